Context: an optimization exercise on an open-source flow, tuned for small area. The choices shown serve that exercise and are no tape-out recipe. Where RTL was checked, it was by simulation tests only, not by an equivalence proof against the original. The runs stand in the order in which they began. Some may have run side by side, so a run need not build on the results above it, and the first need not be the original design. Not every run is shown, and edits may drop behaviour that the tests do not exercise. For runs 5 to 9, only the layout was checked, not whether the RTL still works. No driver is modelled on the clock port, so clocking that relies on it looks cheaper here than on a real chip.

==> design/flow/run.sh <==
#!/bin/bash
# synth_recipe.tcl (not shown) runs the flow's synth.tcl, then flattens the netlist and writes it again
# the make line also repeats each setting of config.mk as NAME=value (left out here)
make -C /OpenROAD-flow-scripts/flow DESIGN_CONFIG=/design/flow/config.mk WORK_HOME=/design/flow/orfs CLKGATE_MAP_FILE= SYNTH_SCRIPT=/design/flow/synth_recipe.tcl finish
==> design/flow/constraint.sdc <==
create_clock -name core_clock -period 20.0 [get_ports {clk}]
set_input_delay 4.0000 -clock core_clock [delete_from_list [all_inputs] [get_ports {clk}]]
set_output_delay 4.0000 -clock core_clock [all_outputs]
set_load 0.01 [all_outputs]
==> design/flow/design.v <==
`timescale 1ns / 1ps
`default_nettype none
 `timescale 1ns / 1ps
`default_nettype none
 `timescale 1ns / 1ps
`default_nettype none
module xmodem(
    output wire xmodem_done,
    output wire xmodem_saw_valid_block,
    output wire xmodem_saw_invalid_block,
    output wire xmodem_receiving_repeat_block,
    output wire xmodem_saw_valid_msg_byte,
    output wire [7:0] xmodem_data_byte,
    output wire tx,
    input wire start,
    input wire rx_pin,
    input wire clk, rst
);
    reg rx_q1, rx_s, rx_d;
    always @(posedge clk, posedge rst)
        if (rst) begin
            rx_q1 <= 1'b1;
            rx_s  <= 1'b1;
        end else begin
            rx_q1 <= rx_pin;
            rx_s  <= rx_q1;
        end
    always @(posedge clk) rx_d <= rx_s;
    wire negedge_rx = ~rx_s & rx_d;
    reg [3:0] r;                             
    reg [8:0] rc;                            
    reg [8:0] data;
    wire r_idle = r[3] & r[1] & r[0];        
    wire r_b10  = r[3] & r[1] & ~r[0];       
    wire rc_max = (rc[7:0] == 8'b0111_1000);
    wire take_sample = ~r_idle & rc_max;
    always @(posedge clk, posedge rst)
        if (rst) r <= 4'd11;
        else if (r_idle) r <= negedge_rx ? 4'd0 : 4'd11;
        else if (rc_max | r_b10) r <= r + 4'd1;
    always @(posedge clk)
        if (r_idle) rc <= 9'b1_0110_0010;    
        else rc <= {rc[7:4], rc[3] ^ rc_max, rc[2:0], rc[8] ^ rc[3]};
    always @(posedge clk, posedge rst)
        if (rst) data <= 9'd0;
        else if (take_sample) data <= {rx_s, data[8:1]};
    wire [7:0] data_byte = data[7:0];
    wire svb = r_b10 & data[8];              
    reg       D;
    reg [6:0] n;
    reg [7:0] chk;
    reg [7:0] prev;
    reg       F1, F2;
    wire b_SA = ~D &  n[1] &  n[0];
    wire b_SB = ~D & ~n[1] & ~n[0];
    wire b_SC = ~D & ~n[1] &  n[0];
    wire b_SE = ~D &  n[1] & ~n[0];
    wire is_SOH = (data_byte == 8'h01);
    wire is_EOT = (data_byte == 8'h04);
    wire adv = svb & (~b_SA | is_SOH);
    always @(posedge clk, posedge rst)
        if (rst) begin
            D <= 1'b0;
            n <= 7'd3;
        end else if (adv) begin
            n[1:0] <= n[1:0] + 2'd1;
            n[6:2] <= n[6:2] + {4'd0, D & n[1] & n[0]};
            D <= D ^ (n == 7'd1);
        end
    always @(posedge clk)
        if (~D & ~n[1]) chk <= 8'd0;
        else if (svb) chk <= chk + data_byte;
    wire [7:0] t;                            
    assign t[0] = 1'b1;
    genvar gi;
    generate
        for (gi = 1; gi < 8; gi = gi + 1) begin : g_t
            assign t[gi] = t[gi-1] & prev[gi-1];
        end
    endgenerate
    wire [7:0] dd = data_byte ^ prev;
    wire [7:0] de = dd ^ t;
    always @(posedge clk)
        if (svb & b_SB) begin
            F1 <= ~|dd;
            F2 <= ~|de;
        end else if (svb & b_SC) begin
            F1 <= (F1 & (&dd)) | (F2 & (&de));
        end
    wire saw_block = svb & b_SE;
    wire valid_block = F1 & (chk == data_byte);
    wire saw_valid_block = saw_block & valid_block;
    wire saw_invalid_block = saw_block & ~valid_block;
    wire saw_EOT_block = svb & b_SA & is_EOT;
    always @(posedge clk, posedge rst)
        if (rst) prev <= 8'd0;
        else if (saw_valid_block & F2) prev <= prev ^ t;
    assign xmodem_data_byte = data_byte;
    assign xmodem_saw_valid_msg_byte = svb & D;
    assign xmodem_saw_valid_block = saw_valid_block;
    assign xmodem_saw_invalid_block = saw_invalid_block;
    assign xmodem_receiving_repeat_block = svb & b_SC & F1;
    assign xmodem_done = saw_EOT_block;
    reg        ps;
    reg [3:0]  tc, ic;
    reg [17:0] tmr;
    wire tfN = (tmr[16:0] == 17'b0_1101_1001_1110_1010);
    wire timeout = (tc == 4'd10) | (ic == 4'd10);
    always @(posedge clk, posedge rst)
        if (rst) ps <= 1'b0;
        else ps <= ps ? ~(timeout | saw_EOT_block) : start;
    always @(posedge clk, posedge rst)
        if (rst) tc <= 4'd0;
        else if (ps & saw_valid_block) tc <= 4'd0;
        else if (ps & tfN) tc <= tc + 4'd1;
    always @(posedge clk, posedge rst)
        if (rst) ic <= 4'd0;
        else if (ps & saw_valid_block) ic <= 4'd0;
        else if (ps & saw_invalid_block) ic <= ic + 4'd1;
    always @(posedge clk, posedge rst)
        if (rst) tmr <= 18'b01_1011_0011_1101_0101;    
        else if (ps & (tfN | ~saw_valid_block))
            tmr <= {tmr[16:0], tmr[17] ^ tmr[6] ^ tfN};
    wire send_ACK = ps ? saw_valid_block : saw_EOT_block;
    wire send_NAK = ps ? (tfN | saw_invalid_block) : start;
    reg [3:0] s;                             
    reg       ack;
    reg [8:0] tcy;                           
    wire s_idle = s[3] & s[1] & s[0];
    wire s_b10  = s[3] & s[1] & ~s[0];
    wire bit_sent = (tcy[7:0] == 8'b0111_1000);
    always @(posedge clk, posedge rst)
        if (rst) s <= 4'd11;
        else if (s_idle) s <= (send_ACK | send_NAK) ? 4'd0 : 4'd11;
        else if (bit_sent | s_b10) s <= s + 4'd1;
    always @(posedge clk)
        if (s_idle) ack <= send_ACK;
    always @(posedge clk)
        if (s_idle) tcy <= 9'b0_1110_0001;   
        else tcy <= {tcy[7:4], tcy[3] ^ bit_sent, tcy[2:0], tcy[8] ^ tcy[3]};
    reg txb;
    always @(*)
        case (s)
            4'd1:    txb = 1'b0;
            4'd2:    txb = ~ack;             
            4'd3:    txb = ack;
            4'd5:    txb = 1'b0;
            4'd6:    txb = ~ack;
            4'd7:    txb = 1'b0;
            4'd8:    txb = 1'b0;
            4'd9:    txb = 1'b0;
            default: txb = 1'b1;
        endcase
    assign tx = txb;
endmodule
==> design/flow/config.mk <==
export PLATFORM = sky130hd
export DESIGN_NAME = xmodem
export DESIGN_NICKNAME = xmodem
export VERILOG_FILES = /design/flow/design.v
export SDC_FILE = /design/flow/constraint.sdc
export NUM_CORES = 4
export LEC_CHECK = 0
export CAP_MARGIN = 20
export CORE_MARGIN = 2
export CORE_UTILIZATION = 40
export SLEW_MARGIN = 20
==> key figures, run 1 <==
Run status
  – Outcome: no timing/DRC/antenna violations

Timing
  – Pins Over Slew Limit: 0
  – Post-Route Setup TNS: 0 ns
  – Achievable Freq: 146 MHz
  – Final setup violating endpoints: 0
  – Final Hold Fails: 0
  – Final min period: 6.85 ns
  – Final worst-path cycle share: 34.2%
  – RSZ-0062 raised after global routing: no
  – Worst slew margin: 32.8%
  – Clk_skew: 0.00612 ns
  – Slew @ Worst Pin: 0.999 ns

Floorplan
  – Die width: 113 microns
  – Die area: 12,700 sq um
  – Core area: 11,500 sq um
  – Initial core utilization: 41.2%
  – I/O pins: 18
  – Site Rows: 39
  – Die height: 113 microns

Cells and area
  – Share of cells above drive strength 1: 17.4%
  – Nets: 480
  – Area Growth Syn to Fin: 10.6%
  – Diodes inserted: 0

Global routing
  – Global-route wire length before repair: 15.4 mm
  – Initial antenna violation count: 0
  – Vias in the first global route: 3,168
  – GR Overflow Total: 0
  – Largest net degree at the start of global routing: 63
  – Gr usage total: 15.1%

Logic synthesis
  – FFs w/ async S/R, synth: 67.4%
  – Synthesis-stage register bit count: 92
  – Synthesized netlist net count: 470
  – Syn Std Cell Area: 4720 sq um
  – Synth cell count leaders: dfrtp_1, nand2_1, dfxtp_1
  – Netlist cell types: 60
  – Synth area leader: dfrtp_1
  – Yosys warns: 1
  – Sequential-to-total area share from yosys stat: 46.8%
  – Area contributors post-synth: dfrtp_1, dfstp_2, dfxtp_1
  – Yosys top cell area share: 21.7%
  – Post-synth top flop: dfrtp_1
  – Gate Count Post-Synth: 440
  – Synthesized area per cell: 10.7 sq um
  – Number of enable flip-flop cells after synthesis: 3
  – Top-count cell post-synth: dfrtp_1

Clock tree
  – Post-CTS Setup Bufs: 0
  – Register clock-pin slew on the reported worst setup and hold paths: 0.06 ns
  – CTS tree: done
  – Clk root buf: clkbuf_16
  – Inserted Clock Buffers: 9
  – CTS H-tree lvls: 3
  – Clock tree buffer depth: 2
  – Post-CTS sizing: 0
  – Clock latency on the worst-skew pair: 0.34 ns
  – # clock sinks: 92
  – Cts hold-fix bufs: 0

Worst setup path
  – CP Cell Sequence: ha_1 > or4b_4 > or3_4 > nor2_1 > clkdlybuf4s50_1
  – R2R setup slack: 17.36 ns
  – Element type at the critical path end: primary output
  – Slowest stage delay, CP: 0.56 ns
  – Crit path arrival time: 2.85 ns
  – Critical path depth: 5
  – Setup CP Type: reg2out
  – CP max stage cell: clkdlybuf4s50_1
  – CP required: 16.00 ns
  – Crit-path max FO: 7
  – Worst reg2reg path endpoint: tmr[5]
  – Crit Reg-Reg Startpoint: data[2]
  – Worst reg-to-reg path cell count: 6
  – CP delay by family, top: simple AND/OR/NAND/NOR gates
  – Buffering stage count on the worst path with inverters included: 1
  – Startpoint types: flop

Drt
  – Vias per cell: 5.33
  – Routed WL: 8.79 mm
  – Drt drc: 0
  – 1st-pass router iterations: 4
  – Wirelength per Cell: 14.7 microns
  – Via count: 3,186
  – ANT nets after route: 0
  – DRT iter0 DRCs: 160

Run
  – Max-cap viol count: 0

Hold path
  – Hold path startpoint: rx_q1
  – Worst hold stages: 0
  – Hold WC Path Type: reg2reg
  – Hold Path End: rx_s

Placement
  – HPWL after DPL: 6.21 mm
  – IO Port Bufs: 17
  – GPL Wtd Cong: 0.798
stage by stage:
stage	area [sq um]	instances	hold slack, ns	utilization (%)	setup WS (ns)
after floorplan	4720	440	0.345	-	14.14
after global placement	4950	582	0.347	43.2	13.53
after detailed placement	4950	582	0.348	43.2	13.51
after CTS	5220	598	0.357	45.5	13.14
after global routing	5220	598	0.365	45.5	13.08
final	5220	598	0.356	45.5	13.15
worst max path at each step:
stage                 start                      to  slack [ns]
finish              data[2]  xmodem_saw_valid_block       13.15
CTS                 data[0]  xmodem_saw_valid_block       13.14
detailed placement  data[0]  xmodem_saw_valid_block       13.51
floorplan           data[2]  xmodem_saw_valid_block       14.14
global placement    data[0]  xmodem_saw_valid_block       13.53
global route        data[0]  xmodem_saw_valid_block       13.08
sequential cells by signal (all words and copies together), names as in the netlist, 7 cells and up:
signal  cells
tmr        18
prev        8
rc          9
chk         8
n           7
tcy         9
data        9
area by class of cell:
type                       count  area [sq um]
inverter                      20          75.1
tap                          143           179
timing repair buffer          18           178
clock inverter                 4          22.5
multi-input combinational    309          2310
clock buffer                  12           246
fill                        1083          6250
sequential                    92          2210
per-layer routing:
layer	track usage [%]	vias up	routed length, microns
met5	0	-	0
met4	4.63	0	105
met3	5.29	9	394
met2	23.1	45	3980
met1	20.2	1555	4310
li1	-	1577	-
cells by family after synthesis:
| logic type | count (synthesis) | synth area share, % |
|---|---|---|
| muxes | 35 | 9.12 |
| xor gates and xnor gates | 30 | 5.57 |
| AOI/OAI and AO/OA | 63 | 8.62 |
| DFF | 92 | 46.8 |
| and+or+nand+nor | 155 | 18.6 |
| adders and majority gates | 26 | 7.05 |
| buffers and inverters | 39 | 4.24 |
placed cells by master (no fill, tap or decap), types with 17 or more instances in the layout:
cell type        count
dfrtp_1             41
nand2_1             30
dfxtp_1             27
ha_1                25
mux2_2              24
nor2_1              23
dfstp_2             21
inv_1               19
o21ai_0             18
nand3_1             17
clkdlybuf4s50_1     17
Power of run 1 is not shown: the default activity estimate is doubtful for this run.
==> inputs of run 2 (changes only) <==
--- a/design/flow/config.mk
+++ b/design/flow/config.mk
@@ -10,2 +10,4 @@
 export CORE_UTILIZATION = 40
+export CTS_BUF_LIST = sky130_fd_sc_hd__clkbuf_8
+export CTS_CLUSTER_SIZE = 24
 export SLEW_MARGIN = 20
==> key figures, run 2 <==
Worst setup path
  – Element type at the critical path end: primary output
  – Crit-path max FO: 7
  – Setup CP Type: reg2out
  – Critical path launch point: data[2]
  – Crit path arrival time: 2.88 ns
  – CP required: 16.00 ns
  – CP Cell Sequence: ha_1 > or4b_4 > or3_4 > nor2_1 > clkdlybuf4s50_1
  – Crit path to: xmodem_saw_valid_block
  – Startpoint types: flop
  – R2R setup slack: 17.35 ns
  – Worst reg-to-reg path cell count: 6
  – Worst reg2reg path endpoint: tmr[5]
  – Slowest stage delay, CP: 0.56 ns
  – Crit Reg-Reg Startpoint: data[2]
  – CP max stage cell: clkdlybuf4s50_1

Logic synthesis
  – Netlist cell types: 60
  – FFs w/ async S/R, synth: 67.4%
  – Synthesis-stage register bit count: 92
  – Syn Std Cell Area: 4720 sq um
  – Synthesized netlist net count: 470
  – Synth area leader: dfrtp_1
  – Synthesized area per cell: 10.7 sq um
  – Yosys top cell area share: 21.7%
  – Post-synth top flop: dfrtp_1
  – Yosys warns: 1
  – Sequential-to-total area share from yosys stat: 46.8%
  – Number of enable flip-flop cells after synthesis: 3
  – Synth cell count leaders: dfrtp_1, nand2_1, dfxtp_1
  – Area contributors post-synth: dfrtp_1, dfstp_2, dfxtp_1
  – Gate Count Post-Synth: 440
  – Top-count cell post-synth: dfrtp_1

Floorplan
  – Die height: 113 microns
  – Initial core utilization: 41.2%
  – Core area: 11,500 sq um
  – Die width: 113 microns
  – I/O pins: 18
  – Die area: 12,700 sq um
  – Site Rows: 39

Placement
  – IO Port Bufs: 17
  – HPWL after DPL: 6.21 mm
  – GPL Wtd Cong: 0.798
  – Pre-CTS WS: 13.51 ns

Timing
  – Worst slew margin: 34.6%
  – Post-Route Setup TNS: 0 ns
  – Final setup violating endpoints: 0
  – Final min period: 6.88 ns
  – Worst Hold Margin: 0.359 ns
  – Final worst slack: 13.12 ns
  – Slew @ Worst Pin: 0.972 ns
  – Pins Over Slew Limit: 0
  – Final worst-path cycle share: 34.4%
  – RSZ-0062 raised after global routing: no
  – Clk_skew: 0.00754 ns
  – Achievable Freq: 145 MHz
  – Final Hold Fails: 0

Clock tree
  – Clk root buf: clkbuf_8
  – Cts hold-fix bufs: 0
  – # clock sinks: 92
  – Register clock-pin slew on the reported worst setup and hold paths: 0.08 ns
  – CTS tree: done
  – Post-CTS Setup Bufs: 0
  – Clock latency on the worst-skew pair: 0.37 ns
  – Inserted Clock Buffers: 9
  – CTS H-tree lvls: 3
  – Clock tree buffer depth: 2
  – Post-CTS sizing: 0

Cells and area
  – Nets: 480
  – Max reg flops: 18
  – Diodes inserted: 0
  – Share of cells above drive strength 1: 17.4%
  – Most frequent cells in the layout: dfrtp_1, nand2_1, dfxtp_1, ha_1, mux2_2
  – Top reg by flops: tmr
  – Commonest non-fill, non-tap cell in the layout: dfrtp_1
  – Area Growth Syn to Fin: 8.46%

Run
  – Max-cap viol count: 0

Drt
  – Drt drc: 0
  – Wirelength per Cell: 14.6 microns
  – Routed WL: 8.73 mm
  – ANT nets after route: 0
  – DRT iter0 DRCs: 168
  – 1st-pass router iterations: 5
  – Via count: 3,176
  – Vias per cell: 5.31

Global routing
  – Global-route wire length before repair: 15.3 mm
  – Vias in the first global route: 3,155
  – Largest net degree at the start of global routing: 63
  – Initial antenna violation count: 0
  – Gr usage total: 15.0%
  – GR Overflow Total: 0

Run status
  – Outcome: no timing/DRC/antenna violations

Hold path
  – Hold WC Path Type: reg2reg
run 2: logic make-up after synthesis:
kind of cell	after synthesis	share of synthesized area, %
and+or+nand+nor	155	18.6
DFF	92	46.8
AOI/OAI and AO/OA	63	8.62
buffers and inverters	39	4.24
muxes	35	9.12
xor gates and xnor gates	30	5.57
adders and majority gates	26	7.05
run 2: metal layers:
layer	vias to the layer above	track usage [%]	share of wire [%]	routed length, microns
met4	0	4.63	1.4	123
met2	43	23.1	45	3910
met1	1551	20.1	49	4310
met3	10	4.81	4.4	385
met5	-	0	0	0
li1	1572	-	-	-
run 2: final cells by class:
| class | count | area, sq um |
|---|---|---|
| fill | 1094 | 6350 |
| multi-input combinational | 309 | 2310 |
| sequential | 92 | 2210 |
| tap | 143 | 179 |
| timing repair buffer | 18 | 178 |
| clock buffer | 10 | 138 |
| inverter | 20 | 75.1 |
| clock inverter | 6 | 30.0 |
run 2: worst min-delay path by stage:
stage	from	to	slack, ns	cells past startpoint
after global routing	rx_q1	rx_s	0.37	0
after detailed placement	rx_q1	rx_s	0.35	0
after global placement	rx_q1	rx_s	0.35	0
after floorplan	rx_q1	rx_s	0.35	0
final	rx_q1	rx_s	0.36	0
after CTS	rx_q1	rx_s	0.36	0
run 2: worst max-delay path, delay by kind of cell, from the launching register on:
family | cells | cell delay (ns)
adders and majority gates | 1 | 0.38
and+or+nand+nor | 3 | 1.11
buffers and inverters | 1 | 0.56
DFF | 1 | 0.47
run 2: per-stage QoR:
step | area, sq um | util, % | cells
final | 5120 | 44.6 | 598
after global routing | 5120 | 44.6 | 598
after CTS | 5120 | 44.6 | 598
after detailed placement | 4950 | 43.2 | 582
after global placement | 4950 | 43.2 | 582
after floorplan | 4720 | - | 440
Power of run 2 is not shown: the default activity estimate is doubtful for this run.
==> inputs of run 3 (changes only) <==
--- a/design/flow/config.mk
+++ b/design/flow/config.mk
@@ -10,4 +10,3 @@
 export CORE_UTILIZATION = 40
-export CTS_BUF_LIST = sky130_fd_sc_hd__clkbuf_8
-export CTS_CLUSTER_SIZE = 24
+export CTS_BUF_LIST = sky130_fd_sc_hd__clkbuf_4 sky130_fd_sc_hd__clkbuf_8
 export SLEW_MARGIN = 20
==> key figures, run 3 <==
Logic synthesis
  – Syn Std Cell Area: 4720 sq um
  – Combinational family with the most area after synthesis: simple AND/OR/NAND/NOR gates
  – Post-synthesis xor/xnor area fraction: 5.57%
  – Post-synthesis simple-gate area fraction: 18.6%
  – Yosys warns: 1
  – Area contributors post-synth: dfrtp_1, dfstp_2, dfxtp_1
  – Synth area leader: dfrtp_1
  – Sequential-to-total area share from yosys stat: 46.8%
  – Mux share of post-synthesis cell area: 9.12%
  – Gate Count Post-Synth: 440
  – Post-synthesis compound-gate area fraction: 8.62%
  – Number of enable flip-flop cells after synthesis: 3
  – Synth cell count leaders: dfrtp_1, nand2_1, dfxtp_1
  – Synthesized netlist net count: 470
  – Yosys top cell area share: 21.7%
  – Netlist cell types: 60
  – Post-synth top flop: dfrtp_1
  – Synthesized area per cell: 10.7 sq um
  – Adder-cell area share of the yosys netlist: 7.05%
  – Top-count cell post-synth: dfrtp_1
  – FFs w/ async S/R, synth: 67.4%
  – Synthesis-stage register bit count: 92

Cells and area
  – Nets: 480
  – Utilization after layout: 44.7%
  – Area Growth Syn to Fin: 8.62%
  – Top reg by flops: tmr
  – Max reg flops: 18
  – Cell Count, Final, Fillers Out: 598
  – Most frequent cells in the layout: dfrtp_1, nand2_1, dfxtp_1, ha_1, mux2_2
  – Share of cells above drive strength 1: 17.8%
  – Diodes inserted: 0
  – Filler Cell Count: 1,091
  – Commonest non-fill, non-tap cell in the layout: dfrtp_1

Timing
  – Final worst-path cycle share: 34.3%
  – Final worst slack: 13.13 ns
  – Worst slew margin: 34.5%
  – Final setup violating endpoints: 0
  – Final Hold Fails: 0
  – Clk_skew: 0.00530 ns
  – Slew @ Worst Pin: 0.973 ns
  – Post-Route Setup TNS: 0 ns
  – Pins Over Slew Limit: 0
  – Final min period: 6.87 ns
  – Achievable Freq: 146 MHz
  – RSZ-0062 raised after global routing: no

Drt
  – Drt drc: 0
  – Routed WL: 8.72 mm
  – 1st-pass router iterations: 4
  – Via count: 3,197
  – Vias per cell: 5.35
  – ANT nets after route: 0
  – Wirelength per Cell: 14.6 microns
  – DRT iter0 DRCs: 162

Floorplan
  – Die width: 113 microns
  – Core area: 11,500 sq um
  – Die area: 12,700 sq um
  – Site Rows: 39
  – I/O pins: 18
  – Die height: 113 microns
  – Initial core utilization: 41.2%

Worst setup path
  – Crit path arrival time: 2.87 ns
  – CP required: 16.00 ns
  – Worst reg-to-reg path cell count: 6
  – Startpoint types: flop
  – Critical path launch point: data[0]
  – Crit-path max FO: 10
  – Element type at the critical path end: primary output
  – Setup CP Type: reg2out
  – Worst reg2reg path endpoint: tmr[5]
  – R2R setup slack: 17.37 ns
  – Crit Reg-Reg Startpoint: data[0]

Clock tree
  – Post-CTS sizing: 0
  – CTS tree: done
  – Clock latency on the worst-skew pair: 0.37 ns
  – Clock tree buffer depth: 2
  – Inserted Clock Buffers: 9
  – Register clock-pin slew on the reported worst setup and hold paths: 0.08 ns
  – Clk root buf: clkbuf_8
  – CTS H-tree lvls: 3
  – # clock sinks: 92
  – Cts hold-fix bufs: 0
  – Post-CTS Setup Bufs: 0

Global routing
  – Gr usage total: 15.0%
  – Global-route wire length before repair: 15.3 mm
  – Largest net degree at the start of global routing: 63
  – Vias in the first global route: 3,159
  – GR Overflow Total: 0
  – Initial antenna violation count: 0

Placement
  – DP Cell Count: 582
  – HPWL after DPL: 6.21 mm
  – GPL Wtd Cong: 0.798
  – IO Port Bufs: 17
  – Pre-CTS WS: 13.51 ns

Hold path
  – Worst hold stages: 0
  – Hold Path End: rx_s
  – Hold path startpoint: rx_q1
  – Hold WC Path Type: reg2reg

Run
  – Max-cap viol count: 0

Run status
  – Outcome: no timing/DRC/antenna violations
[run 3: cell count changes in the layout (fill, tap and decap cells not counted)]
cell      previous run  this run
inv_1               21        19
clkbuf_4             0         2
[run 3: area by class of cell]
| class | instances | area, sq um | share of cell area (%) |
|---|---|---|---|
| flip-flops and latches | 92 | 2210 | 43.1 |
| clock inverters | 4 | 22.5 | 0.439 |
| inverters | 20 | 75.1 | 1.46 |
| repair buffers | 18 | 178 | 3.47 |
| well taps | 143 | 179 | 3.49 |
| clock buffers | 12 | 153 | 2.98 |
| multi-input cells | 309 | 2310 | 45.1 |
[run 3: routing by layer]
layer | GRT usage [%] | part of all wire [%] | up-vias
met5 | 0 | 0 | -
li1 | - | - | 1575
met3 | 4.81 | 5.4 | 12
met1 | 20.1 | 48 | 1562
met4 | 4.63 | 1.5 | 0
met2 | 23.1 | 45 | 48
[run 3: logic make-up after synthesis]
logic type,Yosys count
compound gates,63
xor+xnor,30
flops,92
fa+ha+maj,26
mux,35
simple gates,155
buf+inv,39
[run 3: worst max-delay path by stage]
stage                             endpoint  slack [ns]  depth (start not counted)
finish              xmodem_saw_valid_block       13.13                          5
global route        xmodem_saw_valid_block       13.04                          5
CTS                 xmodem_saw_valid_block       13.10                          5
detailed placement  xmodem_saw_valid_block       13.51                          5
global placement    xmodem_saw_valid_block       13.53                          5
floorplan           xmodem_saw_valid_block       14.14                          4
[run 3: worst max-delay path, cell delays in order (launching register included)]
cell and delay (ns):
dfrtp_1 0.49, ha_1 0.35, or4b_4 0.56, or3_4 0.42, nor2_1 0.12, clkdlybuf4s50_1 0.56
[run 3: through the flow]
stage / instance area, sq um / hold slack [ns]
after floorplan: 4720 / 0.345
after detailed placement: 4950 / 0.348
final: 5130 / 0.360
after global routing: 5130 / 0.369
after global placement: 4950 / 0.347
after CTS: 5130 / 0.360
Power of run 3 is not shown: the default activity estimate is doubtful for this run.
==> inputs of run 4 (changes only) <==
==> design/flow/flow/run.sh (new file) <==
#!/bin/bash
# Own layout flow: the standard synthesis, then an area-oriented re-mapping
# of its combinational logic (registers, their names and cell types kept),
# then the standard layout steps with 1-drive port buffers.
set -euo pipefail
W=$PWD
R=$W/orfs/results/$FLOW_PLATFORM/xmodem/base
LIB=$FLOW_HOME/platforms/$FLOW_PLATFORM/lib/sky130_fd_sc_hd__tt_025C_1v80.lib
YOSYS=${YOSYS_EXE:-$FLOW_HOME/../tools/install/yosys/bin/yosys}

bash standard.sh synth > $W/std_synth.log 2>&1
cp $R/1_2_yosys.v $W/std_1_2_yosys.v

RS_LIB=$LIB RS_IN=$W/std_1_2_yosys.v RS_OUT=$W/resynth.v RS_TOP=$FLOW_TOP \
  RS_ABC=$W/flow/area.abc $YOSYS -c $W/flow/resynth.tcl > $W/resynth.log 2>&1

# replace the synthesized netlist and rebuild 1_synth.odb from it
cp $W/resynth.v $R/1_2_yosys.v
rm -f $R/1_synth.odb $R/1_synth.sdc
bash standard.sh synth > $W/std_synth_odb.log 2>&1

bash standard.sh "BUFFER_PORTS_ARGS=-buffer_cell sky130_fd_sc_hd__buf_1" finish > $W/std_finish.log 2>&1
==> design/flow/flow/area.abc (new file) <==
strash; balance -l; resub -K 6 -l; rewrite -l; resub -K 6 -N 2 -l; refactor -l; resub -K 8 -l; balance -l; resub -K 8 -N 2 -l; rewrite -l; resub -K 10 -l; rewrite -z -l; resub -K 10 -N 2 -l; balance -l; resub -K 12 -l; refactor -z -l; resub -K 12 -N 2 -l; rewrite -z -l; balance -l; balance -l; resub -K 6 -l; rewrite -l; resub -K 6 -N 2 -l; refactor -l; resub -K 8 -l; balance -l; resub -K 8 -N 2 -l; rewrite -l; resub -K 10 -l; rewrite -z -l; resub -K 10 -N 2 -l; balance -l; resub -K 12 -l; refactor -z -l; resub -K 12 -N 2 -l; rewrite -z -l; balance -l; dch -f; amap; strash; balance -l; resub -K 6 -l; rewrite -l; resub -K 6 -N 2 -l; refactor -l; resub -K 8 -l; balance -l; resub -K 8 -N 2 -l; rewrite -l; resub -K 10 -l; rewrite -z -l; resub -K 10 -N 2 -l; balance -l; resub -K 12 -l; refactor -z -l; resub -K 12 -N 2 -l; rewrite -z -l; balance -l; dch -f; amap; topo; dnsize
==> design/flow/flow/resynth.tcl (new file) <==
# Area re-mapping of the standard synthesis's combinational logic.
# The registers (and their names and cell types) are kept as blackbox
# instances; every other cell is read as its liberty function, flattened
# and mapped again by ABC with an area-oriented script.
yosys -import
set LIB $::env(RS_LIB)
set dont_use {}
set fh [open $LIB r]
while {[gets $fh line] >= 0} {
  if {[regexp {^\s*cell\s*\(\s*"?(sky130_fd_sc_hd__\w+)"?\s*\)} $line -> c]} {
    if {[string match *lpflow* $c] || [string match *probe* $c]} { lappend dont_use -dont_use $c }
  }
}
close $fh
read_liberty -ignore_miss_func $LIB
blackbox sky130_fd_sc_hd__df* sky130_fd_sc_hd__edf* sky130_fd_sc_hd__sdf* sky130_fd_sc_hd__sedf* sky130_fd_sc_hd__dl* sky130_fd_sc_hd__conb_1
read_verilog $::env(RS_IN)
hierarchy -top $::env(RS_TOP)
flatten
yosys rename -hide w:*.*
opt -purge
abc -liberty $LIB {*}$dont_use -script $::env(RS_ABC)
setundef -zero
splitnets
opt_clean -purge
hilomap -singleton -hicell sky130_fd_sc_hd__conb_1 HI -locell sky130_fd_sc_hd__conb_1 LO
insbuf -buf sky130_fd_sc_hd__buf_4 A X
opt_clean -purge
yosys rename -hide w:*.*
opt_clean -purge
tee -o $::env(RS_OUT).stat stat -liberty $LIB
write_verilog -noattr -nohex -nodec $::env(RS_OUT)
==> design/flow/standard.sh (new file) <==
#!/bin/bash
# synth_recipe.tcl (not shown) runs the flow's synth.tcl, then flattens the netlist and writes it again
# the make line also repeats each setting of config.mk as NAME=value (left out here)
make -C /OpenROAD-flow-scripts/flow DESIGN_CONFIG=/design/flow/config.mk WORK_HOME=/design/flow/orfs CLKGATE_MAP_FILE= SYNTH_SCRIPT=/design/flow/synth_recipe.tcl "${@:-finish}"
--- a/design/flow/config.mk
+++ b/design/flow/config.mk
@@ -10,3 +10,4 @@
 export CORE_UTILIZATION = 40
-export CTS_BUF_LIST = sky130_fd_sc_hd__clkbuf_4 sky130_fd_sc_hd__clkbuf_8
+export CTS_BUF_LIST = sky130_fd_sc_hd__clkbuf_8
+export CTS_CLUSTER_SIZE = 24
 export SLEW_MARGIN = 20
removed: design/flow/run.sh
==> key figures, run 4 <==
Worst setup path
  – Crit path arrival time: 2.75 ns
  – R2R setup slack: 16.35 ns
  – Setup CP Type: reg2out
  – Worst reg2reg path endpoint: prev[7]
  – Crit Reg-Reg Startpoint: r[1]
  – Worst reg-to-reg path cell count: 14
  – Element type at the critical path end: primary output
  – CP required: 16.00 ns
  – Startpoint types: flop
  – Crit-path max FO: 8

Floorplan
  – Site Rows: 36
  – Die area: 10,900 sq um
  – Initial core utilization: 41.1%
  – Die width: 104 microns
  – Die height: 104 microns
  – Core area: 9770 sq um
  – I/O pins: 18

Timing
  – RSZ-0062 raised after global routing: no
  – Clk_skew: 0.00873 ns
  – Worst slew margin: 37.8%
  – Final Hold Fails: 0
  – Pins Over Slew Limit: 0
  – Achievable Freq: 148 MHz
  – Final worst-path cycle share: 33.7%
  – Post-Route Setup TNS: 0 ns
  – Final setup violating endpoints: 0
  – Slew @ Worst Pin: 0.924 ns
  – Final min period: 6.75 ns
  – Final worst slack: 13.25 ns

Placement
  – GPL Wtd Cong: 0.854
  – Pre-CTS WS: 13.66 ns
  – HPWL after DPL: 5.62 mm
  – Placed standard-cell area: 4200 sq um
  – IO Port Bufs: 17

Clock tree
  – CTS tree: done
  – Inserted Clock Buffers: 9
  – Clk root buf: clkbuf_8
  – Post-CTS sizing: 0
  – Clock tree buffer depth: 2
  – # clock sinks: 92
  – Clock latency on the worst-skew pair: 0.36 ns
  – Post-CTS Setup Bufs: 0
  – CTS H-tree lvls: 3
  – Register clock-pin slew on the reported worst setup and hold paths: 0.09 ns
  – Cts hold-fix bufs: 0

Cells and area
  – Diodes inserted: 0
  – Share of cells above drive strength 1: 7.96%
  – Max reg flops: 18
  – Area Growth Syn to Fin: 9.81%
  – Commonest non-fill, non-tap cell in the layout: nor2_1
  – Utilization after layout: 45.1%
  – Most frequent cells in the layout: nor2_1, clkinv_1, dfrtp_1, o22ai_1, dfxtp_1
  – Finished Cell Area: 4410 sq um
  – Top reg by flops: tmr
  – Nets: 464

Global routing
  – Global-route wire length before repair: 13.5 mm
  – Gr usage total: 15.5%
  – Initial antenna violation count: 0
  – Largest net degree at the start of global routing: 63
  – Vias in the first global route: 2,888
  – GR Overflow Total: 0

Hold path
  – Worst hold stages: 0
  – Hold WC Path Type: reg2reg
  – Hold Path End: rx_s
  – Hold path startpoint: rx_q1

Drt
  – Routed WL: 7.83 mm
  – Via count: 3,097
  – Wirelength per Cell: 13.1 microns
  – Vias per cell: 5.18
  – ANT nets after route: 0
  – Drt drc: 0
  – 1st-pass router iterations: 4
  – DRT iter0 DRCs: 142

Run
  – Max-cap viol count: 0

Logic synthesis
  – Synthesized netlist net count: 442
  – Syn Std Cell Area: 4020 sq um
  – Synthesized area per cell: 9.17 sq um
  – Yosys warns: 1
  – Gate Count Post-Synth: 438

Run status
  – Outcome: no timing/DRC/antenna violations
## run 4: final cells by class
type	count	area, sq um
Fill cell	986	5360
Sequential cell	92	2210
Multi-Input combinational cell	275	1510
Inverter	63	236
Tap cell	133	166
Clock buffer	9	124
Clock inverter	7	85.1
Timing Repair Buffer	19	78.8
## run 4: per-layer routing
metal / part of all wire (%) / routed length [microns] / track usage [%] / vias to the layer above
met3: 1.9 / 152 / 2.94 / 11
li1: - / - / - / 1601
met2: 45 / 3530 / 24.2 / 26
met1: 51 / 3970 / 20.6 / 1459
met5: 0 / 0 / 0 / -
met4: 2.3 / 183 / 8.11 / 0
## run 4: critical path, cell delays in order, from the launching register on
cell and delay (ns):
dfstp_2 0.55, and2_0 0.21, nand3_1 0.24, nor2_1 0.20, nand3_1 0.22, nor4b_1 0.73, buf_1 0.23
## run 4: metrics by stage
step           std cells  hold WS (ns)
2_1_floorplan        438         0.345
5_1_grt              598         0.369
4_1_cts              598         0.361
3_5_place_dp         582         0.348
6_report             598         0.360
3_3_place_gp         582         0.347
## run 4: worst max-delay path by stage
stage / from / end / slack (ns)
detailed placement: r[1] / xmodem_saw_valid_block / 13.66
finish: r[1] / xmodem_saw_valid_block / 13.25
global placement: r[1] / xmodem_saw_valid_block / 13.84
CTS: r[1] / xmodem_saw_valid_block / 13.26
global route: r[1] / xmodem_saw_valid_block / 13.06
floorplan: r[1] / xmodem_saw_valid_block / 14.06
Power of run 4 is not shown: the default activity estimate is doubtful for this run.
==> inputs of run 5 (changes only) <==
--- a/design/flow/design.v
+++ b/design/flow/design.v
@@ -18,2 +18,25 @@
 );
+    wire [7:0] data_byte;
+    wire svb;
+    wire saw_block, valid_block, saw_EOT_block;
+    wire send_ACK, send_NAK;
+    xm_rx u_rx(.clk(clk), .rst(rst), .rx_pin(rx_pin), .data_byte(data_byte), .svb(svb));
+    xm_blk u_blk(.clk(clk), .rst(rst), .data_byte(data_byte), .svb(svb),
+        .saw_block(saw_block), .valid_block(valid_block), .saw_EOT_block(saw_EOT_block),
+        .msg_byte(xmodem_saw_valid_msg_byte), .repeat_block(xmodem_receiving_repeat_block));
+    xm_proto u_proto(.clk(clk), .rst(rst), .start(start), .saw_block(saw_block),
+        .valid_block(valid_block), .saw_EOT_block(saw_EOT_block),
+        .send_ACK(send_ACK), .send_NAK(send_NAK));
+    xm_tx u_tx(.clk(clk), .rst(rst), .send_ACK(send_ACK), .send_NAK(send_NAK), .tx(tx));
+    assign xmodem_data_byte = data_byte;
+    assign xmodem_saw_valid_block = saw_block & valid_block;
+    assign xmodem_saw_invalid_block = saw_block & ~valid_block;
+    assign xmodem_done = saw_EOT_block;
+endmodule
+module xm_rx(
+    input wire clk, rst,
+    input wire rx_pin,
+    output wire [7:0] data_byte,
+    output wire svb                          
+);
     reg rx_q1, rx_s, rx_d;
@@ -32,4 +55,4 @@
     reg [8:0] data;
-    wire r_idle = r[3] & r[1] & r[0];        
-    wire r_b10  = r[3] & r[1] & ~r[0];       
+    wire r_idle = ~r[3] & ~r[2];             
+    wire r_b10  = &r;                        
     wire rc_max = (rc[7:0] == 8'b0111_1000);
@@ -37,4 +60,4 @@
     always @(posedge clk, posedge rst)
-        if (rst) r <= 4'd11;
-        else if (r_idle) r <= negedge_rx ? 4'd0 : 4'd11;
+        if (rst) r <= 4'd0;
+        else if (r_idle) r <= negedge_rx ? 4'd5 : 4'd0;
         else if (rc_max | r_b10) r <= r + 4'd1;
@@ -46,4 +69,12 @@
         else if (take_sample) data <= {rx_s, data[8:1]};
-    wire [7:0] data_byte = data[7:0];
-    wire svb = r_b10 & data[8];              
+    assign data_byte = data[7:0];
+    assign svb = r_b10 & data[8];
+endmodule
+module xm_blk(
+    input wire clk, rst,
+    input wire [7:0] data_byte,
+    input wire svb,
+    output wire saw_block, valid_block, saw_EOT_block,
+    output wire msg_byte, repeat_block
+);
     reg       D;
@@ -53,6 +84,6 @@
     reg       F1, F2;
-    wire b_SA = ~D &  n[1] &  n[0];
-    wire b_SB = ~D & ~n[1] & ~n[0];
-    wire b_SC = ~D & ~n[1] &  n[0];
-    wire b_SE = ~D &  n[1] & ~n[0];
+    wire b_SA = ~D & ~n[1] & ~n[0];
+    wire b_SB = ~D & ~n[1] &  n[0];
+    wire b_SC = ~D &  n[1] & ~n[0];
+    wire b_SE = ~D &  n[1] &  n[0];
     wire is_SOH = (data_byte == 8'h01);
@@ -63,3 +94,3 @@
             D <= 1'b0;
-            n <= 7'd3;
+            n <= 7'd0;
         end else if (adv) begin
@@ -67,7 +98,8 @@
             n[6:2] <= n[6:2] + {4'd0, D & n[1] & n[0]};
-            D <= D ^ (n == 7'd1);
+            D <= D ^ (n == 7'd2);
         end
+    wire [7:0] sum = chk + data_byte;
     always @(posedge clk)
-        if (~D & ~n[1]) chk <= 8'd0;
-        else if (svb) chk <= chk + data_byte;
+        if (b_SA | (b_SC & svb)) chk <= 8'd0;
+        else if (svb) chk <= sum;
     wire [7:0] t;                            
@@ -80,25 +112,26 @@
     endgenerate
-    wire [7:0] dd = data_byte ^ prev;
-    wire [7:0] de = dd ^ t;
+    wire [7:0] dd = chk ^ prev;
+    wire num_eq = ~|dd;                      
+    wire num_p1 = ~|(dd ^ t);                
+    wire cpl_ok = &sum;                      
     always @(posedge clk)
-        if (svb & b_SB) begin
-            F1 <= ~|dd;
-            F2 <= ~|de;
-        end else if (svb & b_SC) begin
-            F1 <= (F1 & (&dd)) | (F2 & (&de));
+        if (svb & b_SC) begin
+            F1 <= cpl_ok & (num_eq | num_p1);
+            F2 <= num_p1;
         end
-    wire saw_block = svb & b_SE;
-    wire valid_block = F1 & (chk == data_byte);
-    wire saw_valid_block = saw_block & valid_block;
-    wire saw_invalid_block = saw_block & ~valid_block;
-    wire saw_EOT_block = svb & b_SA & is_EOT;
+    assign saw_block = svb & b_SE;
+    assign valid_block = F1 & (chk == data_byte);
+    assign saw_EOT_block = svb & b_SA & is_EOT;
+    assign msg_byte = svb & D;
+    assign repeat_block = svb & b_SC & num_eq;
     always @(posedge clk, posedge rst)
         if (rst) prev <= 8'd0;
-        else if (saw_valid_block & F2) prev <= prev ^ t;
-    assign xmodem_data_byte = data_byte;
-    assign xmodem_saw_valid_msg_byte = svb & D;
-    assign xmodem_saw_valid_block = saw_valid_block;
-    assign xmodem_saw_invalid_block = saw_invalid_block;
-    assign xmodem_receiving_repeat_block = svb & b_SC & F1;
-    assign xmodem_done = saw_EOT_block;
+        else if (saw_block & valid_block & F2) prev <= prev ^ t;
+endmodule
+module xm_proto(
+    input wire clk, rst,
+    input wire start,
+    input wire saw_block, valid_block, saw_EOT_block,
+    output wire send_ACK, send_NAK
+);
     reg        ps;
@@ -106,2 +139,4 @@
     reg [17:0] tmr;
+    wire saw_valid_block = saw_block & valid_block;
+    wire saw_invalid_block = saw_block & ~valid_block;
     wire tfN = (tmr[16:0] == 17'b0_1101_1001_1110_1010);
@@ -123,4 +158,10 @@
             tmr <= {tmr[16:0], tmr[17] ^ tmr[6] ^ tfN};
-    wire send_ACK = ps ? saw_valid_block : saw_EOT_block;
-    wire send_NAK = ps ? (tfN | saw_invalid_block) : start;
+    assign send_ACK = ps ? saw_valid_block : saw_EOT_block;
+    assign send_NAK = ps ? (tfN | saw_invalid_block) : start;
+endmodule
+module xm_tx(
+    input wire clk, rst,
+    input wire send_ACK, send_NAK,
+    output wire tx
+);
     reg [3:0] s;                             
--- a/design/flow/config.mk
+++ b/design/flow/config.mk
@@ -7,3 +7,3 @@
 export LEC_CHECK = 0
-export CAP_MARGIN = 20
+export CAP_MARGIN = 0
 export CORE_MARGIN = 2
@@ -12,2 +12,2 @@
 export CTS_CLUSTER_SIZE = 24
-export SLEW_MARGIN = 20
+export SLEW_MARGIN = 0
==> key figures, run 5 <==
Drt
  – DRT iter0 DRCs: 169
  – Via count: 3,131
  – Routed WL: 7.97 mm
  – ANT nets after route: 0
  – 1st-pass router iterations: 4
  – Drt drc: 0
  – Wirelength per Cell: 13.3 microns
  – Vias per cell: 5.24

Worst setup path
  – Startpoint types: flop
  – Crit-path max FO: 12
  – Crit path arrival time: 2.56 ns
  – Crit Reg-Reg Startpoint: u_rx.r[0]
  – Crit path top cell by count: clkinv_1
  – Worst reg-to-reg path cell count: 22
  – Element type at the critical path end: primary output
  – Setup CP Type: reg2out
  – Buffering stage count on the worst path with inverters included: 3
  – CP delay by family, top: simple AND/OR/NAND/NOR gates
  – Worst reg2reg path endpoint: u_blk.prev[7]
  – CP Cell Sequence: clkinv_1 > nor3_1 > nand3_1 > clkinv_1 > nand4_1 > nor2b_1 > buf_1
  – R2R setup slack: 16.10 ns
  – CP required: 16.00 ns
  – CP max stage cell: nand3_1
  – Slowest stage delay, CP: 0.40 ns

Logic synthesis
  – Gate Count Post-Synth: 430
  – Synthesized netlist net count: 434
  – Syn Std Cell Area: 3960 sq um
  – Synthesized area per cell: 9.21 sq um
  – Yosys warns: 4

Floorplan
  – Core area: 9680 sq um
  – Die area: 10,700 sq um
  – Initial core utilization: 40.9%
  – Site Rows: 36
  – Die width: 103 microns
  – Die height: 103 microns
  – I/O pins: 18

Clock tree
  – Clock tree buffer depth: 2
  – Clk root buf: clkbuf_8
  – CTS tree: done
  – Register clock-pin slew on the reported worst setup and hold paths: 0.09 ns
  – Inserted Clock Buffers: 9
  – Cts hold-fix bufs: 0
  – Post-CTS sizing: 0
  – Clock latency on the worst-skew pair: 0.37 ns
  – CTS H-tree lvls: 3
  – # clock sinks: 92
  – Post-CTS Setup Bufs: 0

Cells and area
  – Most frequent cells in the layout: nor2_1, clkinv_1, dfrtp_1, a21oi_1, dfxtp_1
  – Max reg flops: 18
  – Diodes inserted: 0
  – Share of cells above drive strength 1: 7.31%
  – Commonest non-fill, non-tap cell in the layout: nor2_1
  – Cell Count, Final, Fillers Out: 598
  – Nets: 464
  – Area Growth Syn to Fin: 11.9%
  – Top reg by flops: u_proto.tmr

Global routing
  – Initial antenna violation count: 0
  – Global-route wire length before repair: 13.8 mm
  – Vias in the first global route: 3,001
  – Largest net degree at the start of global routing: 63
  – Gr usage total: 16.6%
  – GR Overflow Total: 0

Timing
  – Final worst-path cycle share: 32.8%
  – Clk_skew: 0.0116 ns
  – Final Hold Fails: 0
  – RSZ-0062 raised after global routing: no
  – Slew @ Worst Pin: 0.787 ns
  – Worst slew margin: 47.5%
  – Final setup violating endpoints: 0
  – Post-Route Setup TNS: 0 ns
  – Final min period: 6.56 ns
  – Achievable Freq: 153 MHz
  – Pins Over Slew Limit: 0

Placement
  – IO Port Bufs: 17
  – GPL Wtd Cong: 0.830
  – DP Cell Count: 582
  – HPWL after DPL: 5.63 mm

Run status
  – Outcome: no timing/DRC/antenna violations

Run
  – Max-cap viol count: 0

Hold path
  – Hold Path End: u_rx.rx_s
  – Hold path startpoint: u_rx.rx_q1
  – Hold WC Path Type: reg2reg
  – Worst hold stages: 0
[run 5: worst register-to-register path, cell delays in order (launching register included)]
cell      delay [ns]
dfrtp_1         0.39
clkinv_1        0.11
nor3_1          0.31
nand3_1         0.40
clkinv_1        0.28
nand4_1         0.22
nor2b_1         0.27
nand2_1         0.11
nor2_1          0.14
clkinv_1        0.10
nor2_1          0.14
clkinv_1        0.10
nor2_1          0.14
clkinv_1        0.10
nor2_1          0.14
clkinv_1        0.10
nor2_1          0.13
clkinv_1        0.10
nor2_1          0.14
clkinv_1        0.10
nor2_1          0.16
nor2_1          0.06
a21oi_1         0.11
[run 5: metrics by stage]
stage | instance area (sq um) | utilization [%] | setup slack, ns | hold slack (ns)
after floorplan | 3960 | - | 14.30 | 0.345
after detailed placement | 4200 | 43.4 | 13.85 | 0.348
final | 4430 | 45.7 | 13.44 | 0.360
after CTS | 4430 | 45.7 | 13.43 | 0.361
after global placement | 4200 | 43.4 | 13.95 | 0.348
after global routing | 4430 | 45.7 | 13.17 | 0.368
[run 5: how the worst max path moves through the flow]
stage / cells past startpoint / slack, ns / from / to
after CTS: 7 / 13.43 / u_rx.r[0] / xmodem_saw_valid_block
after global routing: 7 / 13.17 / u_rx.r[0] / xmodem_saw_valid_block
final: 7 / 13.44 / u_rx.r[0] / xmodem_saw_valid_block
after global placement: 6 / 13.95 / u_rx.r[0] / xmodem_receiving_repeat_block
after detailed placement: 7 / 13.85 / u_rx.r[0] / xmodem_saw_valid_block
after floorplan: 6 / 14.30 / u_rx.r[0] / xmodem_saw_valid_block
[run 5: final cells by class]
| type | count | area (sq um) |
|---|---|---|
| well taps | 133 | 166 |
| flip-flops and latches | 92 | 2200 |
| clock inverters | 6 | 86.3 |
| inverters | 62 | 233 |
| repair buffers | 19 | 78.8 |
| fillers | 950 | 5260 |
| multi-input cells | 276 | 1520 |
| clock buffers | 10 | 138 |
[run 5: routing by layer]
| metal | track usage [%] | part of all wire (%) |
|---|---|---|
| met2 | 25.5 | 45 |
| met1 | 23.2 | 49 |
| met3 | 2.62 | 4.3 |
| met4 | 7.79 | 2.0 |
| met5 | 0 | 0 |
Power of run 5 is not shown: the default activity estimate is doubtful for this run.
==> inputs of run 6 (changes only) <==
--- a/design/flow/config.mk
+++ b/design/flow/config.mk
@@ -9,5 +9,6 @@
 export CORE_MARGIN = 2
-export CORE_UTILIZATION = 40
-export CTS_BUF_LIST = sky130_fd_sc_hd__clkbuf_8
-export CTS_CLUSTER_SIZE = 24
+export CORE_UTILIZATION = 60
+export CTS_BUF_LIST = sky130_fd_sc_hd__clkbuf_16
+export CTS_CLUSTER_DIAMETER = 200
+export CTS_CLUSTER_SIZE = 50
 export SLEW_MARGIN = 0
==> key figures, run 6 <==
Drt
  – DRT iter0 DRCs: 121
  – Via count: 3,097
  – Wirelength per Cell: 13.7 microns
  – Drt drc: 0
  – Vias per cell: 5.71
  – Routed WL: 7.43 mm
  – 1st-pass router iterations: 4
  – ANT nets after route: 0

Worst setup path
  – CP required: 16.00 ns
  – Crit path arrival time: 2.52 ns
  – Startpoint types: flop
  – Setup CP Type: reg2out
  – Element type at the critical path end: primary output
  – Crit-path max FO: 12

Clock tree
  – CTS H-tree lvls: 3
  – Clock tree buffer depth: 2
  – Inserted Clock Buffers: 9
  – Post-CTS sizing: 0
  – Clock latency on the worst-skew pair: 0.34 ns
  – CTS tree: done
  – Cts hold-fix bufs: 0
  – # clock sinks: 92
  – Clk root buf: clkbuf_16
  – Post-CTS Setup Bufs: 0
  – Register clock-pin slew on the reported worst setup and hold paths: 0.07 ns

Cells and area
  – Top reg by flops: u_proto.tmr
  – Most frequent cells in the layout: nor2_1, clkinv_1, dfrtp_1, a21oi_1, dfxtp_1
  – Max reg flops: 18
  – Commonest non-fill, non-tap cell in the layout: nor2_1
  – Multi-input gate area: 1520 sq um
  – Share of cells above drive strength 1: 7.53%
  – Filler Cell Count: 494
  – Diodes inserted: 0
  – Nets: 464
  – FF+latch area: 2200 sq um
  – Area Growth Syn to Fin: 12.2%

Timing
  – RSZ-0062 raised after global routing: no
  – Final setup violating endpoints: 0
  – Achievable Freq: 153 MHz
  – Pins Over Slew Limit: 0
  – Post-Route Setup TNS: 0 ns
  – Worst slew margin: 50.3%
  – Clk_skew: 0.00733 ns
  – Slew @ Worst Pin: 0.746 ns
  – Final worst-path cycle share: 32.6%
  – Final Hold Fails: 0
  – Final min period: 6.52 ns

Logic synthesis
  – Syn Std Cell Area: 3960 sq um
  – Yosys warns: 4
  – Gate Count Post-Synth: 430
  – Synthesized netlist net count: 434
  – Synthesized area per cell: 9.21 sq um

Floorplan
  – Die width: 85.2 microns
  – Initial core utilization: 62.3%
  – Die height: 85.2 microns
  – I/O pins: 18
  – Site Rows: 29
  – Die area: 7260 sq um
  – Core area: 6350 sq um

Run
  – Max-cap viol count: 0

Placement
  – GPL Wtd Cong: 0.894
  – HPWL after DPL: 5.27 mm
  – IO Port Bufs: 17

Global routing
  – Gr usage total: 23.0%
  – Global-route wire length before repair: 13.2 mm
  – Vias in the first global route: 2,950
  – GR Overflow Total: 0
  – Initial antenna violation count: 0
  – Largest net degree at the start of global routing: 63

Hold path
  – Hold WC Path Type: reg2reg

Run status
  – Outcome: no timing/DRC/antenna violations
==> run 6: critical path: stages (launching register included) <==
cell and delay (ns):
dfrtp_1 0.39, clkinv_1 0.12, nor3_1 0.32, nand3_1 0.39
clkinv_1 0.28, nand4_1 0.20, nor2b_1 0.30, buf_1 0.18
==> run 6: path summary, 6_finish.rpt <==
path / from / to / slack, ns / depth (start not counted)
min in group asynchronous: rst / u_proto.ps / 3.85 / 3
worst min-delay path: u_rx.rx_q1 / u_rx.rx_s / 0.36 / 0
max in group asynchronous: rst / u_rx.data[2] / 15.65 / 3
worst max register to register: u_rx.r[0] / u_blk.prev[7] / 16.05 / 22
worst min register to register: u_rx.rx_q1 / u_rx.rx_s / 0.36 / 0
worst max-delay path: u_rx.r[0] / xmodem_saw_valid_block / 13.48 / 7
==> run 6: metal layers <==
layer / vias to the layer above / share of wire [%] / global-route usage (%)
met5: - / 0 / 0
met2: 74 / 45 / 35.7
met4: 0 / 1.5 / 7.22
met3: 10 / 4.4 / 6.23
met1: 1429 / 49 / 31.9
li1: 1584 / - / -
==> run 6: area by class of cell <==
class | instances | area share [%]
clock buffers | 9 | 5.07
clock inverters | 7 | 1.86
inverters | 62 | 5.24
multi-input cells | 276 | 34.3
flip-flops and latches | 92 | 49.6
well taps | 77 | 2.17
repair buffers | 19 | 1.77
==> run 6: stage by stage <==
step / util [%] / instances / hold WS [ns] / worst slack, ns / area (sq um)
6_report: 70.0 / 542 / 0.356 / 13.48 / 4440
5_1_grt: 70.0 / 542 / 0.359 / 13.20 / 4440
4_1_cts: 70.0 / 542 / 0.357 / 13.48 / 4440
3_5_place_dp: 65.1 / 526 / 0.347 / 13.85 / 4130
3_3_place_gp: 65.1 / 526 / 0.349 / 13.98 / 4130
2_1_floorplan: - / 430 / 0.345 / 14.30 / 3960
Power of run 6 is not shown: the default activity estimate is doubtful for this run.
==> inputs of run 7 (changes only) <==
==> design/flow/flow/run.sh (replaced) <==
#!/bin/bash
# Own layout flow: the standard synthesis, then an area-oriented re-mapping
# of its combinational logic (registers, their names and cell types kept),
# then the standard layout steps with 1-drive port buffers and a clock
# tree without dummy load cells.
set -euo pipefail
W=$PWD
R=$W/orfs/results/$FLOW_PLATFORM/xmodem/base
LIB=$FLOW_HOME/platforms/$FLOW_PLATFORM/lib/sky130_fd_sc_hd__tt_025C_1v80.lib
YOSYS=${YOSYS_EXE:-$FLOW_HOME/../tools/install/yosys/bin/yosys}

bash standard.sh synth > $W/std_synth.log 2>&1
cp $R/1_2_yosys.v $W/std_1_2_yosys.v

# re-map with each ABC script in flow/abc/, keep the smallest netlist
best=""; best_area=""
for s in $W/flow/abc/*.abc; do
  n=$(basename $s .abc)
  if RS_LIB=$LIB RS_IN=$W/std_1_2_yosys.v RS_OUT=$W/resynth_$n.v RS_TOP=$FLOW_TOP \
      RS_ABC=$s timeout 600 $YOSYS -c $W/flow/resynth.tcl > $W/resynth_$n.log 2>&1; then
    a=$(awk '/Chip area/ {print $NF}' $W/resynth_$n.v.stat)
    echo "$n $a" >> $W/resynth_areas.txt
    if [[ -z "$best" ]] || awk -v a=$a -v b=$best_area 'BEGIN{exit !(a<b)}'; then
      best=$n; best_area=$a
    fi
  fi
done
echo "best $best $best_area" >> $W/resynth_areas.txt
[[ -n "$best" ]]

# replace the synthesized netlist and rebuild 1_synth.odb from it
cp $W/resynth_$best.v $R/1_2_yosys.v
rm -f $R/1_synth.odb $R/1_synth.sdc
bash standard.sh synth > $W/std_synth_odb.log 2>&1

CTS="-sink_clustering_enable -repair_clock_nets -dont_use_dummy_load"
if [[ -f $W/flow/cts_args.txt ]]; then CTS="$CTS $(cat $W/flow/cts_args.txt)"; fi
bash standard.sh "BUFFER_PORTS_ARGS=-buffer_cell sky130_fd_sc_hd__buf_1" "CTS_ARGS=$CTS" finish > $W/std_finish.log 2>&1
==> design/flow/flow/abc/b5.abc (new file) <==
strash; balance -l; resub -K 6 -l; rewrite -l; resub -K 6 -N 2 -l; refactor -l; resub -K 8 -l; balance -l; resub -K 8 -N 2 -l; rewrite -l; resub -K 10 -l; rewrite -z -l; resub -K 10 -N 2 -l; balance -l; resub -K 12 -l; refactor -z -l; resub -K 12 -N 2 -l; rewrite -z -l; balance -l; balance -l; resub -K 6 -l; rewrite -l; resub -K 6 -N 2 -l; refactor -l; resub -K 8 -l; balance -l; resub -K 8 -N 2 -l; rewrite -l; resub -K 10 -l; rewrite -z -l; resub -K 10 -N 2 -l; balance -l; resub -K 12 -l; refactor -z -l; resub -K 12 -N 2 -l; rewrite -z -l; balance -l; dch -f; amap; strash; balance -l; resub -K 6 -l; rewrite -l; resub -K 6 -N 2 -l; refactor -l; resub -K 8 -l; balance -l; resub -K 8 -N 2 -l; rewrite -l; resub -K 10 -l; rewrite -z -l; resub -K 10 -N 2 -l; balance -l; resub -K 12 -l; refactor -z -l; resub -K 12 -N 2 -l; rewrite -z -l; balance -l; dch -f; amap; topo; dnsize
==> design/flow/flow/abc/d4.abc (new file) <==
strash; dc2; balance -l; resub -K 6 -l; rewrite -l; resub -K 6 -N 2 -l; refactor -l; resub -K 8 -l; balance -l; resub -K 8 -N 2 -l; rewrite -l; resub -K 10 -l; rewrite -z -l; resub -K 10 -N 2 -l; balance -l; resub -K 12 -l; refactor -z -l; resub -K 12 -N 2 -l; rewrite -z -l; balance -l; dc2; balance -l; resub -K 6 -l; rewrite -l; resub -K 6 -N 2 -l; refactor -l; resub -K 8 -l; balance -l; resub -K 8 -N 2 -l; rewrite -l; resub -K 10 -l; rewrite -z -l; resub -K 10 -N 2 -l; balance -l; resub -K 12 -l; refactor -z -l; resub -K 12 -N 2 -l; rewrite -z -l; balance -l; dch -f; amap; strash; dc2; balance -l; resub -K 6 -l; rewrite -l; resub -K 6 -N 2 -l; refactor -l; resub -K 8 -l; balance -l; resub -K 8 -N 2 -l; rewrite -l; resub -K 10 -l; rewrite -z -l; resub -K 10 -N 2 -l; balance -l; resub -K 12 -l; refactor -z -l; resub -K 12 -N 2 -l; rewrite -z -l; balance -l; dch -f; amap; topo; dnsize
==> design/flow/flow/cts_args.txt (new file) <==
-buf_list sky130_fd_sc_hd__clkbuf_8 -sink_clustering_size 24
==> design/flow/config.mk (replaced) <==
export PLATFORM = sky130hd
export DESIGN_NAME = xmodem
export DESIGN_NICKNAME = xmodem
export VERILOG_FILES = /design/flow/design.v
export SDC_FILE = /design/flow/constraint.sdc
export NUM_CORES = 4
export LEC_CHECK = 0
export CAP_MARGIN = 20
export CORE_MARGIN = 2
export CORE_UTILIZATION = 40
export SLEW_MARGIN = 20
removed: design/flow/flow/area.abc
==> key figures, run 7 <==
Timing
  – Final setup violating endpoints: 0
  – Pins Over Slew Limit: 0
  – Worst slew margin: 46.8%
  – Clk_skew: 0.0262 ns
  – Slew @ Worst Pin: 0.778 ns
  – Final min period: 6.40 ns
  – Post-Route Setup TNS: 0 ns
  – Final Hold Fails: 0
  – RSZ-0062 raised after global routing: no
  – Achievable Freq: 156 MHz
  – Final worst-path cycle share: 32.0%

Cells and area
  – Max reg flops: 18
  – Diodes inserted: 0
  – Finished Cell Area: 4290 sq um
  – Area Growth Syn to Fin: 9.42%
  – Nets: 457
  – Top reg by flops: u_proto.tmr
  – Filler Cell Count: 956
  – Commonest non-fill, non-tap cell in the layout: nor2_1
  – Share of cells above drive strength 1: 6.21%
  – Most frequent cells in the layout: nor2_1, clkinv_1, dfrtp_1, nand2_1, dfxtp_1

Clock tree
  – Cts hold-fix bufs: 0
  – Clock tree buffer depth: 2
  – Register clock-pin slew on the reported worst setup and hold paths: 0.09 ns
  – # clock sinks: 92
  – Post-CTS Setup Bufs: 0
  – Inserted Clock Buffers: 9
  – Clock latency on the worst-skew pair: 0.36 ns
  – Post-CTS sizing: 0
  – CTS H-tree lvls: 3
  – Clk root buf: clkbuf_8
  – CTS tree: done

Logic synthesis
  – Syn Std Cell Area: 3920 sq um
  – Synthesized area per cell: 9.26 sq um
  – Yosys warns: 4
  – Gate Count Post-Synth: 423
  – Synthesized netlist net count: 427

Placement
  – Placed standard-cell area: 4160 sq um
  – HPWL after DPL: 5.60 mm
  – GPL Wtd Cong: 0.874
  – IO Port Bufs: 17

Worst setup path
  – Crit path arrival time: 2.40 ns
  – CP max stage cell: or4_1
  – Crit-path max FO: 4
  – Startpoint types: flop
  – Crit path top cell by count: clkinv_1
  – R2R setup slack: 16.90 ns
  – CP Cell Sequence: clkinv_1 > o22ai_1 > clkinv_1 > or4_1 > nor3_1 > nand2_1 > clkinv_1 > buf_1
  – CP required: 16.00 ns
  – Element type at the critical path end: primary output
  – Slowest stage delay, CP: 0.48 ns
  – Setup CP Type: reg2out

Floorplan
  – I/O pins: 18
  – Site Rows: 36
  – Initial core utilization: 40.7%
  – Die area: 10,600 sq um
  – Die height: 103 microns
  – Core area: 9640 sq um
  – Die width: 103 microns

Global routing
  – Largest net degree at the start of global routing: 63
  – Initial antenna violation count: 0
  – Gr usage total: 16.3%
  – Vias in the first global route: 2,816
  – Global-route wire length before repair: 13.3 mm
  – GR Overflow Total: 0

Drt
  – Routed WL: 7.67 mm
  – Drt drc: 0
  – DRT iter0 DRCs: 166
  – 1st-pass router iterations: 4
  – Via count: 2,992
  – Wirelength per Cell: 13.1 microns
  – ANT nets after route: 0
  – Vias per cell: 5.12

Run status
  – Outcome: no timing/DRC/antenna violations

Hold path
  – Hold WC Path Type: reg2reg

Run
  – Max-cap viol count: 0
-- run 7: per-layer routing --
layer | wire (microns) | share of wire (%) | vias up | global-route usage, %
li1 | - | - | 1538 | -
met1 | 3780 | 49 | 1398 | 21.5
met2 | 3500 | 46 | 46 | 25.6
met3 | 271 | 3.5 | 10 | 4.54
met4 | 115 | 1.5 | 0 | 6.07
met5 | 0 | 0 | - | 0
-- run 7: final cells by class --
class	instances	area (sq um)	share of cell area [%]
Sequential cell	92	2200	51.4
Inverter	49	184	4.29
Clock buffer	9	124	2.89
Tap cell	133	166	3.88
Timing Repair Buffer	19	78.8	1.84
Multi-Input combinational cell	282	1530	35.7
-- run 7: worst paths after layout --
| kind | to | cells past startpoint | start |
|---|---|---|---|
| min reg2reg | u_rx.rx_s | 0 | u_rx.rx_q1 |
| min in group asynchronous | u_tx.s[2] | 3 | rst |
| max | xmodem_saw_valid_block | 8 | u_rx.data[3] |
| min | u_rx.rx_s | 0 | u_rx.rx_q1 |
| max in group asynchronous | u_blk.n[0] | 3 | rst |
| max reg2reg | u_blk.F1 | 8 | u_blk.chk[2] |
-- run 7: metrics by stage --
step	instances	utilization [%]	setup slack (ns)	hold WS [ns]
after floorplan	423	-	14.23	0.345
after global placement	575	43.2	14.00	0.349
after detailed placement	575	43.2	13.94	0.350
after CTS	584	44.5	13.56	0.363
after global routing	584	44.5	13.37	0.370
final	584	44.5	13.60	0.361
-- run 7: critical path, delay by kind of cell, from the launching register on --
kind	cells	cell delay, ns
DFF	1	0.39
and+or+nand+nor	3	0.89
AOI/OAI and AO/OA	1	0.27
buffers and inverters	4	0.51
Power of run 7 is not shown: the default activity estimate is doubtful for this run.
==> inputs of run 8 (changes only) <==
--- a/design/flow/flow/run.sh
+++ b/design/flow/flow/run.sh
@@ -14,3 +14,9 @@
 
-# re-map with each ABC script in flow/abc/, keep the smallest netlist
+# re-map with each ABC script in flow/abc/ (in parallel), keep the smallest netlist
+for s in $W/flow/abc/*.abc; do
+  n=$(basename $s .abc)
+  ( RS_LIB=$LIB RS_IN=$W/std_1_2_yosys.v RS_OUT=$W/resynth_$n.v RS_TOP=$FLOW_TOP \
+      RS_ABC=$s timeout 600 $YOSYS -c $W/flow/resynth.tcl > $W/resynth_$n.log 2>&1 || true ) &
+done
+wait
 best=""; best_area=""
@@ -18,9 +24,8 @@
   n=$(basename $s .abc)
-  if RS_LIB=$LIB RS_IN=$W/std_1_2_yosys.v RS_OUT=$W/resynth_$n.v RS_TOP=$FLOW_TOP \
-      RS_ABC=$s timeout 600 $YOSYS -c $W/flow/resynth.tcl > $W/resynth_$n.log 2>&1; then
-    a=$(awk '/Chip area/ {print $NF}' $W/resynth_$n.v.stat)
-    echo "$n $a" >> $W/resynth_areas.txt
-    if [[ -z "$best" ]] || awk -v a=$a -v b=$best_area 'BEGIN{exit !(a<b)}'; then
-      best=$n; best_area=$a
-    fi
+  [[ -f $W/resynth_$n.v.stat && -f $W/resynth_$n.v ]] || continue
+  a=$(awk '/Chip area/ {print $NF}' $W/resynth_$n.v.stat)
+  [[ -n "$a" ]] || continue
+  echo "$n $a" >> $W/resynth_areas.txt
+  if [[ -z "$best" ]] || awk -v a=$a -v b=$best_area 'BEGIN{exit !(a<b)}'; then
+    best=$n; best_area=$a
   fi
==> design/flow/flow/abc/d3.abc (new file) <==
strash; &get -n; &deepsyn -T 60; &put; balance -l; resub -K 6 -l; rewrite -l; resub -K 6 -N 2 -l; refactor -l; resub -K 8 -l; balance -l; resub -K 8 -N 2 -l; rewrite -l; resub -K 10 -l; rewrite -z -l; resub -K 10 -N 2 -l; balance -l; resub -K 12 -l; refactor -z -l; resub -K 12 -N 2 -l; rewrite -z -l; balance -l; dch -f; amap; strash; dch -f; amap; topo; dnsize
==> design/flow/flow/abc/d7.abc (new file) <==
strash; &get -n; &deepsyn -T 60 -S 7; &put; balance -l; resub -K 6 -l; rewrite -l; resub -K 6 -N 2 -l; refactor -l; resub -K 8 -l; balance -l; resub -K 8 -N 2 -l; rewrite -l; resub -K 10 -l; rewrite -z -l; resub -K 10 -N 2 -l; balance -l; resub -K 12 -l; refactor -z -l; resub -K 12 -N 2 -l; rewrite -z -l; balance -l; dch -f; amap; strash; dch -f; amap; topo; dnsize
==> design/flow/flow/cts_args.txt (replaced) <==
-root_buf sky130_fd_sc_hd__clkbuf_8 -buf_list sky130_fd_sc_hd__clkbuf_4 -sink_clustering_size 12
--- a/design/flow/config.mk
+++ b/design/flow/config.mk
@@ -9,3 +9,3 @@
 export CORE_MARGIN = 2
-export CORE_UTILIZATION = 40
+export CORE_UTILIZATION = 65
 export SLEW_MARGIN = 20
==> key figures, run 8 <==
Worst setup path
  – Worst reg2reg path endpoint: u_blk.prev[7]
  – Crit-path max FO: 5
  – Worst reg-to-reg path cell count: 16
  – Crit path arrival time: 2.37 ns
  – Startpoint types: flop
  – CP required: 16.00 ns
  – Setup CP Type: reg2out
  – Crit Reg-Reg Startpoint: u_rx.r[0]
  – R2R setup slack: 16.96 ns
  – Element type at the critical path end: primary output

Clock tree
  – Clk root buf: clkbuf_8
  – Post-CTS sizing: 0
  – # clock sinks: 92
  – Post-CTS Setup Bufs: 0
  – CTS tree: done
  – CTS H-tree lvls: 3
  – Cts hold-fix bufs: 0
  – Clock latency on the worst-skew pair: 0.35 ns
  – Clock tree buffer depth: 2
  – Register clock-pin slew on the reported worst setup and hold paths: 0.08 ns
  – Inserted Clock Buffers: 9

Hold path
  – Hold Path End: u_rx.rx_s
  – Hold WC Path Type: reg2reg
  – Hold path startpoint: u_rx.rx_q1
  – Worst hold stages: 0

Drt
  – Via count: 3,073
  – Vias per cell: 5.74
  – Wirelength per Cell: 14.1 microns
  – Drt drc: 0
  – DRT iter0 DRCs: 193
  – Routed WL: 7.56 mm
  – 1st-pass router iterations: 5
  – ANT nets after route: 0

Global routing
  – Initial antenna violation count: 0
  – Met2 usage: 38.8%
  – Gr usage total: 24.7%
  – GR Util met1: 34.3%
  – M3 GR Usage: 5.11%
  – Most used routing layer: met2
  – Global-route wire length before repair: 12.5 mm
  – Vias in the first global route: 2,720
  – GR Overflow Total: 0
  – Largest net degree at the start of global routing: 63

Placement
  – GPL Wtd Cong: 0.866
  – HPWL after DPL: 5.43 mm
  – Placed standard-cell area: 4050 sq um
  – IO Port Bufs: 17

Timing
  – Clk_skew: 0.0245 ns
  – Final setup violating endpoints: 0
  – Final min period: 6.37 ns
  – Final Hold Fails: 0
  – Achievable Freq: 157 MHz
  – Worst slew margin: 48.4%
  – Post-Route Setup TNS: 0 ns
  – Pins Over Slew Limit: 0
  – RSZ-0062 raised after global routing: no
  – Slew @ Worst Pin: 0.774 ns
  – Final worst-path cycle share: 31.8%

Floorplan
  – Initial core utilization: 66.2%
  – Site Rows: 28
  – Die height: 81.2 microns
  – Core area: 5850 sq um
  – Die area: 6590 sq um
  – I/O pins: 18
  – Die width: 81.2 microns

Cells and area
  – Max reg flops: 18
  – Commonest non-fill, non-tap cell in the layout: clkinv_1
  – Area Growth Syn to Fin: 7.85%
  – Top reg by flops: u_proto.tmr
  – Most frequent cells in the layout: clkinv_1, nor2_1, dfrtp_1, o22ai_1, nand2_1
  – Filler Cell Count: 456
  – Diodes inserted: 0
  – FF+latch area: 2200 sq um
  – Share of cells above drive strength 1: 6.30%
  – Finished Cell Area: 4180 sq um
  – Nets: 466
  – Multi-input gate area: 1390 sq um

Logic synthesis
  – Synthesized netlist net count: 435
  – Synthesized area per cell: 8.99 sq um
  – Yosys warns: 4
  – Syn Std Cell Area: 3870 sq um
  – Gate Count Post-Synth: 431

Run status
  – Outcome: no timing/DRC/antenna violations

Run
  – Max-cap viol count: 0
run 8: critical path: stages (launching register included):
cell      delay [ns]
dfrtp_1         0.39
nand4_1         0.16
nor2_1          0.32
clkinv_1        0.19
nor2b_1         0.23
nand2_1         0.14
nor2_1          0.19
nand2_1         0.14
clkinv_1        0.11
buf_1           0.15
run 8: layout make-up:
class,instances,share of cell area (%)
clock buffers,9,2.96
inverters,76,6.83
multi-input cells,263,33.2
flip-flops and latches,92,52.7
well taps,75,2.25
repair buffers,20,2.07
run 8: stage by stage:
stage	setup WS, ns	hold WS, ns	utilization, %	instances
after floorplan	14.30	0.345	-	431
after global placement	14.11	0.347	69.3	526
after detailed placement	14.02	0.352	69.3	526
after CTS	13.62	0.364	71.4	535
after global routing	13.33	0.367	71.4	535
final	13.63	0.362	71.4	535
run 8: how the worst max path moves through the flow:
stage	startpoint	end	slack, ns
5_1_grt	u_rx.r[0]	xmodem_saw_valid_block	13.33
3_5_place_dp	u_rx.r[2]	xmodem_saw_valid_block	14.02
4_1_cts	u_rx.r[2]	xmodem_saw_valid_block	13.62
6_report	u_rx.r[0]	xmodem_saw_valid_block	13.63
2_1_floorplan	u_blk.chk[2]	xmodem_receiving_repeat_block	14.30
3_3_place_gp	u_blk.chk[2]	xmodem_receiving_repeat_block	14.11
run 8: per-layer routing:
layer  routed length [microns]  vias up
met5                         0        -
li1                          -     1562
met2                      3580       64
met3                       256        8
met1                      3640     1439
met4                        82        0
Power of run 8 is not shown: the default activity estimate is doubtful for this run.
==> inputs of run 9 (changes only) <==
==> design/flow/flow/cts_args.txt (replaced) <==
-buf_list sky130_fd_sc_hd__clkbuf_8 -sink_clustering_size 30
==> key figures, run 9 <==
Run status
  – Outcome: no timing/DRC/antenna violations

Placement
  – GPL Wtd Cong: 0.899
  – HPWL after DPL: 5.46 mm
  – IO Port Bufs: 17

Worst setup path
  – Element type at the critical path end: primary output
  – Crit-path max FO: 4
  – Crit path arrival time: 2.32 ns
  – Critical path launch point: u_blk.chk[3]
  – Worst reg2reg path endpoint: u_blk.prev[7]
  – Crit Reg-Reg Startpoint: u_blk.chk[3]
  – R2R setup slack: 16.78 ns
  – CP required: 16.00 ns
  – Setup CP Type: reg2out
  – Startpoint types: flop
  – Worst reg-to-reg path cell count: 16

Clock tree
  – CTS tree: done
  – Clock tree buffer depth: 2
  – Register clock-pin slew on the reported worst setup and hold paths: 0.08 ns
  – Clk root buf: clkbuf_8
  – CTS H-tree lvls: 3
  – Cts hold-fix bufs: 0
  – # clock sinks: 92
  – Post-CTS sizing: 0
  – Clock latency on the worst-skew pair: 0.35 ns
  – Inserted Clock Buffers: 9
  – Post-CTS Setup Bufs: 0

Drt
  – DRT iter0 DRCs: 239
  – Via count: 3,057
  – Wirelength per Cell: 14.1 microns
  – 1st-pass router iterations: 4
  – Routed WL: 7.53 mm
  – Drt drc: 0
  – ANT nets after route: 0
  – Vias per cell: 5.74

Timing
  – Final Hold Fails: 0
  – Final worst-path cycle share: 31.6%
  – Final min period: 6.32 ns
  – Worst Hold Margin: 0.361 ns
  – Post-Route Setup TNS: 0 ns
  – Worst slew margin: 50.0%
  – Achievable Freq: 158 MHz
  – Final setup violating endpoints: 0
  – RSZ-0062 raised after global routing: no
  – Clk_skew: 0.0234 ns
  – Slew @ Worst Pin: 0.750 ns
  – Pins Over Slew Limit: 0

Floorplan
  – Core area: 5850 sq um
  – Initial core utilization: 66.2%
  – I/O pins: 18
  – Die area: 6590 sq um
  – Die width: 81.2 microns
  – Site Rows: 28
  – Die height: 81.2 microns

Logic synthesis
  – Gate Count Post-Synth: 428
  – Synthesized area per cell: 9.04 sq um
  – Syn Std Cell Area: 3870 sq um
  – Synthesized netlist net count: 432
  – Yosys warns: 4

Cells and area
  – FF+latch area: 2200 sq um
  – Multi-input gate area: 1410 sq um
  – Area Growth Syn to Fin: 7.98%
  – Share of cells above drive strength 1: 6.55%
  – Nets: 464
  – Filler Cell Count: 441
  – Diodes inserted: 0
  – Commonest non-fill, non-tap cell in the layout: nor2_1
  – Max reg flops: 18
  – Top reg by flops: u_proto.tmr
  – Most frequent cells in the layout: nor2_1, clkinv_1, dfrtp_1, o22ai_1, dfxtp_1

Global routing
  – Largest net degree at the start of global routing: 63
  – Gr usage total: 25.1%
  – Vias in the first global route: 2,789
  – Global-route wire length before repair: 12.6 mm
  – Initial antenna violation count: 0
  – GR Overflow Total: 0

Hold path
  – Hold Path End: u_rx.rx_s
  – Hold path startpoint: u_rx.rx_q1
  – Hold WC Path Type: reg2reg
  – Worst hold stages: 0

Run
  – Max-cap viol count: 0
==> run 9: layout make-up <==
| type | instances | share of cell area, % |
|---|---|---|
| well taps | 75 | 2.24 |
| clock buffers | 9 | 2.96 |
| multi-input cells | 267 | 33.7 |
| inverters | 69 | 6.20 |
| repair buffers | 21 | 2.18 |
| flip-flops and latches | 92 | 52.7 |
==> run 9: worst max path at each step <==
stage	slack, ns	end
2_1_floorplan	14.43	xmodem_saw_valid_block
3_3_place_gp	14.17	xmodem_saw_valid_block
3_5_place_dp	14.07	xmodem_saw_valid_block
4_1_cts	13.68	xmodem_saw_valid_block
5_1_grt	13.54	xmodem_saw_valid_block
6_report	13.68	xmodem_saw_valid_block
==> run 9: worst max-delay path, stage by stage, from the launching register on <==
cell      delay [ns]
dfxtp_1         0.41
clkinv_1        0.18
o22ai_1         0.31
nand4_1         0.14
nor3_1          0.30
clkinv_1        0.19
nor2_1          0.26
buf_1           0.18
==> run 9: through the flow <==
| stage | cell area [sq um] | worst slack, ns | instances | utilization [%] |
|---|---|---|---|---|
| after global placement | 4050 | 14.17 | 523 | 69.2 |
| final | 4180 | 13.68 | 533 | 71.5 |
| after CTS | 4180 | 13.68 | 532 | 71.4 |
| after global routing | 4180 | 13.54 | 533 | 71.5 |
| after detailed placement | 4050 | 14.07 | 523 | 69.2 |
| after floorplan | 3870 | 14.43 | 428 | - |
==> run 9: routing by layer <==
| metal | GRT usage (%) | vias up | share of wire [%] |
|---|---|---|---|
| li1 | - | 1558 | - |
| met1 | 34.5 | 1438 | 48 |
| met2 | 40.3 | 50 | 47 |
| met3 | 4.44 | 11 | 3.6 |
| met4 | 8.98 | 0 | 1.5 |
| met5 | 0 | - | 0 |
Power of run 9 is not shown: the default activity estimate is doubtful for this run.
==> inputs of run 10 (changes only) <==
--- a/design/flow/design.v
+++ b/design/flow/design.v
@@ -41,3 +41,3 @@
 );
-    reg rx_q1, rx_s, rx_d;
+    reg rx_q1, rx_s;
     always @(posedge clk, posedge rst)
@@ -50,5 +50,3 @@
         end
-    always @(posedge clk) rx_d <= rx_s;
-    wire negedge_rx = ~rx_s & rx_d;
-    reg [3:0] r;                             
+    reg [3:0] r;
     reg [8:0] rc;                            
@@ -56,2 +54,3 @@
     wire r_idle = ~r[3] & ~r[2];             
+    wire negedge_rx = ~rx_s & r[0];          
     wire r_b10  = &r;                        
@@ -61,4 +60,5 @@
         if (rst) r <= 4'd0;
-        else if (r_idle) r <= negedge_rx ? 4'd5 : 4'd0;
-        else if (rc_max | r_b10) r <= r + 4'd1;
+        else if (r_idle) r <= negedge_rx ? 4'd5 : {3'd0, rx_s};
+        else if (r_b10) r <= {3'd0, rx_s};
+        else if (rc_max) r <= r + 4'd1;
     always @(posedge clk)
==> design/flow/flow/cts_args.txt (replaced) <==
-buf_list sky130_fd_sc_hd__clkbuf_8
==> key figures, run 10 <==
Drt
  – Via count: 3,038
  – 1st-pass router iterations: 4
  – Drt drc: 0
  – Wirelength per Cell: 13.8 microns
  – ANT nets after route: 0
  – DRT iter0 DRCs: 147
  – Routed WL: 7.36 mm
  – Vias per cell: 5.69

Clock tree
  – Clock tree buffer depth: 2
  – Inserted Clock Buffers: 9
  – CTS H-tree lvls: 3
  – CTS tree: done
  – Cts hold-fix bufs: 0
  – # clock sinks: 91
  – Clk root buf: clkbuf_8
  – Post-CTS Setup Bufs: 0
  – Register clock-pin slew on the reported worst setup and hold paths: 0.10 ns
  – Clock latency on the worst-skew pair: 0.35 ns
  – Post-CTS sizing: 0

Timing
  – Pins Over Slew Limit: 0
  – Final Hold Fails: 0
  – Achievable Freq: 153 MHz
  – Final worst-path cycle share: 32.6%
  – Final min period: 6.52 ns
  – Worst slew margin: 50.8%
  – Post-Route Setup TNS: 0 ns
  – Final worst slack: 13.48 ns
  – Final setup violating endpoints: 0
  – Worst Hold Margin: 0.366 ns
  – RSZ-0062 raised after global routing: no
  – Clk_skew: 0.0309 ns
  – Slew @ Worst Pin: 0.736 ns

Placement
  – IO Port Bufs: 17
  – HPWL after DPL: 5.43 mm
  – Pre-CTS WS: 13.88 ns
  – GPL Wtd Cong: 0.888

Floorplan
  – Die height: 81.1 microns
  – Die width: 81.1 microns
  – Initial core utilization: 66.4%
  – Die area: 6570 sq um
  – Core area: 5820 sq um
  – I/O pins: 18
  – Site Rows: 28

Global routing
  – Global-route wire length before repair: 12.4 mm
  – GR Util met1: 34.7%
  – Vias in the first global route: 2,782
  – GR Overflow Total: 0
  – M3 GR Usage: 4.78%
  – Gr usage total: 24.3%
  – Largest net degree at the start of global routing: 57
  – Met2 usage: 37.1%
  – Most used routing layer: met2
  – Initial antenna violation count: 0

Logic synthesis
  – Gate Count Post-Synth: 431
  – Yosys warns: 4
  – Syn Std Cell Area: 3860 sq um
  – Synthesized area per cell: 8.95 sq um
  – Synthesized netlist net count: 435

Hold path
  – Hold WC Path Type: reg2reg

Cells and area
  – Commonest non-fill, non-tap cell in the layout: clkinv_1
  – Share of cells above drive strength 1: 6.10%
  – Most frequent cells in the layout: clkinv_1, nor2_1, dfrtp_1, o22ai_1, dfxtp_1
  – Max reg flops: 18
  – Nets: 465
  – Diodes inserted: 0
  – Top reg by flops: u_proto.tmr
  – Filler Cell Count: 469
  – Area Growth Syn to Fin: 7.68%

Worst setup path
  – Setup CP Type: reg2out
  – Element type at the critical path end: primary output
  – Startpoint types: flop
  – Crit path arrival time: 2.52 ns
  – CP required: 16.00 ns
  – Crit-path max FO: 5

Run
  – Max-cap viol count: 0

Run status
  – Outcome: no timing/DRC/antenna violations
[run 10: through the flow]
| step | instance area, sq um | std cells | util [%] |
|---|---|---|---|
| finish | 4160 | 534 | 71.5 |
| global route | 4160 | 534 | 71.5 |
| CTS | 4160 | 534 | 71.5 |
| detailed placement | 4030 | 525 | 69.3 |
| global placement | 4030 | 525 | 69.3 |
| floorplan | 3860 | 431 | - |
[run 10: cell type report]
type | count | area, sq um | area share (%)
flip-flops and latches | 91 | 2180 | 52.5
multi-input cells | 262 | 1380 | 33.3
inverters | 78 | 293 | 7.05
clock buffers | 9 | 124 | 2.98
well taps | 75 | 93.8 | 2.26
repair buffers | 19 | 78.8 | 1.90
[run 10: worst max-delay path, cell delays in order (launching register included)]
cell and delay (ns):
dfrtp_1 0.42, clkinv_1 0.16, o22ai_1 0.31, nand2_1 0.09
nor3_1 0.18, nand3_1 0.11, nor4_1 0.46, nor2b_1 0.28
buf_1 0.19
[run 10: per-layer routing]
layer  share of wire, %  routed length [microns]  vias to the layer above
li1                   -                        -                     1559
met1                 49                     3620                     1421
met2                 46                     3350                       47
met3                3.8                      276                       11
met4                1.4                      105                        0
met5                  0                        0                        -
[run 10: path summary, 6_finish.rpt]
path,end,start,cells after the start,slack [ns]
min,u_rx.rx_s,u_rx.rx_q1,0,0.37
max reg2reg,u_blk.prev[7],u_rx.data[2],15,16.71
max in group asynchronous,u_rx.data[5],rst,3,15.57
min reg2reg,u_rx.rx_s,u_rx.rx_q1,0,0.37
min in group asynchronous,u_proto.ic[3],rst,2,3.51
max,xmodem_saw_valid_block,u_rx.data[2],8,13.48
Power of run 10 is not shown: the default activity estimate is doubtful for this run.
==> inputs of run 11 (changes only) <==
--- a/design/flow/flow/run.sh
+++ b/design/flow/flow/run.sh
@@ -4,3 +4,4 @@
 # then the standard layout steps with 1-drive port buffers and a clock
-# tree without dummy load cells.
+# tree without dummy load cells whose buffers are then downsized where the
+# clock-pin slew allows.
 set -euo pipefail
@@ -42,2 +43,2 @@
 if [[ -f $W/flow/cts_args.txt ]]; then CTS="$CTS $(cat $W/flow/cts_args.txt)"; fi
-bash standard.sh "BUFFER_PORTS_ARGS=-buffer_cell sky130_fd_sc_hd__buf_1" "CTS_ARGS=$CTS" finish > $W/std_finish.log 2>&1
+bash standard.sh "BUFFER_PORTS_ARGS=-buffer_cell sky130_fd_sc_hd__buf_1" "CTS_ARGS=$CTS" "POST_CTS_TCL=$W/flow/post_cts.tcl" finish > $W/std_finish.log 2>&1
==> design/flow/flow/post_cts.tcl (new file) <==
set ::pc_limit 0.110
proc pc_worst_clk_slew {} {
  set w 0
  foreach p [get_pins -hierarchical */CLK] {
    foreach rf {rise fall} {
      set s [get_property $p slew_max_$rf]
      if {$s > $w} { set w $s }
    }
  }
  return $w
}
estimate_parasitics -placement
puts "post_cts: worst clock-pin slew before [pc_worst_clk_slew] ns"
set bufs {}
foreach inst [[ord::get_db_block] getInsts] {
  set m [[$inst getMaster] getName]
  if {[regexp {^sky130_fd_sc_hd__clkbuf_(\d+)$} $m -> sz] && [string match clkbuf_* [$inst getName]]} {
    lappend bufs [$inst getName]
  }
}
foreach name $bufs {
  set c [get_cells $name]
  set orig [get_property $c ref_name]
  set keep $orig
  foreach b {sky130_fd_sc_hd__clkbuf_4 sky130_fd_sc_hd__clkbuf_2} {
    replace_cell $c $b
    estimate_parasitics -placement
    if {[pc_worst_clk_slew] <= $::pc_limit} { set keep $b } else { break }
  }
  replace_cell $c $keep
  estimate_parasitics -placement
  puts "post_cts: $name $orig -> $keep"
}
puts "post_cts: worst clock-pin slew after [pc_worst_clk_slew] ns"
detailed_placement
check_placement -verbose
--- a/design/flow/config.mk
+++ b/design/flow/config.mk
@@ -9,3 +9,3 @@
 export CORE_MARGIN = 2
-export CORE_UTILIZATION = 65
+export CORE_UTILIZATION = 80
 export SLEW_MARGIN = 20
==> key figures, run 11 <==
Cells and area
  – Diodes inserted: 0
  – Most frequent cells in the layout: clkinv_1, nor2_1, dfrtp_1, o22ai_1, dfxtp_1
  – Commonest non-fill, non-tap cell in the layout: clkinv_1
  – Top reg by flops: u_proto.tmr
  – Share of cells above drive strength 1: 6.10%
  – Area Growth Syn to Fin: 6.45%
  – Nets: 465
  – Max reg flops: 18

Timing
  – Post-Route Setup TNS: 0 ns
  – RSZ-0062 raised after global routing: no
  – Final min period: 6.83 ns
  – Final Hold Fails: 0
  – Final worst-path cycle share: 34.1%
  – Clk_skew: 0.0297 ns
  – Pins Over Slew Limit: 0
  – Final setup violating endpoints: 0
  – Slew @ Worst Pin: 0.843 ns
  – Worst slew margin: 43.3%
  – Achievable Freq: 146 MHz

Floorplan
  – Die height: 73.5 microns
  – Site Rows: 25
  – Initial core utilization: 82.2%
  – I/O pins: 18
  – Core area: 4690 sq um
  – Die width: 73.5 microns
  – Die area: 5390 sq um

Worst setup path
  – CP required: 16.00 ns
  – CP max stage cell: dfrtp_1
  – Crit path top cell by count: clkinv_1
  – Buffering stage count on the worst path with inverters included: 3
  – Slowest stage delay, CP: 0.45 ns
  – Setup CP Type: reg2out
  – Element type at the critical path end: primary output
  – CP Cell Sequence: clkinv_1 > o22ai_1 > clkinv_1 > nor3_1 > nand3_1 > nor4_1 > nor2b_1 > buf_1
  – Crit-path max FO: 5
  – Crit path arrival time: 2.83 ns
  – CP delay by family, top: simple AND/OR/NAND/NOR gates
  – Startpoint types: flop

Placement
  – IO Port Bufs: 17
  – HPWL after DPL: 5.87 mm
  – GPL Wtd Cong: 0.921

Run status
  – Outcome: no timing/DRC/antenna violations

Drt
  – Drt drc: 0
  – Vias per cell: 6.33
  – Wirelength per Cell: 16.4 microns
  – Via count: 3,246
  – DRT iter0 DRCs: 272
  – Routed WL: 8.41 mm
  – ANT nets after route: 0
  – 1st-pass router iterations: 19

Clock tree
  – CTS tree: done
  – # clock sinks: 91
  – Clock latency on the worst-skew pair: 0.56 ns
  – Register clock-pin slew on the reported worst setup and hold paths: 0.09 ns

Run
  – Max-cap viol count: 0

Logic synthesis
  – Gate Count Post-Synth: 431
  – Syn Std Cell Area: 3860 sq um
  – Synthesized netlist net count: 435
  – Yosys warns: 4
  – Synthesized area per cell: 8.95 sq um

Global routing
  – Largest net degree at the start of global routing: 63
  – Initial antenna violation count: 0
  – GR Overflow Total: 0
  – Gr usage total: 33.8%
  – Global-route wire length before repair: 13.7 mm
  – Vias in the first global route: 3,009

Hold path
  – Hold WC Path Type: reg2reg
[run 11: final cells by class]
class	count	area [sq um]
clock buffer	9	103
timing repair buffer	19	78.8
multi-input combinational	262	1380
sequential	91	2180
inverter	78	293
fill	252	584
tap	54	67.6
[run 11: worst reg2reg max path, cell delays in order (launching register included)]
cell and delay, ns:
dfrtp_1 0.45, clkinv_1 0.16, o22ai_1 0.26, clkinv_1 0.16, nor3_1 0.19, nand3_1 0.11
nor4_1 0.44, nor2b_1 0.32, nand2_1 0.17, nor3_1 0.31, nand2_1 0.14, nor2_1 0.15
clkinv_1 0.10, nor2_1 0.17, nor2_1 0.06, a21oi_1 0.14
[run 11: worst paths after layout]
check | depth (start not counted) | startpoint | end | slack (ns)
setup / recovery | 8 | u_rx.data[4] | xmodem_saw_valid_block | 13.17
max in group asynchronous | 3 | rst | u_rx.r[1] | 15.84
hold reg to reg | 0 | u_rx.rx_q1 | u_rx.rx_s | 0.36
setup reg to reg | 15 | u_rx.data[4] | u_blk.prev[7] | 16.58
hold / removal | 0 | u_rx.rx_q1 | u_rx.rx_s | 0.36
min in group asynchronous | 3 | rst | u_blk.D | 3.65
[run 11: layer usage]
layer	part of all wire (%)	GRT usage (%)
met1	40	42.0
met2	50	56.3
met3	6.7	7.00
met4	2.8	16.6
met5	0	0
[run 11: through the flow]
stage | utilization (%) | hold slack, ns | instance area, sq um | std cells | setup WS (ns)
2_1_floorplan | - | 0.345 | 3860 | 431 | 14.29
3_3_place_gp | 85.4 | 0.352 | 4010 | 504 | 14.10
3_5_place_dp | 85.4 | 0.348 | 4010 | 504 | 13.89
5_1_grt | 87.5 | 0.366 | 4110 | 513 | 13.06
6_report | 87.5 | 0.362 | 4110 | 513 | 13.17
Power of run 11 is not shown: the default activity estimate is doubtful for this run.
==> inputs of run 12 (changes only) <==
--- a/design/flow/config.mk
+++ b/design/flow/config.mk
@@ -9,3 +9,3 @@
 export CORE_MARGIN = 2
-export CORE_UTILIZATION = 80
+export CORE_UTILIZATION = 65
 export SLEW_MARGIN = 20
==> key figures, run 12 <==
Worst setup path
  – R2R setup slack: 16.70 ns
  – CP required: 16.00 ns
  – Startpoint types: flop
  – Crit-path max FO: 5
  – CP Cell Sequence: clkinv_1 > o22ai_1 > nand2_1 > nor3_1 > nand3_1 > nor4_1 > nor2b_1 > buf_1
  – Crit path arrival time: 2.68 ns
  – Slowest stage delay, CP: 0.46 ns
  – Setup CP Type: reg2out
  – Element type at the critical path end: primary output
  – CP max stage cell: nor4_1

Placement
  – Placed standard-cell area: 4030 sq um
  – GPL Wtd Cong: 0.888
  – IO Port Bufs: 17
  – Pre-CTS WS: 13.88 ns
  – HPWL after DPL: 5.43 mm

Timing
  – Final worst-path cycle share: 33.4%
  – Clk_skew: 0.0339 ns
  – RSZ-0062 raised after global routing: no
  – Final setup violating endpoints: 0
  – Final min period: 6.68 ns
  – Final Hold Fails: 0
  – Final worst slack: 13.32 ns
  – Pins Over Slew Limit: 0
  – Post-Route Setup TNS: 0 ns
  – Slew @ Worst Pin: 0.744 ns
  – Worst slew margin: 50.2%
  – Achievable Freq: 150 MHz

Cells and area
  – Commonest non-fill, non-tap cell in the layout: clkinv_1
  – Nets: 465
  – Multi-input gate area: 1380 sq um
  – Filler Cell Count: 476
  – Finished Cell Area: 4120 sq um
  – Area Growth Syn to Fin: 6.81%
  – Share of cells above drive strength 1: 6.10%
  – FF+latch area: 2180 sq um
  – Max reg flops: 18
  – Diodes inserted: 0
  – Most frequent cells in the layout: clkinv_1, nor2_1, dfrtp_1, o22ai_1, dfxtp_1
  – Top reg by flops: u_proto.tmr

Hold path
  – Hold WC Path Type: reg2reg

Clock tree
  – CTS tree: done
  – Register clock-pin slew on the reported worst setup and hold paths: 0.10 ns
  – Clock latency on the worst-skew pair: 0.49 ns
  – # clock sinks: 91

Logic synthesis
  – Gate Count Post-Synth: 431
  – Syn Std Cell Area: 3860 sq um
  – Synthesized netlist net count: 435
  – Synthesized area per cell: 8.95 sq um
  – Yosys warns: 4

Floorplan
  – I/O pins: 18
  – Initial core utilization: 66.4%
  – Die area: 6570 sq um
  – Site Rows: 28
  – Die width: 81.1 microns
  – Die height: 81.1 microns
  – Core area: 5820 sq um

Drt
  – Routed WL: 7.32 mm
  – Vias per cell: 5.67
  – DRT iter0 DRCs: 145
  – Wirelength per Cell: 13.7 microns
  – 1st-pass router iterations: 4
  – ANT nets after route: 0
  – Drt drc: 0
  – Via count: 3,026

Global routing
  – Vias in the first global route: 2,788
  – GR Overflow Total: 0
  – Largest net degree at the start of global routing: 57
  – Initial antenna violation count: 0
  – Global-route wire length before repair: 12.4 mm
  – Gr usage total: 24.4%

Run status
  – Outcome: no timing/DRC/antenna violations

Run
  – Max-cap viol count: 0
==> run 12: cell types whose count changed in the layout (fill, tap and decap cells not counted) <==
cell | before | now
clkbuf_4 | 2 | 4
clkbuf_8 | 6 | 4
==> run 12: worst paths after layout <==
check | start | endpoint | depth (start not counted)
max in group asynchronous | rst | u_rx.data[6] | 3
min in group asynchronous | rst | u_proto.tc[1] | 2
min reg2reg | u_rx.rx_q1 | u_rx.rx_s | 0
min | u_rx.rx_q1 | u_rx.rx_s | 0
max reg2reg | u_rx.data[2] | u_blk.prev[7] | 15
max | u_rx.data[2] | xmodem_saw_valid_block | 8
==> run 12: per-stage QoR <==
step	hold WS, ns	instances	utilization, %
3_3_place_gp	0.347	525	69.3
5_1_grt	0.371	534	70.9
3_5_place_dp	0.353	525	69.3
2_1_floorplan	0.345	431	-
6_report	0.366	534	70.9
==> run 12: critical path: cells and delay by family, from the launching register on <==
kind / cells / cell delay (ns)
and+or+nand+nor: 5 / 1.12
DFF: 1 / 0.43
buffers and inverters: 2 / 0.35
AOI/OAI and AO/OA: 1 / 0.31
==> run 12: per-layer routing <==
metal | routed length (microns) | track usage [%] | vias up
met4 | 97 | 9.15 | 0
met1 | 3610 | 34.8 | 1416
met3 | 252 | 5.11 | 11
li1 | - | - | 1559
met2 | 3350 | 37.0 | 40
met5 | 0 | 0 | -
==> run 12: final cells by class <==
cell class	count	area share, %
sequential	91	52.9
multi-input combinational	262	33.6
inverter	78	7.10
tap	75	2.28
clock buffer	9	2.19
timing repair buffer	19	1.91
Power of run 12 is not shown: the default activity estimate is doubtful for this run.
==> inputs of run 13 (changes only) <==
--- a/design/flow/design.v
+++ b/design/flow/design.v
@@ -169,9 +169,10 @@
     reg [8:0] tcy;                           
-    wire s_idle = s[3] & s[1] & s[0];
-    wire s_b10  = s[3] & s[1] & ~s[0];
+    wire s_idle = ~|s;                       
+    wire s_b10  = s[3] & s[1] & s[0];        
     wire bit_sent = (tcy[7:0] == 8'b0111_1000);
     always @(posedge clk, posedge rst)
-        if (rst) s <= 4'd11;
-        else if (s_idle) s <= (send_ACK | send_NAK) ? 4'd0 : 4'd11;
-        else if (bit_sent | s_b10) s <= s + 4'd1;
+        if (rst) s <= 4'd0;
+        else if (s_idle) s <= (send_ACK | send_NAK) ? 4'd1 : 4'd0;
+        else if (s_b10) s <= 4'd0;
+        else if (bit_sent) s <= s + 4'd1;
     always @(posedge clk)
@@ -184,10 +185,10 @@
         case (s)
-            4'd1:    txb = 1'b0;
-            4'd2:    txb = ~ack;             
-            4'd3:    txb = ack;
-            4'd5:    txb = 1'b0;
-            4'd6:    txb = ~ack;
-            4'd7:    txb = 1'b0;
+            4'd2:    txb = 1'b0;
+            4'd3:    txb = ~ack;             
+            4'd4:    txb = ack;
+            4'd6:    txb = 1'b0;
+            4'd7:    txb = ~ack;
             4'd8:    txb = 1'b0;
             4'd9:    txb = 1'b0;
+            4'd10:   txb = 1'b0;
             default: txb = 1'b1;
==> key figures, run 13 <==
Cells and area
  – Nets: 473
  – Multi-input gate area: 1370 sq um
  – Cell Count, Final, Fillers Out: 542
  – Area Growth Syn to Fin: 6.96%
  – Filler Cell Count: 461
  – Max reg flops: 18
  – Top reg by flops: u_proto.tmr
  – Share of cells above drive strength 1: 5.35%
  – FF+latch area: 2180 sq um
  – Commonest non-fill, non-tap cell in the layout: clkinv_1
  – Most frequent cells in the layout: clkinv_1, nor2_1, dfrtp_1, nand2_1, o22ai_1
  – Diodes inserted: 0

Global routing
  – Global-route wire length before repair: 12.6 mm
  – Largest net degree at the start of global routing: 63
  – Vias in the first global route: 2,832
  – GR Overflow Total: 0
  – Gr usage total: 25.0%
  – Initial antenna violation count: 0

Logic synthesis
  – Syn Std Cell Area: 3860 sq um
  – Gate Count Post-Synth: 439
  – Synthesized area per cell: 8.80 sq um
  – Synthesized netlist net count: 443
  – Yosys warns: 4

Placement
  – IO Port Bufs: 17
  – HPWL after DPL: 5.48 mm
  – DP Cell Count: 533
  – GPL Wtd Cong: 0.894

Drt
  – Vias per cell: 5.66
  – Wirelength per Cell: 13.9 microns
  – ANT nets after route: 0
  – Drt drc: 0
  – DRT iter0 DRCs: 124
  – Via count: 3,066
  – 1st-pass router iterations: 4
  – Routed WL: 7.51 mm

Worst setup path
  – CP required: 16.00 ns
  – Crit path to: xmodem_receiving_repeat_block
  – Critical path launch point: u_blk.prev[3]
  – Crit path arrival time: 2.69 ns
  – R2R setup slack: 16.06 ns
  – Startpoint types: flop
  – Crit-path max FO: 3
  – Worst reg-to-reg path cell count: 23
  – Worst reg2reg path endpoint: u_blk.prev[7]
  – Setup CP Type: reg2out
  – Element type at the critical path end: primary output
  – Crit Reg-Reg Startpoint: u_rx.data[0]

Floorplan
  – Die width: 81.1 microns
  – Initial core utilization: 66.4%
  – Die area: 6570 sq um
  – Die height: 81.1 microns
  – I/O pins: 18
  – Site Rows: 28
  – Core area: 5820 sq um

Timing
  – Final min period: 6.69 ns
  – RSZ-0062 raised after global routing: no
  – Clk_skew: 0.0358 ns
  – Final Hold Fails: 0
  – Achievable Freq: 149 MHz
  – Slew @ Worst Pin: 0.759 ns
  – Pins Over Slew Limit: 0
  – Worst slew margin: 49.4%
  – Final worst-path cycle share: 33.4%
  – Post-Route Setup TNS: 0 ns
  – Final setup violating endpoints: 0

Clock tree
  – Register clock-pin slew on the reported worst setup and hold paths: 0.11 ns
  – Clock latency on the worst-skew pair: 0.53 ns
  – # clock sinks: 91
  – CTS tree: done

Hold path
  – Hold path startpoint: u_rx.rx_q1
  – Hold WC Path Type: reg2reg

Run
  – Max-cap viol count: 0

Run status
  – Outcome: no timing/DRC/antenna violations
## run 13: cell count changes in the layout (fill, tap and decap cells not counted), sizes merged, moves of 4 or more
cell	previous run	this run
or4	0	6
a22oi	1	5
nand2	21	31
nor2	67	77
o21ai	14	23
a21oi	22	17
clkinv	77	82
nor3	21	12
o22ai	44	31
## run 13: critical path: stages (launching register included)
cell and delay (ns):
dfrtp_1 0.36, clkinv_1 0.09, nor2_1 0.16, nand2_1 0.09
a221oi_1 0.26, nand2_1 0.11, a2111oi_0 0.65, and3_1 0.28
buf_1 0.16
## run 13: routing by layer
metal / track usage [%] / part of all wire, % / routed length, microns
met1: 33.5 / 46 / 3490
met4: 10.8 / 2.2 / 167
met5: 0 / 0 / 0
met3: 4.33 / 3.5 / 260
met2: 40.4 / 48 / 3600
## run 13: worst min path at each step
stage / to / slack (ns) / cells past startpoint
after floorplan: u_rx.rx_s / 0.35 / 0
after global placement: u_rx.rx_s / 0.35 / 0
after detailed placement: u_rx.rx_s / 0.35 / 0
after global routing: u_rx.rx_s / 0.36 / 0
final: u_rx.rx_s / 0.36 / 0
## run 13: cell type report
| type | count | share of cell area (%) |
|---|---|---|
| repair buffers | 19 | 1.91 |
| well taps | 75 | 2.27 |
| clock buffers | 9 | 2.33 |
| multi-input cells | 265 | 33.2 |
| inverters | 83 | 7.54 |
| flip-flops and latches | 91 | 52.7 |
## run 13: through the flow
step	cell area [sq um]	hold slack (ns)	setup WS, ns	utilization (%)
floorplan	3860	0.345	14.21	-
global placement	4040	0.347	13.86	69.4
detailed placement	4040	0.349	13.84	69.4
global route	4130	0.363	13.03	71.0
finish	4130	0.359	13.31	71.0
Power of run 13 is not shown: the default activity estimate is doubtful for this run.

-- separate check: timing with driven ports --
No port has a modelled driver above. Below, the same layouts with a new extraction and two added sets of constraints. Step 1, drivers: a clkbuf_16 drives clk and a buf_2 each remaining input, both assumed. Step 2, shift: input delay + t, output delay - t, t = (earliest + latest rising clock arrival at the registers) / 2. This alone moves slack from input paths to output paths. a / b / c = no drivers / after step 1 / after step 2; a / b = the first two.
run	t, ns	setup WS [ns]	worst setup path after step 2	slew at the worst register clock pin (ns)	pins driven straight from the clock port
run 1	0.377	13.155 / 13.117 / 13.493	register to output	0.06 / 0.06	1
run 2	0.400	13.121 / 13.087 / 13.487	register to output	0.09 / 0.09	1
run 3	0.401	13.130 / 13.096 / 13.497	register to output	0.09 / 0.09	1
run 4	0.389	13.252 / 13.216 / 13.605	register to output	0.09 / 0.09	1
run 5	0.396	13.443 / 13.410 / 13.806	register to output	0.09 / 0.09	1
run 6	0.368	13.481 / 13.447 / 13.815	register to output	0.07 / 0.07	1
run 7	0.382	13.598 / 13.563 / 13.945	register to output	0.09 / 0.09	1
run 8	0.373	13.634 / 13.603 / 13.976	register to output	0.09 / 0.09	1
run 9	0.372	13.682 / 13.653 / 14.025	register to output	0.09 / 0.09	1
run 10	0.369	13.477 / 13.446 / 13.816	register to output	0.10 / 0.10	1
run 11	0.573	13.172 / 13.145 / 13.718	register to output	0.10 / 0.10	1
run 12	0.501	13.319 / 13.291 / 13.792	register to output	0.11 / 0.11	1
run 13	0.539	13.311 / 13.283 / 13.822	register to output	0.11 / 0.11	1
After both steps every run listed still meets setup and hold.
